From an optimization exercise on the open Yosys and OpenROAD flow, aimed at small area; shortcuts taken in it are not production practice.
At most, simulation tests tie the RTL to the original design; equivalence was not proved.
Runs are listed by start time; runs that overlapped did not see each other's results, and the first one shown may already differ from the original design.
Not every run is shown, and edits may drop behaviour that the tests do not exercise.
The RTL of runs 4 and 6 was laid out without a check of its function.
The clock cells of runs 8 to 12 come from the design's own scripts or RTL, not from TritonCTS.
The clock port is modelled as an ideal driver, which makes a skipped or thinned clock tree look cheaper than it is; a real chip needs a root buffer or a tree.

--- flow/run.sh ---
#!/bin/bash
# synth_recipe.tcl (not shown) runs the flow's synth.tcl, then flattens the netlist and writes it again
# the make line also repeats each setting of config.mk as NAME=value (left out here)
make -C /OpenROAD-flow-scripts/flow DESIGN_CONFIG=/design/flow/config.mk WORK_HOME=/design/flow/orfs CLKGATE_MAP_FILE= SYNTH_SCRIPT=/design/flow/synth_recipe.tcl finish
--- flow/config.mk ---
export PLATFORM = sky130hd
export DESIGN_NAME = data
export DESIGN_NICKNAME = data
export VERILOG_FILES = /design/flow/design.v
export SDC_FILE = /design/flow/constraint.sdc
export NUM_CORES = 8
export LEC_CHECK = 0
export CAP_MARGIN = 20
export CORE_MARGIN = 2
export CORE_UTILIZATION = 18
export PLACE_DENSITY = 0.4
export SLEW_MARGIN = 20
--- flow/constraint.sdc ---
create_clock -name core_clock -period 20.0 [get_ports {clk}]
set_input_delay 4.0000 -clock core_clock [delete_from_list [all_inputs] [get_ports {clk}]]
set_output_delay 4.0000 -clock core_clock [all_outputs]
set_load 0.01 [all_outputs]
--- flow/design.v ---
`timescale 1ns / 1ps
module data(
input clr,input clk,
input [3:0]in_data,
input up,input down,input left,input right,
output reg death,output wire [3:0]out_data
    );
assign out_data = lab[in_data];
reg [3:0]state;
parameter stop=4'b0000,
			 change1=4'b0001,change2=4'b0010,change3=4'b0100,change4=4'b1000,
			 nec1=4'b1110,nec2=4'b1101,nec3=4'b1011,nec4=4'b0111,
			 trap=4'b1111,birthset=4'b0101,birth=4'b1010;
always @(posedge clk or posedge clr) begin
	if (clr) state <= stop;
	else begin
		case (state)
		stop: if (up || down || left || right) state <= change1;
				else state <= stop;
		change1: state <= change2;
		change2: state <= change3;
		change3: state <= change4;
		change4: state <= nec1;
		nec1: state <= nec2;
		nec2: state <= nec3;
		nec3: state <= nec4;
		nec4: state <= birthset;
		birthset: state <= birth;
		birth: state <= trap;
		trap: if (up || down || left || right) state <= trap;
				else state <= stop;
		endcase
	end
end
reg [3:0]lab[0:15];
reg [3:0]num1; reg [3:0]num2; reg [3:0]num3; reg [3:0]num4;
always @(posedge clk or posedge clr) begin
	if (clr) begin
		lab[0] = 4'd1; lab[1] = 4'd1; lab[2] = 4'd1; lab[3] = 4'd1;
		lab[4] = 4'd1; lab[5] = 4'd1; lab[6] = 4'd1; lab[7] = 4'd1;
		lab[8] = 4'd1; lab[9] = 4'd1; lab[10] = 4'd1; lab[11] = 4'd1;
		lab[12] = 4'd1; lab[13] = 4'd1; lab[14] = 4'd1; lab[15] = 4'd1;
		death = 1'b0;
	end
	else if ((state == change1) || (state == change2) || (state == change3) || (state == change4))
	begin
	if (((num2 == num1 + 4'd4) && (num3 == num2 + 4'd4) && (num4 == num3 + 4'd4))
	|| ((num2 == num1 - 4'd4) && (num3 == num2 - 4'd4) && (num4 == num3 - 4'd4))
	|| ((num2 == num1 + 4'd1) && (num3 == num2 + 4'd1) && (num4 == num3 + 4'd1))
	|| ((num2 == num1 - 4'd1) && (num3 == num2 - 4'd1) && (num4 == num3 - 4'd1)))
		begin
			if ((lab[num1] == lab[num2]) || (lab[num3] == lab[num4])) begin
				if ((lab[num1] == lab[num2]) && (lab[num1] != 4'd1)) begin lab[num1] = lab[num1] + 4'd1; lab[num2] = 4'd1; end
				if ((lab[num3] == lab[num4]) && (lab[num3] != 4'd1)) begin lab[num3] = lab[num3] + 4'd1; lab[num4] = 4'd1; end
			end
			else if ((lab[num2] == lab[num3]) && (lab[num2] != 4'd1)) begin lab[num2] = lab[num2] + 4'd1; lab[num3] = 4'd1; end
			else if ((lab[num1] == lab[num3]) && (lab[num1] != 4'd1) && (lab[num2] == 4'd1)) begin lab[num1] = lab[num1] + 4'd1; lab[num3] = 4'd1; end
			else if ((lab[num2] == lab[num4]) && (lab[num2] != 4'd1) && (lab[num3] == 4'd1)) begin lab[num2] = lab[num2] + 4'd1; lab[num4] = 4'd1; end
			else if ((lab[num1] == lab[num4]) && (lab[num1] != 4'd1) && (lab[num2] == 4'd1) && (lab[num3] == 4'd1)) begin lab[num1] = lab[num1] + 4'd1; lab[num4] = 4'd1; end
		end
	end
	else if ((state == nec1) || (state == nec2) || (state == nec3) || (state == nec4))
	begin
	if (((num2 == num1 + 4'd4) && (num3 == num2 + 4'd4) && (num4 == num3 + 4'd4))
	|| ((num2 == num1 - 4'd4) && (num3 == num2 - 4'd4) && (num4 == num3 - 4'd4))
	|| ((num2 == num1 + 4'd1) && (num3 == num2 + 4'd1) && (num4 == num3 + 4'd1))
	|| ((num2 == num1 - 4'd1) && (num3 == num2 - 4'd1) && (num4 == num3 - 4'd1)))
		begin
			if (lab[num1] != 1) lab[num1] = lab[num1];
			else if (lab[num2] != 4'd1) begin lab[num1] = lab[num2]; lab[num2] = 4'd1; end
			else if (lab[num3] != 4'd1) begin lab[num1] = lab[num3]; lab[num3] = 4'd1; end
			else begin lab[num1] = lab[num4]; lab[num4] = 4'd1; end
			if (lab[num2] != 4'd1) lab[num2] = lab[num2];
			else if (lab[num3] != 4'd1) begin lab[num2] = lab[num3]; lab[num3] = 4'd1; end
			else begin lab[num2] = lab[num4]; lab[num4] = 4'd1; end
			if (lab[num3] != 4'd1) lab[num3] = lab[num3];
			else begin lab[num3] = lab[num4]; lab[num4] = 4'd1; end
		end
	end
	else if (state == birth)
	begin
	if (((num2 == num1 + 4'd4) && (num3 == num2 + 4'd4) && (num4 == num3 + 4'd4))
	|| ((num2 == num1 + 4'd1) && (num3 == num2 + 4'd1) && (num4 == num3 + 4'd1)))
		begin
			if (lab[num1] == 1) lab[num1] = lab[num1] + 4'd1;
			else if (lab[num2] == 1) lab[num2] = lab[num2] + 4'd1;
			else if (lab[num3] == 1) lab[num3] = lab[num3] + 4'd1;
			else if (lab[num4] == 1) lab[num4] = lab[num4] + 4'd1;
			else death = 1;
		end
	end
end
reg [3:0]num1_q; reg [3:0]num2_q; reg [3:0]num3_q; reg [3:0]num4_q;
always @(posedge clk or posedge clr) begin
	if (clr) begin
		num1_q <= 0; num2_q <= 0; num3_q <= 0; num4_q <= 0;
	end
	else begin
		num1_q <= num1; num2_q <= num2; num3_q <= num3; num4_q <= num4;
	end
end
always @(*) begin
		num1 <= num1_q; num2 <= num2_q; num3 <= num3_q; num4 <= num4_q;
		case (state)
		stop: begin num1 <= 0; num2 <= 0; num3 <= 0; num4 <= 0; end
		change1: begin
			if (up) begin num1 <= 0; num2 <= 4; num3 <= 8; num4 <= 12; end
			else if (down) begin num1 <= 12; num2 <= 8; num3 <= 4; num4 <= 0; end
			else if (left) begin num1 <= 0; num2 <= 1; num3 <= 2; num4 <= 3; end
			else if (right) begin num1 <= 3; num2 <= 2; num3 <= 1; num4 <= 0; end
		end
		change2: begin
			if (up) begin num1 <= 1; num2 <= 5; num3 <= 9; num4 <= 13; end
			else if (down) begin num1 <= 13; num2 <= 9; num3 <= 5; num4 <= 1; end
			else if (left) begin num1 <= 4; num2 <= 5; num3 <= 6; num4 <= 7; end
			else if (right) begin num1 <= 7; num2 <= 6; num3 <= 5; num4 <= 4; end
		end
		change3: begin
			if (up) begin num1 <= 2; num2 <= 6; num3 <= 10; num4 <= 14; end
			else if (down) begin num1 <= 14; num2 <= 10; num3 <= 6; num4 <= 2; end
			else if (left) begin num1 <= 8; num2 <= 9; num3 <= 10; num4 <= 11; end
			else if (right) begin num1 <= 11; num2 <= 10; num3 <= 9; num4 <= 8; end
		end
		change4: begin
			if (up) begin num1 <= 3; num2 <= 7; num3 <= 11; num4 <= 15; end
			else if (down) begin num1 <= 15; num2 <= 11; num3 <= 7; num4 <= 3; end
			else if (left) begin num1 <= 12; num2 <= 13; num3 <= 14; num4 <= 15; end
			else if (right) begin num1 <= 15; num2 <= 14; num3 <= 13; num4 <= 12; end
		end
		nec1: begin
			if (up) begin num1 <= 0; num2 <= 4; num3 <= 8; num4 <= 12; end
			else if (down) begin num1 <= 12; num2 <= 8; num3 <= 4; num4 <= 0; end
			else if (left) begin num1 <= 0; num2 <= 1; num3 <= 2; num4 <= 3; end
			else if (right) begin num1 <= 3; num2 <= 2; num3 <= 1; num4 <= 0; end
		end
		nec2: begin
			if (up) begin num1 <= 1; num2 <= 5; num3 <= 9; num4 <= 13; end
			else if (down) begin num1 <= 13; num2 <= 9; num3 <= 5; num4 <= 1; end
			else if (left) begin num1 <= 4; num2 <= 5; num3 <= 6; num4 <= 7; end
			else if (right) begin num1 <= 7; num2 <= 6; num3 <= 5; num4 <= 4; end
		end
		nec3: begin
			if (up) begin num1 <= 2; num2 <= 6; num3 <= 10; num4 <= 14; end
			else if (down) begin num1 <= 14; num2 <= 10; num3 <= 6; num4 <= 2; end
			else if (left) begin num1 <= 8; num2 <= 9; num3 <= 10; num4 <= 11; end
			else if (right) begin num1 <= 11; num2 <= 10; num3 <= 9; num4 <= 8; end
		end
		nec4: begin
			if (up) begin num1 <= 3; num2 <= 7; num3 <= 11; num4 <= 15; end
			else if (down) begin num1 <= 15; num2 <= 11; num3 <= 7; num4 <= 3; end
			else if (left) begin num1 <= 12; num2 <= 13; num3 <= 14; num4 <= 15; end
			else if (right) begin num1 <= 15; num2 <= 14; num3 <= 13; num4 <= 12; end
		end
		birthset: begin
			if (up) begin num1 <= 12; num2 <= 13; num3 <= 14; num4 <= 15; end
			else if (down) begin num1 <= 0; num2 <= 1; num3 <= 2; num4 <= 3; end
			else if (left) begin num1 <= 3; num2 <= 7; num3 <= 11; num4 <= 15; end
			else if (right) begin num1 <= 0; num2 <= 4; num3 <= 8; num4 <= 12; end
		end
		default: begin
			num1 <= num1_q; num2 <= num2_q; num3 <= num3_q; num4 <= num4_q;
		end
		endcase
end
endmodule
==> results.yml, run 1 <==
outcome:
  status: "no timing/DRC/antenna violations"
logic_synthesis:
  yosys-top-cells-count: "487 x nand2_1, 439 x clkbuf_1, 431 x nor2_1"
  synth_ff_type: "dfrtp_1"
  synth_top_area_cell: "o21ai_0"
  synthTopCellsByArea: "o21ai_0 6.8%, a21oi_1 6.1%, nand2_1 5.9%"
  ys_ff_latch: 85
  syn_avg_cell_area_um2: 6.29
  syn-num-nets: 4938
  muxShareOfSynthArea_pct: 1.99
  yosysMostFrequentCell: "nand2_1"
  synth_top_family_by_area: "compound AO/OA/AOI/OAI gates"
  synthArstFlopShare_pct: 100
  synthXorXnorAreaFrac_pct: 1.73
  yosysSeqAreaShare_pct: 6.97
  yosysWarnings: 2
  synthAdderAreaFrac_pct: 1.38
  synth_cells: 4894
  synth_edf_count: 0
  synth_compound_area_share_pct: 52.1
  syn-cell-area_um2: 30800
  synth_top_area_share_pct: 6.76
  synth_cell_types: 130
  synth_simple_gate_area_share_pct: 26.7
clocking:
  clkTransAtPathRegs_ns: 0.08
  postCtsResizedCells: 0
  post-cts-setup-buffers: 0
  cts.sinks: 85
  clockRootBuffer: "clkbuf_16"
  htree_levels: 3
  insertion_delay_ns: 0.42
  cts_buffer_depth: 2
  cts_tree: "yes"
  postCtsHoldBufs: 0
  cts_buffers: 9
floorplan:
  start_util_pct: 18.2
  core_um2: 170000
  die_area_um2: 174000
  ios: 15
  fp.dieW_um: 418
  fp.dieH_um: 418
  rows: 151
critical_path:
  critical_path_arrival_ns: 18.84
  path_buf_inv: 7
  cpMaxStageDelayCell: "clkdlybuf4s50_1"
  critPathMaxFanout: 35
  cpMostUsedCell: "nand3_1"
  worst_setup_path_start_kind: "input pin"
  path_delay_family: "simple AND/OR/NAND/NOR gates"
  cp.required_ns: 20.34
  max_stage_delay_ns: 0.99
  crit_type: "in -> reg"
  end_kind: "register"
place:
  gp_congestion: 1.16
  io_buffers: 14
  post-dp-hpwl_um: 260000
routing:
  drt_iter0_markers: 11000
  dr.pass1.iters: 9
  vias_per_cell: 7.52
  via_count: 52900
  drt_wl_total_um: 360000
  drc: 0
  detail_route.wl_per_cell_um: 51.2
  ant_nets: 0
sta:
  fin_worst_skew_ns: 0.0179
  relSlewSlack_pct: 6.36
  finalSetupTns_ns: 0
  drv_slew: 0
  tightestPinTransition_ns: 1.40
  rsz0062_at_grt: "false"
  hold_viol: 0
  fin_crit_ns: 18.50
  fmax_mhz: 54.1
  setup_viol: 0
  period_share_pct: 92.5
global_route:
  grt_max_degree: 88
  grt_pass1_wl_um: 462000
  track_usage_pct: 39.2
  antenna_found_initial: 69
  grt_overflow_total: 0
  grt_pass1_vias: 45700
layout:
  fin_nets: 4777
  drive_gt1_share_pct: 14.1
  syn_to_final_growth_pct: 14.8
  utilization_pct: 20.8
  nFillCells: 19400
worst_hold_path:
  hold_class: "reg -> reg"
flow_run:
  maxCapViolations: 0
## kinds of logic after synthesis
group,Yosys count
AOI/OAI and AO/OA,2271
adders and majority gates,34
muxes,59
and+or+nand+nor,1714
xor gates and xnor gates,59
DFF,85
buffers and inverters,672
## layout make-up
type / count / area [um^2] / share of cell area (%)
antenna: 75 / 188 / 0.531
clock buffer: 9 / 225 / 0.637
clock inverter: 7 / 75.1 / 0.212
inverter: 78 / 295 / 0.835
multi-input combinational: 4137 / 26400 / 74.6
sequential: 85 / 2150 / 6.07
tap: 2218 / 2780 / 7.85
timing repair buffer: 422 / 3260 / 9.23
## worst paths after layout
check / cells past startpoint / to / start / slack [ns]
min in group asynchronous: 2 / num2_q[0] / clr / 3.99
setup / recovery: 42 / lab[14][3] / up / 1.50
hold reg to reg: 1 / lab[12][3] / lab[12][3] / 0.50
setup reg to reg: 38 / lab[14][3] / state[3] / 4.64
hold / removal: 1 / lab[12][3] / lab[12][3] / 0.50
max in group asynchronous: 3 / lab[6][2] / clr / 14.70
## per-stage QoR
stage	hold slack (ns)	std cells	worst slack, ns	area, um^2
after floorplan	0.461	4894	6.82	30800
after global placement	0.464	6934	2.00	34800
after detailed placement	0.476	6935	2.03	34800
after CTS	0.493	6951	2.42	35100
after global routing	0.510	6960	1.30	35200
final	0.501	7031	1.50	35300
## sequential cells by signal, summed over array words and instances, names as in the netlist
name and count:
death 1, num4_q 4, num2_q 4, num3_q 4, num1_q 4, lab 64
state 4
## layout by cell type (no fill, tap or decap), types with 23 or more instances in the layout
cell type    n
a2111oi_0   28
a211o_1     24
a211oi_1   102
a21o_1      36
a21oi_1    369
a221oi_1    95
a22o_1     135
a22oi_1    101
a311oi_1    29
a31oi_1    120
and2_1      59
and3_1      42
buf_4      398
dfrtp_1     69
diode_2     75
ha_1        34
inv_1       70
mux2i_1     42
nand2_1    484
nand2b_1    23
nand3_1    190
nand4_1     83
nor2_1     419
nor2b_1     25
nor3_1     138
nor3_2      25
nor4_1      46
o2111ai_1   42
o211ai_1   140
o21ai_0    414
o21ai_1     29
o221ai_1    38
o22ai_1    119
o311ai_0    31
o31ai_1     54
or3_1       42
xnor2_1     49
## per-layer routing
| metal | GRT usage, % | up-vias | share of wire, % |
|---|---|---|---|
| li1 | - | 19000 | - |
| met1 | 44.6 | 25700 | 35 |
| met2 | 50.7 | 6114 | 36 |
| met3 | 22.4 | 2093 | 17 |
| met4 | 35.1 | 50 | 11 |
| met5 | 2.67 | - | 0.14 |
Power of run 1 is not shown: default switching activity piles up to over one toggle a cycle in this logic, so the estimate is an artifact.
==> run 2: changes to the inputs <==
==> flow/design.v (replaced) <==
module data(
input clr,input clk,
input [3:0]in_data,
input up,input down,input left,input right,
output reg death,output wire [3:0]out_data
    );
reg [3:0] state;
localparam STOP = 4'b1011, BIRTHSET = 4'b1000, BIRTH = 4'b1001, TRAP = 4'b1010;
wire any = up | down | left | right;
always @(posedge clk or posedge clr) begin
	if (clr) state <= STOP;
	else if (state == STOP) begin
		if (any) state <= 4'b0000;
	end
	else if (state == TRAP) begin
		if (!any) state <= STOP;
	end
	else state <= state + 4'd1;
end
reg       v_q, col_q, rev_q;
reg [1:0] idx_q;
reg       v, col, rev;
reg [1:0] idx;
wire d_col = up | down;
wire d_rev = up ? 1'b0 : down ? 1'b1 : left ? 1'b0 : 1'b1;
always @(*) begin
	v = v_q; col = col_q; rev = rev_q; idx = idx_q;
	if (state == STOP) v = 1'b0;
	else if (!state[3]) begin
		if (any) begin v = 1'b1; col = d_col; rev = d_rev; idx = state[1:0]; end
	end
	else if (state == BIRTHSET) begin
		if (any) begin
			v = 1'b1; rev = 1'b0;
			col = ~up & ~down;
			idx = {2{up | (~down & left)}};
		end
	end
end
always @(posedge clk) begin
	v_q <= v; col_q <= col; rev_q <= rev; idx_q <= idx;
end
reg [3:0] lab [0:15];
assign out_data = lab[in_data];
reg [3:0] x0, x1, x2, x3;
always @(*) begin
	if (col) begin
		x0 = lab[{2'd0, idx}]; x1 = lab[{2'd1, idx}]; x2 = lab[{2'd2, idx}]; x3 = lab[{2'd3, idx}];
	end else begin
		x0 = lab[{idx, 2'd0}]; x1 = lab[{idx, 2'd1}]; x2 = lab[{idx, 2'd2}]; x3 = lab[{idx, 2'd3}];
	end
end
wire [3:0] a = rev ? x3 : x0;
wire [3:0] b = rev ? x2 : x1;
wire [3:0] c = rev ? x1 : x2;
wire [3:0] d = rev ? x0 : x3;
reg [3:0] ma, mb, mc, md;	 
always @(*) begin
	ma = a; mb = b; mc = c; md = d;
	if ((a == b) || (c == d)) begin
		if ((a == b) && (a != 4'd1)) begin ma = a + 4'd1; mb = 4'd1; end
		if ((c == d) && (c != 4'd1)) begin mc = c + 4'd1; md = 4'd1; end
	end
	else if ((b == c) && (b != 4'd1)) begin mb = b + 4'd1; mc = 4'd1; end
	else if ((a == c) && (a != 4'd1) && (b == 4'd1)) begin ma = a + 4'd1; mc = 4'd1; end
	else if ((b == d) && (b != 4'd1) && (c == 4'd1)) begin mb = b + 4'd1; md = 4'd1; end
	else if ((a == d) && (a != 4'd1) && (b == 4'd1) && (c == 4'd1)) begin ma = a + 4'd1; md = 4'd1; end
end
reg [3:0] sa, sb, sc, sd;	 
always @(*) begin
	sa = a; sb = b; sc = c; sd = d;
	if (sa != 4'd1) ;
	else if (sb != 4'd1) begin sa = sb; sb = 4'd1; end
	else if (sc != 4'd1) begin sa = sc; sc = 4'd1; end
	else begin sa = sd; sd = 4'd1; end
	if (sb != 4'd1) ;
	else if (sc != 4'd1) begin sb = sc; sc = 4'd1; end
	else begin sb = sd; sd = 4'd1; end
	if (sc != 4'd1) ;
	else begin sc = sd; sd = 4'd1; end
end
reg [3:0] ba, bb, bc, bd;	 
reg full;
always @(*) begin
	ba = a; bb = b; bc = c; bd = d; full = 1'b0;
	if (a == 4'd1) ba = 4'd2;
	else if (b == 4'd1) bb = 4'd2;
	else if (c == 4'd1) bc = 4'd2;
	else if (d == 4'd1) bd = 4'd2;
	else full = 1'b1;
end
wire do_merge = v & (state[3:2] == 2'b00);
wire do_slide = v & (state[3:2] == 2'b01);
wire do_birth = v & ~rev & (state == BIRTH);
wire act = do_merge | do_slide | do_birth;
reg [3:0] ya, yb, yc, yd;
always @(*) begin
	if (do_merge) begin ya = ma; yb = mb; yc = mc; yd = md; end
	else if (do_slide) begin ya = sa; yb = sb; yc = sc; yd = sd; end
	else begin ya = ba; yb = bb; yc = bc; yd = bd; end
end
wire [3:0] y0 = rev ? yd : ya;
wire [3:0] y1 = rev ? yc : yb;
wire [3:0] y2 = rev ? yb : yc;
wire [3:0] y3 = rev ? ya : yd;
wire [3:0] yp [0:3];
assign yp[0] = y0; assign yp[1] = y1; assign yp[2] = y2; assign yp[3] = y3;
integer i;
always @(posedge clk or posedge clr) begin
	if (clr) begin
		for (i = 0; i < 16; i = i + 1) lab[i] <= 4'd1;
		death <= 1'b0;
	end
	else begin
		for (i = 0; i < 16; i = i + 1) begin
			if (act & ~col & (idx == i[3:2])) lab[i] <= yp[i[1:0]];
			else if (act & col & (idx == i[1:0])) lab[i] <= yp[i[3:2]];
		end
		if (do_birth & full) death <= 1'b1;
	end
end
endmodule
--- a/flow/config.mk
+++ b/flow/config.mk
@@ -6,4 +6,5 @@
 export NUM_CORES = 8
 export LEC_CHECK = 0
+export ABC_AREA = 1
 export CAP_MARGIN = 20
 export CORE_MARGIN = 2
==> run 2 against run 1 <==
Still clean on timing, DRC and antenna. Final cell count fell by 75%. Fmax rose by 84%. Register-to-register slack improved by 9.6 ns.
==> results.yml, run 2 <==
logic_synthesis:
  synth_compound_area_share_pct: 6.11
  synth_cell_types: 48
  synth_top_area_cell: "nand2_1"
  synth_top_area_share_pct: 21.4
  syn_avg_cell_area_um2: 6.24
  synth_top_family_by_area: "simple AND/OR/NAND/NOR gates"
  syn-num-nets: 1248
  yosysWarnings: 2
  synthArstFlopShare_pct: 93.2
  synthAdderAreaFrac_pct: 1.63
  yosys-top-cells-count: "437 x nand2_1, 273 x nand3_1, 69 x nor2_1"
  muxShareOfSynthArea_pct: 0.131
  syn-cell-area_um2: 7660
  synth_edf_count: 0
  ys_ff_latch: 74
  synth_simple_gate_area_share_pct: 59.0
  synth_ff_type: "dfrtp_1"
  synth_cells: 1228
  synthXorXnorAreaFrac_pct: 1.13
  synthTopCellsByArea: "nand2_1 21%, nand3_1 18%, dfrtp_1 16%"
  yosysMostFrequentCell: "nand2_1"
  yosysSeqAreaShare_pct: 24.2
layout:
  final_common_cell: "nand2_1"
  diodes: 0
  drive_gt1_share_pct: 14.0
  mostFrequentLayoutCells: "437 x nand2_1, 273 x nand3_1, 66 x nor2_1"
  layout_top_registers: "lab: 64 flops, state: 4 flops, idx_q: 2 flops"
  fin_area_um2: 8590
  largest_register_ffs: 64
  fin_nets: 1240
  instances_no_fill: 1764
  syn_to_final_growth_pct: 12.1
sta:
  fmax_mhz: 99.2
  drv_slew: 0
  fin_ws_ns: 9.92
  tightestPinTransition_ns: 1.13
  fin_crit_ns: 10.08
  setup_viol: 0
  hold_viol: 0
  rsz0062_at_grt: "false"
  relSlewSlack_pct: 24.7
  finalSetupTns_ns: 0
  period_share_pct: 50.4
  fin_worst_skew_ns: 0.0147
worst_hold_path:
  hold_class: "reg -> reg"
  min_to: "death"
  worstHoldPathCells: 1
  hp-start: "death"
routing:
  dr.pass1.iters: 5
  vias_per_cell: 5.00
  drt_wl_total_um: 36600
  via_count: 8817
  ant_nets: 0
  drt_iter0_markers: 927
  drc: 0
  detail_route.wl_per_cell_um: 20.7
floorplan:
  rows: 75
  core_um2: 41900
  start_util_pct: 18.3
  ios: 15
  fp.dieW_um: 210
  fp.dieH_um: 210
  die_area_um2: 44200
clocking:
  postCtsHoldBufs: 0
  post-cts-setup-buffers: 0
  postCtsResizedCells: 0
  cts_tree: "yes"
  clockRootBuffer: "clkbuf_16"
  cts_buffers: 9
  cts_buffer_depth: 2
  clkTransAtPathRegs_ns: 0.07
  insertion_delay_ns: 0.36
  htree_levels: 3
  cts.sinks: 74
critical_path:
  reg2reg_from: "state[0]"
  worst_setup_path_start_kind: "input pin"
  regToRegEndpoint: "lab[4][2]"
  crit_type: "in -> out"
  cp.required_ns: 16.00
  end_kind: "primary output"
  critPathMaxFanout: 5
  rr_worst_depth: 29
  regToRegSetupSlack_ns: 14.27
  critical_path_arrival_ns: 6.08
global_route:
  grt_max_degree: 70
  grt_pass1_wl_um: 55000
  grt_overflow_total: 0
  grt_pass1_vias: 8339
  track_usage_pct: 16.5
  antenna_found_initial: 0
place:
  placedCellCount: 1747
  gp_congestion: 0.899
  post-dp-hpwl_um: 27300
  placed_cell_area_um2: 8260
  place_ws_ns: 9.91
  io_buffers: 14
outcome:
  status: "no timing/DRC/antenna violations"
flow_run:
  maxCapViolations: 0
run 2: metal layers:
| layer | global-route usage [%] | routed length, um | vias up |
|---|---|---|---|
| met1 | 22.5 | 16500 | 4293 |
| met3 | 2.76 | 2300 | 68 |
| met2 | 26.2 | 16600 | 327 |
| met4 | 6.19 | 1210 | 0 |
| met5 | 0 | 0 | - |
| li1 | - | - | 4129 |
run 2: logic make-up after synthesis:
kind of cell,count (synthesis)
buf+inv,121
compound gates,73
flops,74
xor+xnor,9
simple gates,940
mux,1
fa+ha+maj,10
run 2: how the worst max path moves through the flow:
stage | from | to | cells past startpoint | slack (ns)
floorplan | in_data[3] | out_data[1] | 7 | 11.14
global placement | in_data[0] | out_data[1] | 10 | 9.91
detailed placement | in_data[2] | out_data[1] | 9 | 9.91
CTS | in_data[2] | out_data[1] | 9 | 9.91
global route | in_data[2] | out_data[1] | 9 | 9.80
finish | in_data[2] | out_data[1] | 9 | 9.92
run 2: cell type report:
class                      instances  area (um^2)
sequential                        74         1850
multi-input combinational       1033         5220
timing repair buffer              25          243
inverter                          77          298
tap                              539          674
clock buffer                      10          239
clock inverter                     6         63.8
fill                            4757        33400
run 2: critical path, cell delays in order:
cell and delay, ns:
clkdlybuf4s50_1 0.46, nor2_1 0.11, inv_1 0.08, nor2_1 0.32
inv_1 0.14, nand4_1 0.12, a2111oi_0 0.06, a32oi_1 0.22
clkdlybuf4s50_1 0.56
run 2: through the flow:
stage / util, % / hold WS, ns
3_3_place_gp: 19.7 / 0.477
4_1_cts: 20.4 / 0.487
6_report: 20.5 / 0.476
2_1_floorplan: - / 0.454
5_1_grt: 20.5 / 0.492
3_5_place_dp: 19.7 / 0.469
Power of run 2 is left out for the same reason.
==> run 3: changes to the inputs <==
==> flow/design.v (replaced) <==
module data(
input clr,input clk,
input [3:0]in_data,
input up,input down,input left,input right,
output reg death,output wire [3:0]out_data
    );
reg [3:0] state;
localparam STOP = 4'b1011, BIRTHSET = 4'b1000, BIRTH = 4'b1001, TRAP = 4'b1010;
wire any = up | down | left | right;
always @(posedge clk or posedge clr) begin
	if (clr) state <= STOP;
	else if (state == STOP) begin
		if (any) state <= 4'b0000;
	end
	else if (state == TRAP) begin
		if (!any) state <= STOP;
	end
	else state <= state + 4'd1;
end
reg       v_q, col_q, rev_q;
reg [1:0] idx_q;
reg       v, col, rev;
reg [1:0] idx;
wire d_col = up | down;
wire d_rev = up ? 1'b0 : down ? 1'b1 : left ? 1'b0 : 1'b1;
always @(*) begin
	v = v_q; col = col_q; rev = rev_q; idx = idx_q;
	if (state == STOP) v = 1'b0;
	else if (!state[3]) begin
		if (any) begin v = 1'b1; col = d_col; rev = d_rev; idx = state[1:0]; end
	end
	else if (state == BIRTHSET) begin
		if (any) begin
			v = 1'b1; rev = 1'b0;
			col = ~up & ~down;
			idx = {2{up | (~down & left)}};
		end
	end
end
always @(posedge clk) begin
	v_q <= v; col_q <= col; rev_q <= rev; idx_q <= idx;
end
reg [3:0] lab [0:15];
assign out_data = lab[in_data];
wire mm = v & (state[3:2] == 2'b00);		 
wire ms = v & (state[3:2] == 2'b01);		 
wire mb = v & ~rev & (state == BIRTH);		 
wire act = mm | ms | mb;
wire [3:0] rs, cs;	 
genvar g;
generate for (g = 0; g < 4; g = g + 1) begin : S
	assign rs[g] = ~col & (idx == g);
	assign cs[g] = col & (idx == g);
end endgenerate
wire [1:0] key = idx ^ {2{rev}};
wire [15:0] sel;
generate for (g = 0; g < 16; g = g + 1) begin : SL
	assign sel[g] = rs[g/4] | cs[g%4];
end endgenerate
wire [3:0] rb [0:3];
generate for (g = 0; g < 4; g = g + 1) begin : RB
	assign rb[g] = ({4{sel[0*4+(0^g)]}} & lab[0*4+(0^g)]) | ({4{sel[1*4+(1^g)]}} & lab[1*4+(1^g)])
	             | ({4{sel[2*4+(2^g)]}} & lab[2*4+(2^g)]) | ({4{sel[3*4+(3^g)]}} & lab[3*4+(3^g)]);
end endgenerate
wire [3:0] a = rb[key];
wire [3:0] b = rb[key ^ 2'd1];
wire [3:0] c = rb[key ^ 2'd2];
wire [3:0] d = rb[key ^ 2'd3];
wire [3:0] ya, yb, yc, yd;
wire full;
op u_op (.a(a), .b(b), .c(c), .d(d), .mm(mm), .ms(ms), .mb(mb),
	.ya(ya), .yb(yb), .yc(yc), .yd(yd), .full(full));
wire [3:0] yq [0:3];
assign yq[0] = ya; assign yq[1] = yb; assign yq[2] = yc; assign yq[3] = yd;
wire [3:0] wb [0:3];
generate for (g = 0; g < 4; g = g + 1) begin : WB
	assign wb[g] = yq[g ^ key];
end endgenerate
generate for (g = 0; g < 16; g = g + 1) begin : W
	wire en = act & sel[g];
	always @(posedge clk or posedge clr)
		if (clr) lab[g] <= 4'd1; else if (en) lab[g] <= wb[(g/4) ^ (g%4)];
end endgenerate
always @(posedge clk or posedge clr)
	if (clr) death <= 1'b0;
	else if (mb & full) death <= 1'b1;
endmodule
module op(input [3:0] a, b, c, d, input mm, ms, mb,
	output [3:0] ya, yb, yc, yd, output full);
wire a1 = a == 4'd1, b1 = b == 4'd1, c1 = c == 4'd1, d1 = d == 4'd1;
wire eab = a == b, ecd = c == d;
wire [3:0] x = c1 ? d : c;
wire [3:0] y = b1 ? a : b;
wire m_ab = mm & eab & ~a1;
wire m_cd = mm & ecd & ~c1;
wire m_yx = mm & ~eab & ~ecd & (y == x);
assign full = ~a1 & ~b1 & ~c1 & ~d1;
wire inc_a = m_ab | (m_yx & b1) | (mb & a1);
wire inc_b = (m_yx & ~b1) | (mb & ~a1 & b1);
wire inc_c = m_cd | (mb & ~a1 & ~b1 & c1);
wire inc_d = mb & ~a1 & ~b1 & ~c1 & d1;
wire one_b = m_ab;
wire one_c = m_yx & ~c1;
wire one_d = m_cd | (m_yx & c1);
reg [3:0] s0, s1, s2, s3;
always @(*) begin
	s0 = a; s1 = b; s2 = c; s3 = d;
	if (s0 != 4'd1) ;
	else if (s1 != 4'd1) begin s0 = s1; s1 = 4'd1; end
	else if (s2 != 4'd1) begin s0 = s2; s2 = 4'd1; end
	else begin s0 = s3; s3 = 4'd1; end
	if (s1 != 4'd1) ;
	else if (s2 != 4'd1) begin s1 = s2; s2 = 4'd1; end
	else begin s1 = s3; s3 = 4'd1; end
	if (s2 != 4'd1) ;
	else begin s2 = s3; s3 = 4'd1; end
end
assign ya = inc_a ? a + 4'd1 : ms ? s0 : a;
assign yb = inc_b ? b + 4'd1 : one_b ? 4'd1 : ms ? s1 : b;
assign yc = inc_c ? c + 4'd1 : one_c ? 4'd1 : ms ? s2 : c;
assign yd = inc_d ? 4'd2 : one_d ? 4'd1 : ms ? s3 : d;
endmodule
==> flow/flow/run.sh (new file) <==
#!/bin/bash
# Layout: the standard flow (standard.sh) with an area-oriented ABC script
# for synthesis, no adder cells (ABC maps the adders), small clock buffers
# without dummy loads and buf_1 port buffers. Each make step logs to
# orfs/logs as usual; make's own output goes to flow_make.log.
set -euo pipefail
W=$(pwd)
rm -rf "$W/scripts_local"
cp -r "$FLOW_HOME/scripts" "$W/scripts_local"
cp "$W/flow/abc_area.script" "$W/scripts_local/abc_area.script"
export SCRIPTS_DIR="$W/scripts_local"
bash "$W/standard.sh" \
  "ADDER_MAP_FILE=" \
  "CTS_ARGS=-sink_clustering_enable -repair_clock_nets -dont_use_dummy_load -buf_list {sky130_fd_sc_hd__clkbuf_4 sky130_fd_sc_hd__clkbuf_8}" \
  "BUFFER_PORTS_ARGS=-buffer_cell sky130_fd_sc_hd__buf_1" \
  finish > "$W/flow_make.log" 2>&1
==> flow/flow/abc_area.script (new file) <==
strash
&get -n
&st
&deepsyn -T 120
&put
dch -f
amap
==> flow/standard.sh (new file) <==
#!/bin/bash
# synth_recipe.tcl (not shown) runs the flow's synth.tcl, then flattens the netlist and writes it again
# the make line also repeats each setting of config.mk as NAME=value (left out here)
make -C /OpenROAD-flow-scripts/flow DESIGN_CONFIG=/design/flow/config.mk WORK_HOME=/design/flow/orfs CLKGATE_MAP_FILE= SYNTH_SCRIPT=/design/flow/synth_recipe.tcl "${@:-finish}"
--- a/flow/config.mk
+++ b/flow/config.mk
@@ -9,5 +9,5 @@
 export CAP_MARGIN = 20
 export CORE_MARGIN = 2
-export CORE_UTILIZATION = 18
-export PLACE_DENSITY = 0.4
+export CORE_UTILIZATION = 40
+export PLACE_DENSITY = 0.6
 export SLEW_MARGIN = 20
removed: flow/run.sh
==> run 3 against run 2 <==
Via count down 44%. Design area shrank 41%. Still clean on timing, DRC and antenna. Fmax shrank 20%. Synthesized area decreased by 39%. Utilization up 24 points. Hold slack better by 0.0035 ns. Critical path depth is 20 higher. First-iteration DRC count down 47%. Non-clock buffer count decreased by 7. Flip-flop and latch count stayed put. Synthesized cell count shrank 53%. Wire length down 57%.
==> results.yml, run 3 <==
clocking:
  cts.sinks: 74
  insertion_delay_ns: 0.35
  cts_buffers: 9
  postCtsHoldBufs: 0
  clkTransAtPathRegs_ns: 0.07
  cts_tree: "yes"
  htree_levels: 3
  postCtsResizedCells: 0
  cts_buffer_depth: 2
  post-cts-setup-buffers: 0
  clockRootBuffer: "clkbuf_8"
sta:
  setup_viol: 0
  fin_crit_ns: 12.63
  hold_viol: 0
  relSlewSlack_pct: 32.8
  finalSetupTns_ns: 0
  rsz0062_at_grt: "false"
  fin_worst_skew_ns: 0.0312
  period_share_pct: 63.1
  drv_slew: 0
  fmax_mhz: 79.2
  tightestPinTransition_ns: 0.983
logic_synthesis:
  synth_edf_count: 0
  yosysWarnings: 3
  syn-cell-area_um2: 4650
  synthTopCellsByArea: "dfrtp_1 27%, o22ai_1 11%, dfstp_2 11%"
  syn-num-nets: 591
  synth_top_area_cell: "dfrtp_1"
  synth_cell_types: 35
  synth_top_area_share_pct: 26.9
  yosys-top-cells-count: "100 x nor2_1, 84 x o22ai_1, 82 x clkinv_1"
  syn_avg_cell_area_um2: 8.00
  yosysMostFrequentCell: "nor2_1"
  synthArstFlopShare_pct: 93.2
  synth_cells: 581
  yosysSeqAreaShare_pct: 39.8
  ys_ff_latch: 74
  synth_ff_type: "dfrtp_1"
layout:
  largest_register_ffs: 64
  drive_gt1_share_pct: 5.76
  diodes: 0
  fin_nets: 620
  instances_no_fill: 751
  mostFrequentLayoutCells: "100 x nor2_1, 82 x o22ai_1, 81 x clkinv_1"
  final_common_cell: "nor2_1"
  layout_top_registers: "lab: 64 flops, state: 4 flops, idx_q: 2 flops"
  syn_to_final_growth_pct: 8.56
  fin_area_um2: 5040
place:
  gp_congestion: 0.999
  post-dp-hpwl_um: 12100
  io_buffers: 14
  placedCellCount: 742
  placed_cell_area_um2: 4920
routing:
  drc: 0
  dr.pass1.iters: 7
  detail_route.wl_per_cell_um: 20.8
  via_count: 4958
  drt_wl_total_um: 15600
  drt_iter0_markers: 493
  vias_per_cell: 6.60
  ant_nets: 0
flow_run:
  maxCapViolations: 0
critical_path:
  max_stage_delay_ns: 0.86
  crit_type: "in -> reg"
  cpMaxStageDelayCell: "a2111oi_0"
  path_delay_family: "compound AO/OA/AOI/OAI gates"
  worst_setup_path_start_kind: "input pin"
  path_buf_inv: 5
  critPathMaxFanout: 10
  cp.required_ns: 20.19
  critical_path_arrival_ns: 12.82
  end_kind: "register"
global_route:
  grt_pass1_vias: 4561
  antenna_found_initial: 0
  grt_max_degree: 70
  grt_overflow_total: 0
  track_usage_pct: 25.0
  grt_pass1_wl_um: 24600
floorplan:
  rows: 39
  die_area_um2: 12500
  ios: 15
  fp.dieW_um: 112
  start_util_pct: 40.9
  fp.dieH_um: 112
  core_um2: 11400
outcome:
  status: "no timing/DRC/antenna violations"
worst_hold_path:
  hold_class: "reg -> reg"
[run 3: stage by stage]
stage          setup WS [ns]  hold slack (ns)  util (%)
6_report                7.37            0.479      44.4
5_1_grt                 6.67            0.496      44.4
4_1_cts                 7.77            0.482      44.4
3_5_place_dp            7.42            0.472      43.3
3_3_place_gp            7.66            0.467      43.3
2_1_floorplan           8.04            0.443         -
[run 3: routing by layer]
metal / share of wire, % / up-vias / GRT usage (%)
met5: 0 / - / 0
met4: 4.0 / 0 / 10.5
met3: 6.6 / 41 / 3.10
met2: 45 / 244 / 38.9
met1: 44 / 2367 / 35.3
li1: - / 2306 / -
[run 3: cell families (layout without fill, tap and decap cells)]
kind of cell	after synthesis	in the layout	share of synthesized area, %
AOI/OAI and AO/OA	269	269	39.7
buffers and inverters	82	109	6.63
DFF	74	74	39.8
and+or+nand+nor	156	156	13.8
[run 3: path summary, 6_finish.rpt]
| check | cells after the start | start | end | slack, ns |
|---|---|---|---|---|
| setup / recovery | 29 | down | lab[14][3] | 7.37 |
| hold / removal | 1 | death | death | 0.48 |
| setup reg to reg | 27 | state[3] | lab[14][3] | 10.77 |
| hold reg to reg | 1 | death | death | 0.48 |
| max in group asynchronous | 3 | clr | lab[0][3] | 15.52 |
| min in group asynchronous | 3 | clr | lab[12][2] | 3.90 |
[run 3: final cells by class]
cell class,instances,area [um^2]
fillers,1146,6330
multi-input cells,425,2500
flip-flops and latches,74,1850
inverters,82,308
well taps,143,179
clock buffers,9,124
repair buffers,18,82.6
Power of run 3 is left out for the same reason.
==> run 4: changes to the inputs <==
--- a/flow/design.v
+++ b/flow/design.v
@@ -42,5 +42,6 @@
 end
 reg [3:0] lab [0:15];
-assign out_data = lab[in_data];
+wire [3:0] cell_out = lab[in_data];
+assign out_data = clr ? 4'd1 : cell_out;
 wire mm = v & (state[3:2] == 2'b00);		 
 wire ms = v & (state[3:2] == 2'b01);		 
@@ -53,9 +54,9 @@
 	assign cs[g] = col & (idx == g);
 end endgenerate
-wire [1:0] key = idx ^ {2{rev}};
-wire [15:0] sel;
+wire [15:0] sel;	 
 generate for (g = 0; g < 16; g = g + 1) begin : SL
 	assign sel[g] = rs[g/4] | cs[g%4];
 end endgenerate
+wire [1:0] key = idx ^ {2{rev}};
 wire [3:0] rb [0:3];
 generate for (g = 0; g < 4; g = g + 1) begin : RB
@@ -78,7 +79,8 @@
 end endgenerate
 generate for (g = 0; g < 16; g = g + 1) begin : W
-	wire en = act & sel[g];
-	always @(posedge clk or posedge clr)
-		if (clr) lab[g] <= 4'd1; else if (en) lab[g] <= wb[(g/4) ^ (g%4)];
+	wire en = (act & sel[g]) | clr;
+	wire [3:0] nv = clr ? 4'd1 : wb[(g/4) ^ (g%4)];
+	always @(posedge clk)
+		if (en) lab[g] <= nv;
 end endgenerate
 always @(posedge clk or posedge clr)
--- a/flow/flow/run.sh
+++ b/flow/flow/run.sh
@@ -12,5 +12,5 @@
 bash "$W/standard.sh" \
   "ADDER_MAP_FILE=" \
-  "CTS_ARGS=-sink_clustering_enable -repair_clock_nets -dont_use_dummy_load -buf_list {sky130_fd_sc_hd__clkbuf_4 sky130_fd_sc_hd__clkbuf_8}" \
+  "CTS_ARGS=-sink_clustering_enable -repair_clock_nets -dont_use_dummy_load -buf_list {sky130_fd_sc_hd__clkbuf_4}" \
   "BUFFER_PORTS_ARGS=-buffer_cell sky130_fd_sc_hd__buf_1" \
   finish > "$W/flow_make.log" 2>&1
==> run 4 against run 3 <==
Still clean. Fmax decreased by 2.5%. Wire length decreased by 0.45%. Critical path depth increased by 7. First-iteration DRC count increased by 34%. Via count decreased by 7.5%. Sequential share of layout area increased by 7.4 points. Setup slack got worse by 0.32 ns. Final cell count decreased by 6.8%. Register-to-register slack got worse by 0.50 ns. Global-route usage increased by 0.28 points. Non-clock buffer count decreased by 2. Critical endpoint is now lab[15][3].
==> results.yml, run 4 <==
outcome:
  status: "no timing/DRC/antenna violations"
place:
  post-dp-hpwl_um: 12600
  io_buffers: 14
  gp_congestion: 0.963
logic_synthesis:
  syn-num-nets: 542
  syn_avg_cell_area_um2: 8.59
  ys_ff_latch: 74
  synth_top_area_share_pct: 42.1
  synth_cell_types: 43
  synthTopCellsByArea: "edfxtp_1 42%, o22ai_1 7.4%, nor2_1 7.2%"
  synth_ff_type: "edfxtp_1"
  yosys-top-cells-count: "88 x nor2_1, 70 x clkinv_1, 64 x edfxtp_1"
  yosysMostFrequentCell: "nor2_1"
  yosysSeqAreaShare_pct: 47.1
  synth_top_area_cell: "edfxtp_1"
  syn-cell-area_um2: 4570
  synthArstFlopShare_pct: 6.76
  synth_cells: 532
  synth_edf_count: 64
  yosysWarnings: 3
critical_path:
  regToRegSetupSlack_ns: 10.27
  regToRegEndpoint: "lab[15][3]"
  worst_setup_path_start_kind: "input pin"
  end_kind: "register"
  rr_worst_depth: 35
  cp.required_ns: 20.10
  max_stage_delay_ns: 0.78
  cpMostUsedCell: "nor2_1"
  reg2reg_from: "state[3]"
  critical_path_arrival_ns: 13.05
  critPathMaxFanout: 16
  crit_type: "in -> reg"
  cpMaxStageDelayCell: "nor2_1"
clocking:
  clkTransAtPathRegs_ns: 0.12
  cts_tree: "yes"
  clockRootBuffer: "clkbuf_4"
  htree_levels: 3
  insertion_delay_ns: 0.42
  cts.sinks: 74
  postCtsResizedCells: 0
  cts_buffers: 9
  cts_buffer_depth: 2
  postCtsHoldBufs: 0
  post-cts-setup-buffers: 0
floorplan:
  core_um2: 11300
  fp.dieH_um: 111
  rows: 39
  ios: 15
  start_util_pct: 40.5
  die_area_um2: 12300
  fp.dieW_um: 111
sta:
  setup_viol: 0
  finalSetupTns_ns: 0
  fin_crit_ns: 12.95
  period_share_pct: 64.7
  hold_viol: 0
  tightestPinTransition_ns: 1.10
  relSlewSlack_pct: 26.1
  fmax_mhz: 77.2
  fin_worst_skew_ns: 0.0389
  drv_slew: 0
  rsz0062_at_grt: "false"
routing:
  vias_per_cell: 6.55
  drt_wl_total_um: 15600
  via_count: 4587
  drc: 0
  ant_nets: 0
  detail_route.wl_per_cell_um: 22.2
  dr.pass1.iters: 7
  drt_iter0_markers: 661
worst_hold_path:
  min_to: "death"
  hp-start: "death"
  hold_class: "reg -> reg"
  worstHoldPathCells: 1
layout:
  fin_nets: 569
  final_common_cell: "nor2_1"
  mostFrequentLayoutCells: "88 x nor2_1, 70 x clkinv_1, 64 x edfxtp_1"
  multiInputGateArea_um2: 2150
  nFillCells: 1099
  layout_top_registers: "lab: 64 flops, state: 4 flops, idx_q: 2 flops"
  seqCellArea_um2: 2150
  largest_register_ffs: 64
  diodes: 0
  drive_gt1_share_pct: 2.51
  syn_to_final_growth_pct: 6.87
global_route:
  grt_max_degree: 31
  grt_overflow_total: 0
  grt_pass1_wl_um: 23800
  antenna_found_initial: 0
  track_usage_pct: 25.3
  grt_pass1_vias: 4163
flow_run:
  maxCapViolations: 0
run 4: layer usage:
layer / GRT usage, % / part of all wire, % / wire (um)
met5: 0 / 0 / 0
met4: 10.3 / 3.8 / 599
met3: 3.61 / 11 / 1670
met1: 35.4 / 40 / 6300
met2: 39.6 / 45 / 7000
run 4: area by class of cell:
type | instances | share of cell area, %
timing repair buffer | 16 | 1.38
tap | 143 | 3.66
inverter | 70 | 5.38
clock buffer | 9 | 1.38
multi-input combinational | 388 | 44.1
sequential | 74 | 44.1
run 4: worst max-delay path by stage:
| stage | start | end | slack (ns) |
|---|---|---|---|
| after global routing | down | lab[15][3] | 6.27 |
| after CTS | down | lab[15][3] | 7.38 |
| final | down | lab[15][3] | 7.05 |
| after detailed placement | down | lab[15][3] | 6.96 |
| after global placement | down | lab[0][3] | 7.21 |
| after floorplan | down | lab[11][3] | 8.81 |
run 4: cell families after synthesis:
kind of cell / after synthesis / synth area share [%]
buffers and inverters: 70 / 5.75
DFF: 74 / 47.1
AOI/OAI and AO/OA: 210 / 30.6
and+or+nand+nor: 178 / 16.6
run 4: stage by stage:
step | std cells | setup slack [ns] | util (%) | instance area (um^2) | hold WS (ns)
6_report | 700 | 7.05 | 43.3 | 4880 | 0.486
5_1_grt | 700 | 6.27 | 43.3 | 4880 | 0.523
4_1_cts | 700 | 7.38 | 43.3 | 4880 | 0.495
3_5_place_dp | 691 | 6.96 | 42.7 | 4810 | 0.462
3_3_place_gp | 691 | 7.21 | 42.7 | 4810 | 0.449
2_1_floorplan | 532 | 8.81 | - | 4570 | 0.435
run 4: critical path, delay by kind of cell:
| kind | cells | cell delay (ns) |
|---|---|---|
| AO/OA/AOI/OAI | 12 | 3.04 |
| buffers and inverters | 9 | 2.43 |
| AND/OR/NAND/NOR | 15 | 3.54 |
Power of run 4 is left out for the same reason.
==> run 5: changes to the inputs <==
--- a/flow/design.v
+++ b/flow/design.v
@@ -42,6 +42,10 @@
 end
 reg [3:0] lab [0:15];
+reg fresh;
+always @(posedge clk or posedge clr)
+	if (clr) fresh <= 1'b1;
+	else fresh <= 1'b0;
 wire [3:0] cell_out = lab[in_data];
-assign out_data = clr ? 4'd1 : cell_out;
+assign out_data = fresh ? 4'd1 : cell_out;
 wire mm = v & (state[3:2] == 2'b00);		 
 wire ms = v & (state[3:2] == 2'b01);		 
@@ -79,8 +83,7 @@
 end endgenerate
 generate for (g = 0; g < 16; g = g + 1) begin : W
-	wire en = (act & sel[g]) | clr;
-	wire [3:0] nv = clr ? 4'd1 : wb[(g/4) ^ (g%4)];
 	always @(posedge clk)
-		if (en) lab[g] <= nv;
+		if (fresh) lab[g] <= 4'd1;
+		else if (act & sel[g]) lab[g] <= wb[(g/4) ^ (g%4)];
 end endgenerate
 always @(posedge clk or posedge clr)
--- a/flow/flow/run.sh
+++ b/flow/flow/run.sh
@@ -12,5 +12,5 @@
 bash "$W/standard.sh" \
   "ADDER_MAP_FILE=" \
-  "CTS_ARGS=-sink_clustering_enable -repair_clock_nets -dont_use_dummy_load -buf_list {sky130_fd_sc_hd__clkbuf_4}" \
+  "CTS_ARGS=-sink_clustering_enable -repair_clock_nets -dont_use_dummy_load -buf_list {sky130_fd_sc_hd__clkbuf_4 sky130_fd_sc_hd__clkbuf_8}" \
   "BUFFER_PORTS_ARGS=-buffer_cell sky130_fd_sc_hd__buf_1" \
   finish > "$W/flow_make.log" 2>&1
==> run 5 against run 4 <==
Still clean on timing, DRC and antenna. Setup slack gained 0.47 ns. Die area grew 1.8%. Flip-flop and latch count grew 1. Design area grew 3.4%. First-iteration DRC count shrank 25%. Synthesized area grew 1.9%. Wire length grew 8.7%. Fmax grew 3.8%. Critical path depth shrank 3. Register-to-register slack gained 0.69 ns.
==> results.yml, run 5 <==
outcome:
  status: "no timing/DRC/antenna violations"
clocking:
  clkTransAtPathRegs_ns: 0.08
  postCtsResizedCells: 0
  cts_buffer_depth: 2
  cts.sinks: 75
  cts_buffers: 9
  insertion_delay_ns: 0.38
  postCtsHoldBufs: 0
  htree_levels: 3
  post-cts-setup-buffers: 0
  cts_tree: "yes"
  clockRootBuffer: "clkbuf_8"
routing:
  drt_iter0_markers: 495
  vias_per_cell: 6.49
  ant_nets: 0
  via_count: 5345
  met2WireLength_um: 7690
  dr_wl_met3_um: 1250
  drc: 0
  detail_route.wl_per_cell_um: 20.6
  drt-met1-wl_um: 7140
  drt_wl_total_um: 16900
  highest_layer: "met4"
  dr.pass1.iters: 6
layout:
  nFillCells: 1194
  largest_register_ffs: 64
  mostFrequentLayoutCells: "118 x clkinv_1, 113 x o22ai_1, 105 x nor2_1"
  fin_nets: 692
  final_common_cell: "clkinv_1"
  fin_area_um2: 5050
  utilization_pct: 44.4
  multiInputGateArea_um2: 2680
  syn_to_final_growth_pct: 8.41
  layout_top_registers: "lab: 64 flops, state: 4 flops, idx_q: 2 flops"
  diodes: 0
  seqCellArea_um2: 1540
  drive_gt1_share_pct: 2.65
sta:
  drv_slew: 0
  fmax_mhz: 80.2
  relSlewSlack_pct: 39.3
  fin_crit_ns: 12.47
  fin_worst_skew_ns: 0.0279
  hold_viol: 0
  setup_viol: 0
  rsz0062_at_grt: "false"
  finalSetupTns_ns: 0
  tightestPinTransition_ns: 0.900
  period_share_pct: 62.4
critical_path:
  endpoint: "lab[15][1]"
  reg2reg_from: "state[3]"
  cp.required_ns: 20.22
  cpMaxStageDelayCell: "o21ai_0"
  worst_setup_path_start_kind: "input pin"
  crit_type: "in -> reg"
  critPathMaxFanout: 34
  regToRegEndpoint: "lab[15][1]"
  critical_path_arrival_ns: 12.69
  path_buf_inv: 11
  path_delay_family: "compound AO/OA/AOI/OAI gates"
  regToRegSetupSlack_ns: 10.96
  worstSetupStartpoint: "down"
  cpMostUsedCell: "clkinv_1"
  end_kind: "register"
  max_stage_delay_ns: 0.73
  rr_worst_depth: 31
  crit_cells: 33
logic_synthesis:
  synthTopCellsByArea: "dfxtp_1 30%, o22ai_1 15%, clkinv_1 9.5%"
  synth_top_area_share_pct: 29.7
  ys_ff_latch: 75
  synth_cells: 653
  yosysWarnings: 3
  yosys-top-cells-count: "118 x clkinv_1, 114 x o22ai_1, 105 x nor2_1"
  synth_cell_types: 37
  synth_ff_type: "dfxtp_1"
  syn_avg_cell_area_um2: 7.13
  synth_edf_count: 0
  synth_top_area_cell: "dfxtp_1"
  yosysMostFrequentCell: "clkinv_1"
  syn-cell-area_um2: 4650
  syn-num-nets: 663
  yosysSeqAreaShare_pct: 33.0
  synthArstFlopShare_pct: 8.00
place:
  post-dp-hpwl_um: 13600
  gp_congestion: 1.05
  io_buffers: 14
  placed_cell_area_um2: 4920
global_route:
  track_usage_pct: 27.1
  grt_max_degree: 37
  grt_overflow_total: 0
  antenna_found_initial: 0
  grt_pass1_wl_um: 26400
  grt_pass1_vias: 4798
floorplan:
  ios: 15
  rows: 39
  fp.dieH_um: 112
  fp.dieW_um: 112
  start_util_pct: 40.9
  die_area_um2: 12500
  core_um2: 11400
flow_run:
  maxCapViolations: 0
worst_hold_path:
  hold_class: "reg -> reg"
[run 5: routing by layer]
layer | track usage, % | vias up
li1 | - | 2501
met1 | 35.1 | 2460
met2 | 42.9 | 310
met3 | 4.84 | 74
met4 | 14.7 | 0
met5 | 0 | -
[run 5: kinds of logic after synthesis]
kind of cell,after synthesis,synth area share [%]
compound gates,263,38.3
simple gates,195,18.9
buf+inv,118,9.52
flops,75,33.0
xor+xnor,1,0.188
other cells,1,0.0806
[run 5: final cells by class]
| class | count | area share [%] |
|---|---|---|
| sequential | 75 | 30.4 |
| timing repair buffer | 18 | 1.64 |
| inverter | 118 | 8.78 |
| multi-input combinational | 460 | 53.1 |
| clock buffer | 9 | 2.45 |
| tap | 143 | 3.55 |
[run 5: how the worst min path moves through the flow]
| stage | endpoint | cells past startpoint | from |
|---|---|---|---|
| 6_report | death | 1 | death |
| 5_1_grt | lab[13][1] | 2 | lab[13][1] |
| 4_1_cts | death | 1 | death |
| 3_5_place_dp | death | 1 | death |
| 3_3_place_gp | death | 1 | death |
| 2_1_floorplan | lab[15][1] | 2 | lab[15][1] |
[run 5: worst reg2reg max path: cells and delay by family, from the launching register on]
kind	cells	cell delay [ns]
simple gates	8	1.41
buf+inv	9	2.52
flops	1	0.59
compound gates	14	4.36
[run 5: metrics by stage]
step | hold slack (ns) | instances | setup slack (ns)
floorplan | 0.447 | 653 | 7.51
global placement | 0.465 | 814 | 7.44
detailed placement | 0.459 | 814 | 7.41
CTS | 0.475 | 823 | 7.78
global route | 0.502 | 823 | 6.56
finish | 0.468 | 823 | 7.53
Power of run 5 is left out for the same reason.
==> run 6: changes to the inputs <==
--- a/flow/design.v
+++ b/flow/design.v
@@ -83,7 +83,8 @@
 end endgenerate
 generate for (g = 0; g < 16; g = g + 1) begin : W
+	wire en = (act & sel[g]) | fresh;
+	wire [3:0] nv = fresh ? 4'd1 : wb[(g/4) ^ (g%4)];
 	always @(posedge clk)
-		if (fresh) lab[g] <= 4'd1;
-		else if (act & sel[g]) lab[g] <= wb[(g/4) ^ (g%4)];
+		if (en) lab[g] <= nv;
 end endgenerate
 always @(posedge clk or posedge clr)
==> run 6 against run 5 <==
Hold slack gained 0.024 ns. Wire length shrank 7.4%. Final cell count shrank 14%. Non-clock buffer count grew 1. Design area shrank 1.1%. Global-route usage shrank 1.5 points. Die area shrank 1.3%. Flip-flop and latch count is the same. Synthesized area shrank 1.3%. Count of clock-buffer cells in the layout is the same. Utilization shrank 0.32 points. Sequential share of layout area grew 13 points. Highest routed layer unchanged.
==> results.yml, run 6 <==
sta:
  fin_crit_ns: 11.86
  hold_viol: 0
  rsz0062_at_grt: "false"
  fmax_mhz: 84.3
  finalSetupTns_ns: 0
  period_share_pct: 59.3
  setup_viol: 0
  tightestPinTransition_ns: 1.04
  relSlewSlack_pct: 30.6
  drv_slew: 0
  fin_worst_skew_ns: 0.0172
logic_synthesis:
  syn-cell-area_um2: 4590
  syn-num-nets: 546
  yosysMostFrequentCell: "nor2_1"
  ys_ff_latch: 75
  synth_top_area_share_pct: 41.8
  synth_edf_count: 64
  yosysWarnings: 3
  synth_top_area_cell: "edfxtp_1"
  synthTopCellsByArea: "edfxtp_1 42%, nor2_1 8.2%, o22ai_1 7.1%"
  synth_cells: 536
  synthArstFlopShare_pct: 8.00
  synth_ff_type: "edfxtp_1"
  yosys-top-cells-count: "100 x nor2_1, 66 x clkinv_1, 64 x edfxtp_1"
  synth_cell_types: 42
  syn_avg_cell_area_um2: 8.57
  yosysSeqAreaShare_pct: 47.4
routing:
  drc: 0
  drt_iter0_markers: 741
  ant_nets: 0
  detail_route.wl_per_cell_um: 22.2
  via_count: 4613
  vias_per_cell: 6.52
  dr.pass1.iters: 6
  drt_wl_total_um: 15700
critical_path:
  critPathMaxFanout: 19
  crit_type: "in -> reg"
  max_stage_delay_ns: 0.68
  end_kind: "register"
  cpMostUsedCell: "clkinv_1"
  cpMaxStageDelayCell: "o22ai_1"
  cp.required_ns: 20.05
  worst_setup_path_start_kind: "input pin"
  critical_path_arrival_ns: 11.91
layout:
  final_common_cell: "nor2_1"
  mostFrequentLayoutCells: "99 x nor2_1, 66 x clkinv_1, 64 x edfxtp_1"
  largest_register_ffs: 64
  drive_gt1_share_pct: 3.37
  layout_top_registers: "lab: 64 flops, state: 4 flops, idx_q: 2 flops"
  fin_nets: 576
  diodes: 0
  syn_to_final_growth_pct: 8.61
clocking:
  cts_buffers: 9
  cts_buffer_depth: 2
  insertion_delay_ns: 0.35
  clockRootBuffer: "clkbuf_8"
  clkTransAtPathRegs_ns: 0.06
  cts.sinks: 75
  postCtsHoldBufs: 0
  post-cts-setup-buffers: 0
  htree_levels: 3
  postCtsResizedCells: 0
  cts_tree: "yes"
outcome:
  status: "no timing/DRC/antenna violations"
floorplan:
  rows: 39
  fp.dieW_um: 111
  ios: 15
  start_util_pct: 40.6
  fp.dieH_um: 111
  core_um2: 11300
  die_area_um2: 12400
global_route:
  grt_overflow_total: 0
  antenna_found_initial: 0
  grt_pass1_vias: 4195
  track_usage_pct: 25.7
  grt_max_degree: 21
  grt_pass1_wl_um: 24300
place:
  io_buffers: 14
  post-dp-hpwl_um: 12500
  gp_congestion: 1.05
flow_run:
  maxCapViolations: 0
worst_hold_path:
  hold_class: "reg -> reg"
## run 6: changes by cell type after synthesis, sizes merged, moves of 24 or more
| cell | previous run | this run |
|---|---|---|
| o22a | 30 | 6 |
| dfxtp | 69 | 5 |
| edfxtp | 0 | 64 |
| clkinv | 118 | 66 |
| o22ai | 114 | 52 |
## run 6: layout make-up
type                    instances  area [um^2]
flip-flops and latches         75         2180
well taps                     143          179
multi-input cells             395         2170
fillers                      1113         6330
repair buffers                 19         90.1
clock buffers                   9          124
inverters                      66          248
## run 6: routing by layer
| layer | vias to the layer above | part of all wire, % | GRT usage [%] |
|---|---|---|---|
| met1 | 2180 | 42 | 37.0 |
| li1 | 2098 | - | - |
| met2 | 306 | 45 | 39.1 |
| met5 | - | 0 | 0 |
| met3 | 29 | 11 | 5.47 |
| met4 | 0 | 2.1 | 7.65 |
## run 6: stage by stage
step / setup slack, ns / cell area [um^2] / std cells / hold WS (ns) / utilization, %
5_1_grt: 7.30 / 4990 / 707 / 0.519 / 44.1
6_report: 8.14 / 4990 / 707 / 0.492 / 44.1
4_1_cts: 7.96 / 4990 / 707 / 0.492 / 44.0
2_1_floorplan: 9.26 / 4590 / 536 / 0.470 / -
3_5_place_dp: 7.62 / 4860 / 698 / 0.474 / 42.9
3_3_place_gp: 7.68 / 4860 / 698 / 0.467 / 42.9
## run 6: final timing paths
check                         start  cells past startpoint  slack (ns)        end
max reg2reg                state[1]                     29       11.52  lab[7][1]
min reg2reg                   death                      1        0.49      death
min in group asynchronous       clr                      2        3.50      death
max                            down                     29        8.14  lab[7][1]
min                           death                      1        0.49      death
max in group asynchronous       clr                      2       16.27   state[3]
## run 6: critical path, delay by kind of cell
| family | cells | cell delay (ns) |
|---|---|---|
| simple gates | 13 | 3.14 |
| buf+inv | 8 | 1.91 |
| compound gates | 8 | 2.84 |
## run 6: kinds of logic after synthesis
| kind of cell | share of synthesized area (%) |
|---|---|
| other | 0.0816 |
| AO/OA/AOI/OAI | 28.6 |
| buffers and inverters | 5.39 |
| AND/OR/NAND/NOR | 18.3 |
| flip-flops | 47.4 |
| XOR/XNOR | 0.191 |
Power of run 6 is left out for the same reason.
==> run 7: changes to the inputs <==
--- a/flow/design.v
+++ b/flow/design.v
@@ -83,8 +83,7 @@
 end endgenerate
 generate for (g = 0; g < 16; g = g + 1) begin : W
-	wire en = (act & sel[g]) | fresh;
-	wire [3:0] nv = fresh ? 4'd1 : wb[(g/4) ^ (g%4)];
 	always @(posedge clk)
-		if (en) lab[g] <= nv;
+		if (fresh) lab[g] <= 4'd1;
+		else if (act & sel[g]) lab[g] <= wb[(g/4) ^ (g%4)];
 end endgenerate
 always @(posedge clk or posedge clr)
==> flow/flow/run.sh (replaced) <==
#!/bin/bash
# Layout: the standard flow (standard.sh) with two changes to synthesis
# and two to the layout steps:
# - synthesis maps the logic with ABC several times (multi_abc.tcl, area
#   oriented, seeds fixed) and keeps the smallest result; registers are
#   mapped as in the standard synthesis and keep their names;
# - no adder cells (ABC maps the adders with the rest of the logic);
# - small clock buffers and no dummy loads in clock tree synthesis;
# - buf_1 port buffers.
# Each make step logs to orfs/logs as usual; make's own output goes to
# flow_make.log.
set -euo pipefail
W=$(pwd)
rm -rf "$W/scripts_local"
cp -r "$FLOW_HOME/scripts" "$W/scripts_local"
cp "$W/flow/multi_abc.tcl" "$W/scripts_local/multi_abc.tcl"
grep -q '^  log_cmd abc {\*}\$abc_args$' "$W/scripts_local/synth.tcl"
sed -i 's/^  log_cmd abc {\*}\$abc_args$/  source $::env(SCRIPTS_DIR)\/multi_abc.tcl/' "$W/scripts_local/synth.tcl"
export SCRIPTS_DIR="$W/scripts_local"
bash "$W/standard.sh" \
  "ADDER_MAP_FILE=" \
  "CTS_ARGS=-sink_clustering_enable -repair_clock_nets -dont_use_dummy_load -buf_list {sky130_fd_sc_hd__clkbuf_4 sky130_fd_sc_hd__clkbuf_8}" \
  "BUFFER_PORTS_ARGS=-buffer_cell sky130_fd_sc_hd__buf_1" \
  finish > "$W/flow_make.log" 2>&1
==> flow/flow/multi_abc.tcl (new file) <==
# Sourced by synth.tcl in place of its single abc call. Maps the logic with
# ABC several times from the same starting netlist, each run with its own
# random seeds for &deepsyn, and keeps the run with the smallest cell area.
# The registers are already mapped and ABC does not touch them.
design -save multi_abc_start
set multi_abc_best -1
foreach multi_abc_seed {1 3 5 7 9 11 13 15} {
  design -load multi_abc_start
  set script $::env(OBJECTS_DIR)/abc_area_s$multi_abc_seed.script
  set fh [open $script w]
  puts $fh "strash"
  puts $fh "&get -n"
  puts $fh "&st"
  puts $fh "&deepsyn -T 30 -S $multi_abc_seed"
  puts $fh "&deepsyn -T 30 -S [expr {$multi_abc_seed + 1}]"
  puts $fh "&put"
  puts $fh "dch -f -x"
  puts $fh "amap -F 4 -A 10"
  close $fh
  log_cmd abc {*}[lreplace $abc_args 1 1 $script]
  set st [tee -q -s result.string stat {*}$lib_args]
  if {![regexp {Chip area for module '[^']*': ([0-9.eE+]+)} $st -> area]} { error "multi_abc: no area in stat" }
  puts "multi_abc: seed $multi_abc_seed area $area"
  if {$multi_abc_best < 0 || $area < $multi_abc_best} {
    set multi_abc_best $area
    design -save multi_abc_best
  }
}
design -load multi_abc_best
puts "multi_abc: kept area $multi_abc_best"
removed: flow/flow/abc_area.script
==> run 7 against run 6 <==
Synthesized cell count increased by 10%. Hold slack got worse by 0.015 ns. Design area decreased by 4.8%. Critical path depth increased by 3. Wire length decreased by 2.3%. Die area decreased by 4.7%. Via count increased by 6.0%. Non-clock buffer count decreased by 2. Final cell count increased by 7.1%. Largest cell class is now multi-input gates. Highest routed layer unchanged.
==> results.yml, run 7 <==
sta:
  tightestPinTransition_ns: 0.898
  period_share_pct: 60.7
  fin_crit_ns: 12.14
  fmax_mhz: 82.4
  fin_worst_skew_ns: 0.0202
  finalSetupTns_ns: 0
  relSlewSlack_pct: 39.5
  rsz0062_at_grt: "false"
  setup_viol: 0
  hold_viol: 0
  drv_slew: 0
routing:
  detail_route.wl_per_cell_um: 20.2
  ant_nets: 0
  drc: 0
  dr.pass1.iters: 10
  vias_per_cell: 6.46
  via_count: 4892
  drt_wl_total_um: 15300
  drt_iter0_markers: 651
critical_path:
  end_kind: "register"
  worst_setup_path_start_kind: "input pin"
  max_stage_delay_ns: 0.66
  cpMostUsedCell: "clkinv_1"
  cp.required_ns: 20.20
  critical_path_arrival_ns: 12.34
  crit_type: "in -> reg"
  critPathMaxFanout: 25
  cpMaxStageDelayCell: "a2111oi_0"
layout:
  nFillCells: 1137
  layout_top_registers: "lab: 64 flops, state: 4 flops, idx_q: 2 flops"
  mostFrequentLayoutCells: "119 x clkinv_1, 116 x o22ai_1, 69 x dfxtp_1"
  largest_register_ffs: 64
  final_common_cell: "clkinv_1"
  fin_nets: 629
  diodes: 0
  syn_to_final_growth_pct: 8.65
  drive_gt1_share_pct: 2.76
logic_synthesis:
  ys_ff_latch: 75
  yosysSeqAreaShare_pct: 35.2
  syn_avg_cell_area_um2: 7.39
  syn-num-nets: 601
  synth_cell_types: 35
  synth_top_area_share_pct: 31.6
  yosysWarnings: 3
  yosys-top-cells-count: "119 x clkinv_1, 116 x o22ai_1, 69 x dfxtp_1"
  syn-cell-area_um2: 4370
  synth_cells: 591
  synthArstFlopShare_pct: 8.00
  synth_ff_type: "dfxtp_1"
  yosysMostFrequentCell: "clkinv_1"
  synth_edf_count: 0
  synthTopCellsByArea: "dfxtp_1 32%, o22ai_1 17%, clkinv_1 10%"
  synth_top_area_cell: "dfxtp_1"
global_route:
  grt_max_degree: 35
  grt_pass1_wl_um: 23800
  track_usage_pct: 26.8
  grt_pass1_vias: 4429
  grt_overflow_total: 0
  antenna_found_initial: 0
outcome:
  status: "no timing/DRC/antenna violations"
flow_run:
  maxCapViolations: 0
clocking:
  post-cts-setup-buffers: 0
  postCtsHoldBufs: 0
  postCtsResizedCells: 0
  clkTransAtPathRegs_ns: 0.07
  cts_tree: "yes"
  cts_buffers: 9
  insertion_delay_ns: 0.35
  cts_buffer_depth: 2
  cts.sinks: 75
  clockRootBuffer: "clkbuf_8"
  htree_levels: 3
worst_hold_path:
  hold_class: "reg -> reg"
place:
  gp_congestion: 1.03
  post-dp-hpwl_um: 12200
  io_buffers: 14
floorplan:
  start_util_pct: 40.7
  rows: 38
  die_area_um2: 11800
  core_um2: 10700
  fp.dieH_um: 109
  fp.dieW_um: 109
  ios: 15
==> run 7: changes by cell type after synthesis, moves of 24 or more <==
cell,previous run,this run
clkinv_1,66,119
dfxtp_1,5,69
edfxtp_1,64,0
nor2_1,100,66
o21ai_0,51,26
o22a_1,6,30
o22ai_1,52,116
==> run 7: cell families (layout without fill, tap and decap cells) <==
kind of cell / count (synthesis) / count (layout) / synth area share (%)
buffers and inverters: 119 / 145 / 10.2
and+or+nand+nor: 137 / 137 / 13.1
DFF: 75 / 75 / 35.2
xor gates and xnor gates: 1 / 1 / 0.200
AOI/OAI and AO/OA: 258 / 258 / 41.2
other: 1 / 1 / 0.0858
==> run 7: through the flow <==
step | cell area, um^2 | setup WS, ns | hold WS [ns] | cells | utilization, %
final | 4750 | 7.86 | 0.477 | 757 | 44.2
after global routing | 4750 | 6.93 | 0.492 | 757 | 44.2
after CTS | 4750 | 8.15 | 0.483 | 757 | 44.2
after detailed placement | 4620 | 7.82 | 0.464 | 748 | 43.0
after global placement | 4620 | 8.12 | 0.460 | 748 | 43.0
after floorplan | 4370 | 6.83 | 0.447 | 591 | -
==> run 7: path summary, 6_finish.rpt <==
path	startpoint	to	slack, ns	cells past startpoint
hold / removal	death	death	0.48	1
setup reg to reg	state[3]	lab[8][1]	11.09	28
min in group asynchronous	clr	state[2]	3.50	2
hold reg to reg	death	death	0.48	1
max in group asynchronous	clr	state[0]	16.25	2
setup / recovery	down	lab[8][1]	7.86	32
==> run 7: layout make-up <==
cell class	instances	area, um^2	area share (%)
inverters	119	447	9.41
well taps	140	175	3.69
multi-input cells	397	2390	50.3
flip-flops and latches	75	1540	32.4
repair buffers	17	75.1	1.58
clock buffers	9	124	2.61
==> run 7: worst max-delay path, delay by kind of cell <==
| kind | cells | cell delay (ns) |
|---|---|---|
| buffers and inverters | 9 | 1.79 |
| and+or+nand+nor | 8 | 2.24 |
| AOI/OAI and AO/OA | 15 | 4.29 |
==> run 7: metal layers <==
layer	GRT usage, %	vias to the layer above	wire [um]
li1	-	2308	-
met1	36.7	2233	6530
met2	40.8	303	6750
met3	6.81	48	1590
met4	9.16	0	453
met5	0	-	0
Power of run 7 is left out for the same reason.
==> run 8: changes to the inputs <==
==> flow/flow/run.sh (replaced) <==
#!/bin/bash
# Layout: the standard flow (standard.sh) with these changes:
# - synthesis maps the logic with ABC several times (multi_abc.tcl, area
#   oriented, seeds fixed) and keeps the smallest result; registers are
#   mapped as in the standard synthesis and keep their names;
# - no adder cells (ABC maps the adders with the rest of the logic);
# - clock tree: one level of clkbuf_16, one per group of flip-flops
#   (clock_tree.tcl) instead of clock_tree_synthesis;
# - buf_1 port buffers.
# Each make step logs to orfs/logs as usual; make's own output goes to
# flow_make.log.
set -euo pipefail
W=$(pwd)
rm -rf "$W/scripts_local"
cp -r "$FLOW_HOME/scripts" "$W/scripts_local"
cp "$W/flow/multi_abc.tcl" "$W/flow/clock_tree.tcl" "$W/scripts_local/"
grep -q '^  log_cmd abc {\*}\$abc_args$' "$W/scripts_local/synth.tcl"
sed -i 's/^  log_cmd abc {\*}\$abc_args$/  source $::env(SCRIPTS_DIR)\/multi_abc.tcl/' "$W/scripts_local/synth.tcl"
grep -q '^log_cmd clock_tree_synthesis {\*}\$cts_args$' "$W/scripts_local/cts.tcl"
sed -i 's/^log_cmd clock_tree_synthesis {\*}\$cts_args$/source $::env(SCRIPTS_DIR)\/clock_tree.tcl/' "$W/scripts_local/cts.tcl"
export SCRIPTS_DIR="$W/scripts_local"
export CLOCK_TREE_PORT=clk CLOCK_TREE_BUF=sky130_fd_sc_hd__clkbuf_16 CLOCK_TREE_GROUPS=3
bash "$W/standard.sh" \
  "ADDER_MAP_FILE=" \
  "BUFFER_PORTS_ARGS=-buffer_cell sky130_fd_sc_hd__buf_1" \
  finish > "$W/flow_make.log" 2>&1
==> flow/flow/clock_tree.tcl (new file) <==
# Sourced by cts.tcl in place of clock_tree_synthesis. A one-level clock
# tree: the flip-flops are split into CLOCK_TREE_GROUPS groups of equal size
# by location (balanced k-means), and each group gets one clock buffer at its centre, driven by
# the clock port. Every buffer is the same cell, so the clock reaches all
# groups through the same kind of stage.
set ct_block [ord::get_db_block]
set ct_groups $::env(CLOCK_TREE_GROUPS)
set ct_master [[ord::get_db] findMaster $::env(CLOCK_TREE_BUF)]
set ct_clk_net [[$ct_block findBTerm $::env(CLOCK_TREE_PORT)] getNet]
set ct_sinks {}
foreach it [$ct_clk_net getITerms] {
  if {[$it isInputSignal] || [[$it getMTerm] getSigType] eq "CLOCK"} { lappend ct_sinks $it }
}
set ct_pts {}
foreach it $ct_sinks {
  set bb [[$it getInst] getBBox]
  lappend ct_pts [list [expr {([$bb xMin] + [$bb xMax]) / 2.0}] [expr {([$bb yMin] + [$bb yMax]) / 2.0}]]
}
set n [llength $ct_pts]
# start from points spread along x+y
set order [lsort -real -indices [lmap p $ct_pts {expr {[lindex $p 0] + [lindex $p 1]}}]]
set cents {}
for {set k 0} {$k < $ct_groups} {incr k} {
  lappend cents [lindex $ct_pts [lindex $order [expr {int(($k + 0.5) * $n / $ct_groups)}]]]
}
# balanced k-means: each group takes at most ceil(n / groups) flip-flops
set cap [expr {($n + $ct_groups - 1) / $ct_groups}]
for {set iter 0} {$iter < 50} {incr iter} {
  set pairs {}
  set i 0
  foreach p $ct_pts {
    for {set k 0} {$k < $ct_groups} {incr k} {
      set c [lindex $cents $k]
      lappend pairs [list [expr {abs([lindex $p 0] - [lindex $c 0]) + abs([lindex $p 1] - [lindex $c 1])}] $i $k]
    }
    incr i
  }
  set assign [lrepeat $n -1]
  set fill [lrepeat $ct_groups 0]
  foreach pr [lsort -real -index 0 $pairs] {
    lassign $pr d i k
    if {[lindex $assign $i] >= 0 || [lindex $fill $k] >= $cap} continue
    lset assign $i $k
    lset fill $k [expr {[lindex $fill $k] + 1}]
  }
  set new {}
  for {set k 0} {$k < $ct_groups} {incr k} {
    set sx 0.0; set sy 0.0; set m 0
    foreach p $ct_pts a $assign { if {$a == $k} { set sx [expr {$sx + [lindex $p 0]}]; set sy [expr {$sy + [lindex $p 1]}]; incr m } }
    if {$m > 0} { lappend new [list [expr {$sx / $m}] [expr {$sy / $m}]] } else { lappend new [lindex $cents $k] }
  }
  if {$new eq $cents} break
  set cents $new
}
for {set k 0} {$k < $ct_groups} {incr k} {
  set c [lindex $cents $k]
  set buf [odb::dbInst_create $ct_block $ct_master "clkbuf_leaf_$k"]
  $buf setLocation [expr {int([lindex $c 0]) - [$ct_master getWidth] / 2}] [expr {int([lindex $c 1])}]
  $buf setPlacementStatus PLACED
  set net [odb::dbNet_create $ct_block "clknet_leaf_$k"]
  $net setSigType CLOCK
  [$buf findITerm A] connect $ct_clk_net
  [$buf findITerm X] connect $net
  set m 0
  foreach it $ct_sinks a $assign {
    if {$a == $k} { $it disconnect; $it connect $net; incr m }
  }
  puts "clock_tree: buffer $k at [lindex $c 0] [lindex $c 1] drives $m flip-flops"
}
global_connect
==> run 8 against run 7 <==
Fmax down 5.3%. Global-route usage shrank 0.16 points. Synthesized cell count up 0.68%. Still clean. Die area hardly changed.
==> results.yml, run 8 <==
critical_path:
  max_stage_delay_ns: 0.82
  path_buf_inv: 7
  worst_setup_path_start_kind: "input pin"
  reg2reg_from: "state[0]"
  crit_type: "in -> reg"
  end_kind: "register"
  worstSetupStartpoint: "down"
  crit_cells: 32
  critical_path_arrival_ns: 12.84
  regToRegEndpoint: "lab[8][2]"
  path_delay_family: "compound AO/OA/AOI/OAI gates"
  cp.required_ns: 20.02
  cpMaxStageDelayCell: "nor4_1"
  rr_worst_depth: 30
  regToRegSetupSlack_ns: 10.86
  critPathMaxFanout: 8
  endpoint: "lab[8][2]"
floorplan:
  start_util_pct: 40.6
  fp.dieH_um: 108
  rows: 38
  fp.dieW_um: 108
  die_area_um2: 11800
  ios: 15
  core_um2: 10700
routing:
  drt_wl_total_um: 15700
  drt_iter0_markers: 631
  detail_route.wl_per_cell_um: 20.8
  dr.pass1.iters: 6
  drc: 0
  ant_nets: 0
  via_count: 4849
  vias_per_cell: 6.42
flow_run:
  maxCapViolations: 0
logic_synthesis:
  synthArstFlopShare_pct: 8.00
  syn_avg_cell_area_um2: 7.34
  synthTopCellsByArea: "dfxtp_1 32%, o22ai_1 15%, clkinv_1 9.9%"
  synth_top_area_share_pct: 31.6
  yosysMostFrequentCell: "clkinv_1"
  synth_ff_type: "dfxtp_1"
  ys_ff_latch: 75
  yosysSeqAreaShare_pct: 35.2
  synth_cell_types: 37
  syn-cell-area_um2: 4370
  synth_edf_count: 0
  yosysWarnings: 3
  syn-num-nets: 605
  synth_top_area_cell: "dfxtp_1"
  yosys-top-cells-count: "115 x clkinv_1, 105 x o22ai_1, 71 x nor2_1"
  synth_cells: 595
layout:
  diodes: 0
  fin_nets: 627
  mostFrequentLayoutCells: "115 x clkinv_1, 105 x o22ai_1, 71 x nor2_1"
  drive_gt1_share_pct: 1.79
  syn_to_final_growth_pct: 7.54
  seqCellArea_um2: 1540
  largest_register_ffs: 64
  final_common_cell: "clkinv_1"
  layout_top_registers: "lab: 64 flops, state: 4 flops, idx_q: 2 flops"
  multiInputGateArea_um2: 2400
  nFillCells: 1152
global_route:
  grt_max_degree: 36
  antenna_found_initial: 0
  grt_pass1_vias: 4303
  grt_overflow_total: 0
  track_usage_pct: 26.6
  grt_pass1_wl_um: 24300
place:
  io_buffers: 14
  gp_congestion: 0.983
  post-dp-hpwl_um: 12600
outcome:
  status: "no timing/DRC/antenna violations"
sta:
  finalSetupTns_ns: 0
  fin_crit_ns: 12.82
  rsz0062_at_grt: "false"
  fmax_mhz: 78.0
  drv_slew: 0
  setup_viol: 0
  tightestPinTransition_ns: 0.993
  period_share_pct: 64.1
  hold_viol: 0
  fin_worst_skew_ns: 0.0136
  relSlewSlack_pct: 33.2
clocking:
  postCtsResizedCells: 0
  postCtsHoldBufs: 0
  post-cts-setup-buffers: 0
  insertion_delay_ns: 0.16
  clkTransAtPathRegs_ns: 0.09
worst_hold_path:
  hold_class: "reg -> reg"
  hp-start: "lab[14][2]"
-- run 8: cell types whose count changed after synthesis, sizes merged, moves of 5 or more --
cell	change
o22ai	-11
a222oi	+9
nand2	+9
a21oi	+7
nor2	+5
o22a	-5
-- run 8: layout make-up --
| class | instances | area share, % |
|---|---|---|
| plain buffers | 3 | 1.60 |
| repair buffers | 17 | 1.60 |
| multi-input cells | 405 | 51.1 |
| inverters | 115 | 9.20 |
| flip-flops and latches | 75 | 32.7 |
| well taps | 140 | 3.73 |
-- run 8: logic make-up (layout without fill, tap and decap cells) --
| family | after synthesis | count (layout) | share of synthesized area, % |
|---|---|---|---|
| compound gates | 256 | 256 | 40.9 |
| flops | 75 | 75 | 35.2 |
| xor+xnor | 1 | 1 | 0.201 |
| buf+inv | 115 | 135 | 9.89 |
| other cells | 1 | 1 | 0.0859 |
| simple gates | 147 | 147 | 13.7 |
-- run 8: through the flow --
stage / hold WS [ns] / area (um^2) / util [%] / cells / worst slack [ns]
6_report: 0.502 / 4690 / 43.7 / 755 / 7.18
5_1_grt: 0.521 / 4690 / 43.7 / 755 / 6.36
3_5_place_dp: 0.484 / 4620 / 43.0 / 752 / 7.36
4_1_cts: 0.488 / 4690 / 43.7 / 755 / 7.32
2_1_floorplan: 0.446 / 4370 / - / 595 / 8.11
3_3_place_gp: 0.477 / 4620 / 43.0 / 752 / 7.43
-- run 8: worst reg2reg max path: cells and delay by family (launching register included) --
kind / cells / cell delay, ns
compound gates: 15 / 4.51
xor+xnor: 1 / 0.14
buf+inv: 6 / 1.56
flops: 1 / 0.58
simple gates: 8 / 2.16
-- run 8: worst min-delay path by stage --
stage                       endpoint  slack (ns)  depth (start not counted)
after floorplan            lab[5][3]        0.45                          2
after global placement    lab[11][2]        0.48                          2
after detailed placement   lab[4][3]        0.48                          2
after CTS                  lab[4][3]        0.49                          2
after global routing      lab[11][2]        0.52                          2
final                     lab[14][2]        0.50                          2
-- run 8: per-layer routing --
layer | GRT usage, % | vias to the layer above | part of all wire, % | wire length [um]
met1 | 38.8 | 2264 | 45 | 7040
met4 | 6.68 | 0 | 3.1 | 488
met2 | 42.1 | 249 | 44 | 6910
li1 | - | 2311 | - | -
met5 | 0 | - | 0 | 0
met3 | 2.35 | 25 | 8.2 | 1290
Power of run 8 is left out for the same reason.
==> run 9: changes to the inputs <==
--- a/flow/flow/run.sh
+++ b/flow/flow/run.sh
@@ -1,7 +1,7 @@
 #!/bin/bash
 # Layout: the standard flow (standard.sh) with these changes:
-# - synthesis maps the logic with ABC several times (multi_abc.tcl, area
-#   oriented, seeds fixed) and keeps the smallest result; registers are
-#   mapped as in the standard synthesis and keep their names;
+# - synthesis maps the logic with ABC 24 times in parallel (multi_abc.tcl,
+#   abc_par.sh; area oriented, seeds fixed) and keeps the smallest result;
+#   registers are mapped as in the standard synthesis and keep their names;
 # - no adder cells (ABC maps the adders with the rest of the logic);
 # - clock tree: one level of clkbuf_16, one per group of flip-flops
@@ -14,5 +14,5 @@
 rm -rf "$W/scripts_local"
 cp -r "$FLOW_HOME/scripts" "$W/scripts_local"
-cp "$W/flow/multi_abc.tcl" "$W/flow/clock_tree.tcl" "$W/scripts_local/"
+cp "$W/flow/multi_abc.tcl" "$W/flow/abc_par.sh" "$W/flow/clock_tree.tcl" "$W/scripts_local/"
 grep -q '^  log_cmd abc {\*}\$abc_args$' "$W/scripts_local/synth.tcl"
 sed -i 's/^  log_cmd abc {\*}\$abc_args$/  source $::env(SCRIPTS_DIR)\/multi_abc.tcl/' "$W/scripts_local/synth.tcl"
==> flow/flow/abc_par.sh (new file) <==
#!/bin/bash
# abc_par.sh ABC IN_BLIF OUT_DIR JOBS PREAMBLE SCRIPT...
# Runs each SCRIPT (a string of ABC commands) on IN_BLIF after PREAMBLE (the
# library commands), JOBS at a time; run i writes OUT_DIR/out_i.blif and its
# full log OUT_DIR/log_i.txt. Prints "i area" for each run that finished.
abc=$1; in=$2; out=$3; jobs=$4; pre=$5; shift 5
i=0
for s in "$@"; do
  i=$((i + 1))
  ( "$abc" -c "read_blif $in; $pre; $s; write_blif $out/out_$i.blif; print_stats" > "$out/log_$i.txt" 2>&1 ) &
  while [ "$(jobs -rp | wc -l)" -ge "$jobs" ]; do sleep 0.5; done
done
wait
for j in $(seq 1 $i); do
  a=$(grep -o 'area *= *[0-9.]*' "$out/log_$j.txt" | tail -1 | grep -o '[0-9.]*$')
  if [ -n "$a" ] && [ -s "$out/out_$j.blif" ]; then echo "$j $a"; fi
done
==> flow/flow/multi_abc.tcl (replaced) <==
# Sourced by synth.tcl in place of its single abc call. Maps the logic with
# ABC several times from the same starting netlist, each run with its own
# random seeds for &deepsyn (area oriented), and keeps the run with the
# smallest cell area. The runs go in parallel (abc_par.sh, NUM_CORES at a
# time) on the netlist yosys hands to ABC; the chosen mapping is then read
# back through yosys's abc pass. The registers are already mapped and ABC
# does not touch them.
set ma_dir $::env(OBJECTS_DIR)/multi_abc
file delete -force $ma_dir
file mkdir $ma_dir
proc ma_script {path lines} {
  set fh [open $path w]
  foreach l $lines { puts $fh $l }
  close $fh
}
# the netlist yosys gives ABC, and the library commands it uses
design -save multi_abc_start
ma_script $ma_dir/dump.script [list "write_blif $ma_dir/in.blif" "strash" "map"]
log_cmd abc {*}[lreplace $abc_args 1 1 $ma_dir/dump.script]
design -load multi_abc_start
set ma_lib {}
set ma_x {}
foreach {k v} [lrange $abc_args 2 end] {
  if {$k eq "-liberty"} { lappend ma_lib $v }
  if {$k eq "-dont_use"} { append ma_x " -X $v" }
}
set ma_pre ""
foreach l $ma_lib { append ma_pre "read_lib$ma_x -w $l; " }
set ma_runs {}
foreach s {1 3 5 7 9 11 13 15 17 19 21 23 25 27 29 31 33 35 37 39 41 43 45 47} {
  lappend ma_runs "strash; &get -n; &st; &deepsyn -T 30 -S $s; &deepsyn -T 30 -S [expr {$s + 1}]; &put; dch -f -x; amap -F 4 -A 10"
}
set ma_abc [file join [file dirname $::env(YOSYS_EXE)] yosys-abc]
set ma_best -1
set ma_area -1
if {[catch {exec bash $::env(SCRIPTS_DIR)/abc_par.sh $ma_abc $ma_dir/in.blif $ma_dir $::env(NUM_CORES) $ma_pre {*}$ma_runs 2>@1} ma_res]} {
  puts "multi_abc: parallel runs failed: $ma_res"
  set ma_res ""
}
foreach l [split $ma_res "\n"] {
  if {[scan $l "%d %f" i a] == 2} {
    puts "multi_abc: run $i area $a"
    if {$ma_area < 0 || $a < $ma_area} { set ma_area $a; set ma_best $i }
  }
}
if {$ma_best < 0} {
  # fall back to the first script, run by yosys's abc pass itself
  puts "multi_abc: no parallel result; running the first script directly"
  ma_script $ma_dir/first.script [split [lindex $ma_runs 0] ";"]
  log_cmd abc {*}[lreplace $abc_args 1 1 $ma_dir/first.script]
} else {
  puts "multi_abc: keeping run $ma_best (logic area $ma_area)"
  ma_script $ma_dir/load.script [list "read_blif $ma_dir/out_$ma_best.blif"]
  log_cmd abc {*}[lreplace $abc_args 1 1 $ma_dir/load.script]
}
==> run 9 against run 8 <==
Highest routed layer unchanged. Register-to-register slack barely moved. Wire length did not move. Still clean. Die area did not move.
==> results.yml, run 9 <==
logic_synthesis:
  synthArstFlopShare_pct: 8.00
  yosysSeqAreaShare_pct: 35.2
  syn-num-nets: 605
  yosysWarnings: 3
  syn_avg_cell_area_um2: 7.34
  syn-cell-area_um2: 4370
  ys_ff_latch: 75
  yosys-top-cells-count: "115 x clkinv_1, 105 x o22ai_1, 71 x nor2_1"
  synth_top_area_share_pct: 31.6
  synth_edf_count: 0
  synth_cells: 595
  yosysMostFrequentCell: "clkinv_1"
  synth_top_area_cell: "dfxtp_1"
  synth_cell_types: 37
  synth_ff_type: "dfxtp_1"
  synthTopCellsByArea: "dfxtp_1 32%, o22ai_1 15%, clkinv_1 9.9%"
clocking:
  post-cts-setup-buffers: 0
  clkTransAtPathRegs_ns: 0.09
  postCtsHoldBufs: 0
  postCtsResizedCells: 0
  insertion_delay_ns: 0.16
sta:
  rsz0062_at_grt: "false"
  hold_viol: 0
  fin_crit_ns: 12.82
  period_share_pct: 64.1
  relSlewSlack_pct: 33.2
  drv_slew: 0
  tightestPinTransition_ns: 0.993
  fin_worst_skew_ns: 0.0136
  finalSetupTns_ns: 0
  fmax_mhz: 78.0
  setup_viol: 0
layout:
  mostFrequentLayoutCells: "115 x clkinv_1, 105 x o22ai_1, 71 x nor2_1"
  multiInputGateArea_um2: 2400
  layout_top_registers: "lab: 64 flops, state: 4 flops, idx_q: 2 flops"
  fin_nets: 627
  largest_register_ffs: 64
  drive_gt1_share_pct: 1.79
  diodes: 0
  seqCellArea_um2: 1540
  nFillCells: 1152
  final_common_cell: "clkinv_1"
  syn_to_final_growth_pct: 7.54
global_route:
  grt_pass1_wl_um: 24300
  grt_max_degree: 36
  grt_pass1_vias: 4303
  grt_overflow_total: 0
  track_usage_pct: 26.6
  antenna_found_initial: 0
routing:
  drt_wl_total_um: 15700
  via_count: 4849
  drt_iter0_markers: 631
  ant_nets: 0
  detail_route.wl_per_cell_um: 20.8
  drc: 0
  vias_per_cell: 6.42
  dr.pass1.iters: 6
floorplan:
  start_util_pct: 40.6
  rows: 38
  fp.dieW_um: 108
  ios: 15
  fp.dieH_um: 108
  die_area_um2: 11800
  core_um2: 10700
critical_path:
  regToRegSetupSlack_ns: 10.86
  critPathMaxFanout: 8
  rr_worst_depth: 30
  regToRegEndpoint: "lab[8][2]"
  crit_type: "in -> reg"
  cpMaxStageDelayCell: "nor4_1"
  end_kind: "register"
  max_stage_delay_ns: 0.82
  worst_setup_path_start_kind: "input pin"
  endpoint: "lab[8][2]"
  cp.required_ns: 20.02
  worstSetupStartpoint: "down"
  critical_path_arrival_ns: 12.84
  reg2reg_from: "state[0]"
place:
  gp_congestion: 0.983
  post-dp-hpwl_um: 12600
  io_buffers: 14
worst_hold_path:
  worstHoldPathCells: 2
  hold_class: "reg -> reg"
flow_run:
  maxCapViolations: 0
outcome:
  status: "no timing/DRC/antenna violations"
run 9: cell counts in the layout (fill, tap and decap cells not counted):
Identical to the previous run, type by type.
run 9: stage by stage:
stage	worst slack, ns	util [%]	hold WS [ns]	instances	instance area [um^2]
2_1_floorplan	8.11	-	0.446	595	4370
3_3_place_gp	7.43	43.0	0.477	752	4620
3_5_place_dp	7.36	43.0	0.484	752	4620
4_1_cts	7.32	43.7	0.488	755	4690
5_1_grt	6.36	43.7	0.521	755	4690
6_report	7.18	43.7	0.502	755	4690
run 9: worst max-delay path, delay by kind of cell:
family          cells  cell delay [ns]
compound gates     15             4.51
xor+xnor            1             0.14
buf+inv             7             1.64
simple gates        9             2.51
run 9: per-layer routing:
metal | global-route usage [%] | routed length, um
met1 | 38.8 | 7040
met2 | 42.1 | 6910
met3 | 2.35 | 1290
met4 | 6.68 | 488
met5 | 0 | 0
run 9: kinds of logic (layout without fill, tap and decap cells):
| family | count (synthesis) | after routing | synth area share (%) |
|---|---|---|---|
| compound gates | 256 | 256 | 40.9 |
| simple gates | 147 | 147 | 13.7 |
| buf+inv | 115 | 135 | 9.89 |
| flops | 75 | 75 | 35.2 |
| other cells | 1 | 1 | 0.0859 |
| xor+xnor | 1 | 1 | 0.201 |
run 9: final cells by class:
| type | count | area share (%) |
|---|---|---|
| Timing Repair Buffer | 17 | 1.60 |
| Sequential cell | 75 | 32.7 |
| Inverter | 115 | 9.20 |
| Tap cell | 140 | 3.73 |
| Multi-Input combinational cell | 405 | 51.1 |
| Buffer | 3 | 1.60 |
run 9: how the worst min path moves through the flow:
stage | start | end | slack [ns]
after detailed placement | lab[4][3] | lab[4][3] | 0.48
after CTS | lab[4][3] | lab[4][3] | 0.49
final | lab[14][2] | lab[14][2] | 0.50
after floorplan | lab[5][3] | lab[5][3] | 0.45
after global routing | lab[11][2] | lab[11][2] | 0.52
after global placement | lab[11][2] | lab[11][2] | 0.48
Power of run 9 is left out for the same reason.
==> run 10: changes to the inputs <==
--- a/flow/config.mk
+++ b/flow/config.mk
@@ -9,5 +9,5 @@
 export CAP_MARGIN = 20
 export CORE_MARGIN = 2
-export CORE_UTILIZATION = 40
-export PLACE_DENSITY = 0.6
+export CORE_UTILIZATION = 65
+export PLACE_DENSITY = 0.75
 export SLEW_MARGIN = 20
==> run 10 against run 9 <==
Largest cell class unchanged. Fmax up 6.2%. Clock skew rose by 0.0087 ns. Synthesized area up 1.1%.
==> results.yml, run 10 <==
outcome:
  status: "no timing/DRC/antenna violations"
sta:
  setup_viol: 0
  drv_slew: 0
  fin_ws_ns: 7.93
  fmax_mhz: 82.8
  period_share_pct: 60.4
  finalSetupTns_ns: 0
  relSlewSlack_pct: 41.1
  rsz0062_at_grt: "false"
  tightestPinTransition_ns: 0.861
  fin_crit_ns: 12.07
  fin_worst_skew_ns: 0.0223
  hold_viol: 0
critical_path:
  crit_type: "in -> reg"
  worst_setup_path_start_kind: "input pin"
  critPathMaxFanout: 26
  critical_path_arrival_ns: 12.10
  end_kind: "register"
  max_stage_delay_ns: 0.69
  cpMaxStageDelayCell: "a2111oi_0"
  cpMostUsedCell: "nor2_1"
  cp.required_ns: 20.03
clocking:
  post-cts-setup-buffers: 0
  clkTransAtPathRegs_ns: 0.11
  postCtsResizedCells: 0
  insertion_delay_ns: 0.17
  postCtsHoldBufs: 0
layout:
  mostFrequentLayoutCells: "127 x clkinv_1, 124 x o22ai_1, 69 x dfxtp_1"
  syn_to_final_growth_pct: 5.92
  layout_top_registers: "lab: 64 flops, state: 4 flops, idx_q: 2 flops"
  final_common_cell: "clkinv_1"
  diodes: 0
  largest_register_ffs: 64
  drive_gt1_share_pct: 1.89
  fin_nets: 647
floorplan:
  fp.dieH_um: 86.4
  core_um2: 6680
  start_util_pct: 66.1
  ios: 15
  die_area_um2: 7470
  rows: 30
  fp.dieW_um: 86.4
global_route:
  grt_pass1_vias: 4513
  antenna_found_initial: 0
  grt_pass1_wl_um: 22900
  track_usage_pct: 38.8
  grt_max_degree: 36
  grt_overflow_total: 0
routing:
  vias_per_cell: 7.07
  ant_nets: 0
  detail_route.wl_per_cell_um: 20.6
  drt_wl_total_um: 14700
  drc: 0
  dr.pass1.iters: 9
  drt_iter0_markers: 795
  via_count: 5056
logic_synthesis:
  yosys-top-cells-count: "127 x clkinv_1, 124 x o22ai_1, 69 x dfxtp_1"
  synth_cells: 614
  synth_top_area_share_pct: 31.3
  synth_cell_types: 35
  yosysMostFrequentCell: "clkinv_1"
  synthTopCellsByArea: "dfxtp_1 31%, o22ai_1 18%, clkinv_1 11%"
  ys_ff_latch: 75
  synth_ff_type: "dfxtp_1"
  yosysSeqAreaShare_pct: 34.8
  yosysWarnings: 3
  syn_avg_cell_area_um2: 7.19
  syn-cell-area_um2: 4420
  synth_edf_count: 0
  synthArstFlopShare_pct: 8.00
  syn-num-nets: 624
  synth_top_area_cell: "dfxtp_1"
worst_hold_path:
  hold_class: "reg -> reg"
place:
  post-dp-hpwl_um: 11700
  gp_congestion: 1.05
  io_buffers: 14
  place_ws_ns: 8.07
flow_run:
  maxCapViolations: 0
==> run 10: cell types whose count changed in the layout (fill, tap and decap cells not counted), moves of 7 or more <==
cell,delta
a221oi_1,-8
a222oi_1,-10
clkinv_1,+12
o21ai_0,+7
o221ai_1,+10
o22ai_1,+19
==> run 10: per-layer routing <==
layer  track usage (%)  share of wire (%)  wire length (um)
met5                 0                  0                 0
met3              5.43                 11              1660
met4              15.9                5.2               759
met1              50.8                 39              5670
met2              64.3                 45              6630
==> run 10: kinds of logic after synthesis <==
group | count (synthesis) | synth area share, %
AOI/OAI and AO/OA | 268 | 41.0
and+or+nand+nor | 143 | 13.3
buffers and inverters | 127 | 10.8
DFF | 75 | 34.8
other | 1 | 0.0849
==> run 10: stage by stage <==
step,instance area [um^2],utilization [%],std cells,hold WS [ns]
CTS,4680,70.0,715,0.464
global route,4680,70.0,715,0.511
detailed placement,4600,68.9,712,0.461
floorplan,4420,-,614,0.445
global placement,4600,68.9,712,0.461
finish,4680,70.0,715,0.484
==> run 10: worst max-delay path, delay by kind of cell <==
family	cells	cell delay (ns)
simple gates	13	2.35
buf+inv	8	1.70
compound gates	15	4.03
==> run 10: path summary, 6_finish.rpt <==
kind                            startpoint         to  slack (ns)  depth (start not counted)
worst max-delay path                  down  lab[1][3]        7.93                         36
worst min-delay path                 death      death        0.48                          1
worst max register to register    state[0]  lab[1][3]       11.67                         34
worst min register to register       death      death        0.48                          1
max in group asynchronous              clr      fresh       16.08                          2
min in group asynchronous              clr   state[2]        3.66                          2
==> run 10: area by class of cell <==
cell class              instances  area, um^2
fillers                       581        2000
flip-flops and latches         75        1540
inverters                     127         477
well taps                      80         100
multi-input cells             412        2410
repair buffers                 18        82.6
plain buffers                   3        75.1
Power of run 10 is left out for the same reason.
==> run 11: changes to the inputs <==
--- a/flow/design.v
+++ b/flow/design.v
@@ -41,11 +41,12 @@
 	v_q <= v; col_q <= col; rev_q <= rev; idx_q <= idx;
 end
-reg [3:0] lab [0:15];
 reg fresh;
 always @(posedge clk or posedge clr)
 	if (clr) fresh <= 1'b1;
 	else fresh <= 1'b0;
-wire [3:0] cell_out = lab[in_data];
-assign out_data = fresh ? 4'd1 : cell_out;
+reg [63:0] lab;
+wire [63:0] lab_d;
+always @(posedge clk) lab <= lab_d;
+board_out u_out (.lab(lab), .in_data(in_data), .fresh(fresh), .out_data(out_data));
 wire mm = v & (state[3:2] == 2'b00);		 
 wire ms = v & (state[3:2] == 2'b01);		 
@@ -63,31 +64,44 @@
 end endgenerate
 wire [1:0] key = idx ^ {2{rev}};
-wire [3:0] rb [0:3];
-generate for (g = 0; g < 4; g = g + 1) begin : RB
-	assign rb[g] = ({4{sel[0*4+(0^g)]}} & lab[0*4+(0^g)]) | ({4{sel[1*4+(1^g)]}} & lab[1*4+(1^g)])
-	             | ({4{sel[2*4+(2^g)]}} & lab[2*4+(2^g)]) | ({4{sel[3*4+(3^g)]}} & lab[3*4+(3^g)]);
-end endgenerate
-wire [3:0] a = rb[key];
-wire [3:0] b = rb[key ^ 2'd1];
-wire [3:0] c = rb[key ^ 2'd2];
-wire [3:0] d = rb[key ^ 2'd3];
-wire [3:0] ya, yb, yc, yd;
+wire [3:0] a, b, c, d, ya, yb, yc, yd;
 wire full;
+line_read u_read (.lab(lab), .sel(sel), .key(key), .a(a), .b(b), .c(c), .d(d));
 op u_op (.a(a), .b(b), .c(c), .d(d), .mm(mm), .ms(ms), .mb(mb),
 	.ya(ya), .yb(yb), .yc(yc), .yd(yd), .full(full));
+line_write u_write (.lab(lab), .sel(sel), .key(key), .act(act), .fresh(fresh),
+	.ya(ya), .yb(yb), .yc(yc), .yd(yd), .lab_d(lab_d));
+always @(posedge clk or posedge clr)
+	if (clr) death <= 1'b0;
+	else if (mb & full) death <= 1'b1;
+endmodule
+module board_out(input [63:0] lab, input [3:0] in_data, input fresh, output [3:0] out_data);
+wire [3:0] cv = lab[{in_data, 2'b00} +: 4];
+assign out_data = fresh ? 4'd1 : cv;
+endmodule
+module line_read(input [63:0] lab, input [15:0] sel, input [1:0] key, output [3:0] a, b, c, d);
+wire [3:0] rb [0:3];
+genvar g;
+generate for (g = 0; g < 4; g = g + 1) begin : RB
+	assign rb[g] = ({4{sel[0*4+(0^g)]}} & lab[4*(0*4+(0^g)) +: 4]) | ({4{sel[1*4+(1^g)]}} & lab[4*(1*4+(1^g)) +: 4])
+	             | ({4{sel[2*4+(2^g)]}} & lab[4*(2*4+(2^g)) +: 4]) | ({4{sel[3*4+(3^g)]}} & lab[4*(3*4+(3^g)) +: 4]);
+end endgenerate
+assign a = rb[key];
+assign b = rb[key ^ 2'd1];
+assign c = rb[key ^ 2'd2];
+assign d = rb[key ^ 2'd3];
+endmodule
+module line_write(input [63:0] lab, input [15:0] sel, input [1:0] key, input act, fresh,
+	input [3:0] ya, yb, yc, yd, output [63:0] lab_d);
 wire [3:0] yq [0:3];
 assign yq[0] = ya; assign yq[1] = yb; assign yq[2] = yc; assign yq[3] = yd;
 wire [3:0] wb [0:3];
+genvar g;
 generate for (g = 0; g < 4; g = g + 1) begin : WB
-	assign wb[g] = yq[g ^ key];
+	assign wb[g] = fresh ? 4'd1 : yq[g ^ key];
 end endgenerate
 generate for (g = 0; g < 16; g = g + 1) begin : W
-	always @(posedge clk)
-		if (fresh) lab[g] <= 4'd1;
-		else if (act & sel[g]) lab[g] <= wb[(g/4) ^ (g%4)];
+	wire en = (act & sel[g]) | fresh;
+	assign lab_d[4*g +: 4] = ({4{en}} & wb[(g/4) ^ (g%4)]) | ({4{~en}} & lab[4*g +: 4]);
 end endgenerate
-always @(posedge clk or posedge clr)
-	if (clr) death <= 1'b0;
-	else if (mb & full) death <= 1'b1;
 endmodule
 module op(input [3:0] a, b, c, d, input mm, ms, mb,
--- a/flow/flow/run.sh
+++ b/flow/flow/run.sh
@@ -1,7 +1,9 @@
 #!/bin/bash
 # Layout: the standard flow (standard.sh) with these changes:
-# - synthesis maps the logic with ABC 24 times in parallel (multi_abc.tcl,
-#   abc_par.sh; area oriented, seeds fixed) and keeps the smallest result;
-#   registers are mapped as in the standard synthesis and keep their names;
+# - synthesis keeps the hierarchy (SYNTH_HIERARCHICAL 1) and maps each
+#   module with ABC 24 times in parallel (multi_abc.tcl, abc_par.sh; area
+#   oriented, seeds fixed), keeping the smallest result for each; the
+#   registers are all in the top module, mapped as in the standard synthesis
+#   and keep their names; synth_recipe.tcl flattens the design afterwards;
 # - no adder cells (ABC maps the adders with the rest of the logic);
 # - clock tree: one level of clkbuf_16, one per group of flip-flops
==> flow/flow/multi_abc.tcl (replaced) <==
# Sourced by synth.tcl in place of its single abc call. The design is
# synthesized with its hierarchy (SYNTH_HIERARCHICAL 1); each module's logic
# is mapped with ABC several times from the same starting netlist, each run
# with its own random seeds for &deepsyn (area oriented), and the run with
# the smallest cell area is kept for that module. The runs go in parallel (abc_par.sh, NUM_CORES at a
# time) on the netlist yosys hands to ABC; the chosen mapping is then read
# back through yosys's abc pass. The registers are already mapped and ABC
# does not touch them.
set ma_dir $::env(OBJECTS_DIR)/multi_abc
file delete -force $ma_dir
file mkdir $ma_dir
proc ma_script {path lines} {
  set fh [open $path w]
  foreach l $lines { puts $fh $l }
  close $fh
}
set ma_lib {}
set ma_x {}
foreach {k v} [lrange $abc_args 2 end] {
  if {$k eq "-liberty"} { lappend ma_lib $v }
  if {$k eq "-dont_use"} { append ma_x " -X $v" }
}
set ma_pre ""
foreach l $ma_lib { append ma_pre "read_lib$ma_x -w $l; " }
set ma_runs {}
foreach s {1 3 5 7 9 11 13 15 17 19 21 23 25 27 29 31 33 35 37 39 41 43 45 47} {
  lappend ma_runs "strash; &get -n; &st; &deepsyn -T 30 -S $s; &deepsyn -T 30 -S [expr {$s + 1}]; &put; dch -f -x; amap -F 4 -A 10"
}
set ma_abc [file join [file dirname $::env(YOSYS_EXE)] yosys-abc]
set ma_mods {}
foreach l [split [tee -q -s result.string ls] "\n"] {
  if {[regexp {^\s+(\S+)\s*$} $l -> m]} { lappend ma_mods $m }
}
foreach m $ma_mods {
  set md $ma_dir/$m
  file mkdir $md
  # the netlist yosys gives ABC for this module
  design -save multi_abc_start
  ma_script $md/dump.script [list "write_blif $md/in.blif" "strash" "map"]
  log_cmd abc {*}[lreplace $abc_args 1 1 $md/dump.script] $m
  design -load multi_abc_start
  set ma_best -1
  set ma_area -1
  if {[catch {exec bash $::env(SCRIPTS_DIR)/abc_par.sh $ma_abc $md/in.blif $md $::env(NUM_CORES) $ma_pre {*}$ma_runs 2>@1} ma_res]} {
    puts "multi_abc: $m: parallel runs failed: $ma_res"
    set ma_res ""
  }
  foreach l [split $ma_res "\n"] {
    if {[scan $l "%d %f" i a] == 2} {
      puts "multi_abc: $m: run $i area $a"
      if {$ma_area < 0 || $a < $ma_area} { set ma_area $a; set ma_best $i }
    }
  }
  if {$ma_best < 0} {
    puts "multi_abc: $m: no parallel result; running the first script directly"
    ma_script $md/first.script [split [lindex $ma_runs 0] ";"]
    log_cmd abc {*}[lreplace $abc_args 1 1 $md/first.script] $m
  } else {
    puts "multi_abc: $m: keeping run $ma_best (logic area $ma_area)"
    ma_script $md/load.script [list "read_blif $md/out_$ma_best.blif"]
    log_cmd abc {*}[lreplace $abc_args 1 1 $md/load.script] $m
  }
}
--- a/flow/config.mk
+++ b/flow/config.mk
@@ -9,5 +9,6 @@
 export CAP_MARGIN = 20
 export CORE_MARGIN = 2
-export CORE_UTILIZATION = 65
-export PLACE_DENSITY = 0.75
+export CORE_UTILIZATION = 40
+export PLACE_DENSITY = 0.6
 export SLEW_MARGIN = 20
+export SYNTH_HIERARCHICAL = 1
==> run 11 against run 10 <==
Synthesized cell count is 3.6% lower. Wire length up 1.9%. Register-to-register slack got worse by 0.04 ns. Critical path type unchanged. Utilization fell by 26 points. Critical endpoint is now lab[7]. Sequential share of layout area hardly changed. Critical path depth down 8. Design area about the same. Fmax down 1.0%. First-iteration DRC count shrank 22%. Setup slack got worse by 0.13 ns. Final cell count rose by 4.9%.
==> results.yml, run 11 <==
global_route:
  grt_max_degree: 29
  met2_usage_pct: 41.6
  met3_usage_pct: 4.40
  antenna_found_initial: 0
  use_met1_pct: 34.9
  grt_pass1_vias: 4361
  track_usage_pct: 25.6
  busiest_layer: "met2"
  grt_overflow_total: 0
  grt_pass1_wl_um: 23600
routing:
  drt_wl_total_um: 15000
  drc: 0
  dr.pass1.iters: 8
  drt_iter0_markers: 623
  vias_per_cell: 6.52
  via_count: 4891
  ant_nets: 0
  detail_route.wl_per_cell_um: 20.0
layout:
  syn_to_final_growth_pct: 7.56
  largest_register_ffs: 64
  multiInputGateArea_um2: 2620
  seqCellArea_um2: 1540
  instances_no_fill: 750
  final_common_cell: "nand2_1"
  layout_top_registers: "lab: 64 flops, state: 4 flops, idx_q: 2 flops"
  mostFrequentLayoutCells: "95 x nand2_1, 91 x o21ai_0, 69 x dfxtp_1"
  fin_nets: 622
  diodes: 0
  nFillCells: 1130
  drive_gt1_share_pct: 1.80
worst_hold_path:
  hold_class: "reg -> reg"
flow_run:
  maxCapViolations: 0
logic_synthesis:
  synth_ff_type: "dfxtp_1"
  yosysMostFrequentCell: "nand2_1"
  synth_top_area_cell: "dfxtp_1"
  synth_top_area_share_pct: 31.8
  synth_cells: 592
  synth_cell_types: 41
  yosys-top-cells-count: "95 x nand2_1, 91 x o21ai_0, 69 x dfxtp_1"
  synthTopCellsByArea: "dfxtp_1 32%, o21ai_0 10%, o22ai_1 9.2%"
  syn-num-nets: 602
  syn-cell-area_um2: 4350
  synth_edf_count: 0
  yosysSeqAreaShare_pct: 35.3
  ys_ff_latch: 75
  yosysWarnings: 10
  syn_avg_cell_area_um2: 7.35
  synthArstFlopShare_pct: 8.00
place:
  io_buffers: 14
  placedCellCount: 747
  post-dp-hpwl_um: 12100
  gp_congestion: 1.00
sta:
  fmax_mhz: 82.0
  hold_viol: 0
  fin_crit_ns: 12.20
  finalSetupTns_ns: 0
  period_share_pct: 61.0
  rsz0062_at_grt: "false"
  tightestPinTransition_ns: 1.00
  setup_viol: 0
  drv_slew: 0
  fin_worst_skew_ns: 0.0228
  relSlewSlack_pct: 33.1
critical_path:
  cp.required_ns: 20.07
  critPathMaxFanout: 28
  end_kind: "register"
  worst_setup_path_start_kind: "input pin"
  critical_path_arrival_ns: 12.27
  crit_type: "in -> reg"
floorplan:
  core_um2: 10700
  die_area_um2: 11700
  fp.dieW_um: 108
  fp.dieH_um: 108
  start_util_pct: 40.5
  rows: 38
  ios: 15
outcome:
  status: "no timing/DRC/antenna violations"
clocking:
  postCtsHoldBufs: 0
  clkTransAtPathRegs_ns: 0.11
  postCtsResizedCells: 0
  insertion_delay_ns: 0.17
  post-cts-setup-buffers: 0
run 11: logic make-up (layout without fill, tap and decap cells):
kind of cell,Yosys count,count (layout),share of synthesized area (%)
compound gates,282,282,43.2
flops,75,75,35.3
buf+inv,56,74,4.83
other cells,1,1,0.0862
simple gates,178,178,16.6
run 11: path summary, 6_finish.rpt:
check	start	end	slack, ns	cells after the start
max	down	lab[7]	7.80	28
min	death	death	0.48	1
max reg2reg	state[3]	lab[7]	11.63	24
min reg2reg	death	death	0.48	1
max in group asynchronous	clr	state[3]	16.09	2
min in group asynchronous	clr	death	3.66	2
run 11: per-module statistics from Yosys (local to each module, per instance):
module	area [um^2]	times used
data	1850	1
line_write	902	1
op	641	1
line_read	566	1
board_out	395	1
run 11: cell type report:
cell class	count	area share, %
Buffer	3	1.60
Inverter	56	4.49
Multi-Input combinational cell	461	56.0
Sequential cell	75	32.8
Tap cell	140	3.74
Timing Repair Buffer	15	1.28
run 11: routing by layer:
layer  routed length, um  up-vias
li1                    -     2326
met1                6190     2250
met2                6670      270
met3                1660       45
met4                 487        0
met5                   0        -
run 11: critical path, stage by stage:
cell and delay, ns:
buf_1 0.09, nor2_1 0.16, clkinv_1 0.10, nor3_1 0.30, nor4_1 0.15, nor2_1 0.16, clkinv_1 0.14, o221ai_1 0.52
clkinv_1 0.38, o22ai_2 0.88, clkinv_1 0.54, nand2_1 0.37, o22a_1 0.19, o221ai_1 0.28, nor4_2 0.67, clkinv_1 0.27
o21ai_0 0.32, clkinv_1 0.13, a2111oi_0 0.44, o2111ai_1 0.36, o221ai_1 0.36, nand2_1 0.14, nor2_1 0.19, nand2_1 0.10
a21oi_1 0.29, o221ai_1 0.19, o22a_1 0.30, o21ai_0 0.21
run 11: per-stage QoR:
| step | setup WS [ns] | area [um^2] | hold WS (ns) | utilization (%) |
|---|---|---|---|---|
| after detailed placement | 7.54 | 4590 | 0.447 | 42.7 |
| after global routing | 6.84 | 4680 | 0.504 | 43.5 |
| after floorplan | 8.78 | 4350 | 0.440 | - |
| after CTS | 7.49 | 4670 | 0.451 | 43.4 |
| final | 7.80 | 4680 | 0.476 | 43.5 |
| after global placement | 7.84 | 4590 | 0.449 | 42.7 |
Power of run 11 is left out for the same reason.
==> run 12: changes to the inputs <==
--- a/flow/flow/run.sh
+++ b/flow/flow/run.sh
@@ -2,5 +2,5 @@
 # Layout: the standard flow (standard.sh) with these changes:
 # - synthesis keeps the hierarchy (SYNTH_HIERARCHICAL 1) and maps each
-#   module with ABC 24 times in parallel (multi_abc.tcl, abc_par.sh; area
+#   module with ABC 48 times in parallel (multi_abc.tcl, abc_par.sh; area
 #   oriented, seeds fixed), keeping the smallest result for each; the
 #   registers are all in the top module, mapped as in the standard synthesis
--- a/flow/flow/multi_abc.tcl
+++ b/flow/flow/multi_abc.tcl
@@ -24,5 +24,5 @@
 foreach l $ma_lib { append ma_pre "read_lib$ma_x -w $l; " }
 set ma_runs {}
-foreach s {1 3 5 7 9 11 13 15 17 19 21 23 25 27 29 31 33 35 37 39 41 43 45 47} {
+foreach s {1 3 5 7 9 11 13 15 17 19 21 23 25 27 29 31 33 35 37 39 41 43 45 47 49 51 53 55 57 59 61 63 65 67 69 71 73 75 77 79 81 83 85 87 89 91 93 95} {
   lappend ma_runs "strash; &get -n; &st; &deepsyn -T 30 -S $s; &deepsyn -T 30 -S [expr {$s + 1}]; &put; dch -f -x; amap -F 4 -A 10"
 }
==> run 12 against run 11 <==
Hold slack lost 0.012 ns. Via count is 1.7% lower. Flip-flop and latch count stayed put. Register-to-register slack got worse by 0.62 ns. Setup slack got worse by 0.51 ns. Utilization up 1.1 points. Sequential share of layout area up 0.24 points. Highest routed layer unchanged.
==> results.yml, run 12 <==
clocking:
  postCtsResizedCells: 0
  post-cts-setup-buffers: 0
  insertion_delay_ns: 0.17
  postCtsHoldBufs: 0
  clkTransAtPathRegs_ns: 0.11
outcome:
  status: "no timing/DRC/antenna violations"
logic_synthesis:
  ys_ff_latch: 75
  yosysSeqAreaShare_pct: 35.5
  synth_cells: 589
  synth_top_area_cell: "dfxtp_1"
  synth_ff_type: "dfxtp_1"
  syn-num-nets: 599
  synthTopCellsByArea: "dfxtp_1 32%, o22ai_1 11%, o21ai_0 11%"
  synth_cell_types: 41
  yosys-top-cells-count: "93 x nand2_1, 91 x o21ai_0, 78 x o22ai_1"
  yosysMostFrequentCell: "nand2_1"
  synthArstFlopShare_pct: 8.00
  syn-cell-area_um2: 4330
  synth_edf_count: 0
  syn_avg_cell_area_um2: 7.35
  synth_top_area_share_pct: 31.9
  yosysWarnings: 10
sta:
  tightestPinTransition_ns: 1.15
  hold_viol: 0
  fin_crit_ns: 12.70
  fmax_mhz: 78.7
  period_share_pct: 63.5
  drv_slew: 0
  fin_worst_skew_ns: 0.0211
  relSlewSlack_pct: 22.9
  finalSetupTns_ns: 0
  setup_viol: 0
  rsz0062_at_grt: "false"
floorplan:
  core_um2: 10400
  ios: 15
  fp.dieH_um: 108
  rows: 37
  die_area_um2: 11700
  fp.dieW_um: 108
  start_util_pct: 41.5
global_route:
  grt_overflow_total: 0
  grt_max_degree: 29
  antenna_found_initial: 0
  grt_pass1_vias: 4420
  grt_pass1_wl_um: 24000
  track_usage_pct: 26.2
routing:
  detail_route.wl_per_cell_um: 20.2
  ant_nets: 0
  drt_iter0_markers: 554
  vias_per_cell: 6.46
  drc: 0
  drt_wl_total_um: 15000
  via_count: 4806
  dr.pass1.iters: 7
layout:
  nFillCells: 1070
  largest_register_ffs: 64
  fin_area_um2: 4650
  drive_gt1_share_pct: 1.64
  seqCellArea_um2: 1540
  mostFrequentLayoutCells: "93 x nand2_1, 91 x o21ai_0, 77 x o22ai_1"
  syn_to_final_growth_pct: 7.37
  fin_nets: 620
  multiInputGateArea_um2: 2600
  layout_top_registers: "lab: 64 flops, state: 4 flops, idx_q: 2 flops"
  diodes: 0
  final_common_cell: "nand2_1"
place:
  placed_cell_area_um2: 4570
  post-dp-hpwl_um: 11900
  gp_congestion: 0.936
  io_buffers: 14
flow_run:
  maxCapViolations: 0
critical_path:
  regToRegEndpoint: "lab[23]"
  cp.required_ns: 20.08
  crit_type: "in -> reg"
  max_stage_delay_ns: 1.03
  cpMaxStageDelayCell: "nor4_1"
  critical_path_arrival_ns: 12.78
  critPathMaxFanout: 28
  reg2reg_from: "state[3]"
  regToRegSetupSlack_ns: 11.01
  rr_worst_depth: 26
  end_kind: "register"
  worst_setup_path_start_kind: "input pin"
  cpMostUsedCell: "clkinv_1"
worst_hold_path:
  worstHoldPathCells: 1
  hold_class: "reg -> reg"
  hp-start: "death"
  min_to: "death"
[run 12: kinds of logic (layout without fill, tap and decap cells)]
group	Yosys count	in the layout	synth area share (%)
compound gates	287	287	43.6
simple gates	174	174	16.3
flops	75	75	35.5
buf+inv	52	71	4.51
other cells	1	1	0.0867
[run 12: per-layer routing]
layer  up-vias  wire [um]  global-route usage [%]
met4         0        555                    7.33
met5         -          0                       0
met2       242       6750                    43.3
met3        45       1240                    2.71
met1      2197       6500                    36.3
li1       2322          -                       -
[run 12: metrics by stage]
step                util [%]  hold WS (ns)  instances  setup WS, ns
floorplan                  -         0.436        589          8.74
global placement        43.9         0.437        741          7.65
detailed placement      43.9         0.442        741          7.41
CTS                     44.6         0.442        744          7.37
global route            44.6         0.517        744          6.29
finish                  44.6         0.464        744          7.30
[run 12: layout make-up]
cell class,count,area share [%]
Multi-Input combinational cell,462,56.0
Buffer,3,1.62
Inverter,52,4.20
Tap cell,136,3.66
Timing Repair Buffer,16,1.45
Sequential cell,75,33.1
[run 12: how the worst max path moves through the flow]
stage,from,cells past startpoint,end
global route,down,29,lab[42]
global placement,down,29,lab[6]
CTS,down,29,lab[6]
finish,down,28,lab[23]
detailed placement,down,29,lab[14]
floorplan,down,28,lab[18]
[run 12: worst max-delay path: cells and delay by family]
kind	cells	cell delay (ns)
AOI/OAI and AO/OA	14	4.68
buffers and inverters	7	1.80
and+or+nand+nor	7	2.29
[run 12: per-module statistics from Yosys, one instance, submodules excluded]
module,flops+latches,cells inside
data,75,141
line_write,0,181
op,0,124
line_read,0,80
board_out,0,63
Power of run 12 is left out for the same reason.

[re-timing with driven ports]
Ports are ideal in the flow. The routed layouts listed here were re-timed in OpenROAD. Step 1 assumes that a clkbuf_16 drives the clock port and a buf_2 every other input. Step 2 times the ports against the registers' clock, not the clock port: input delays grow and output delays shrink by t, the midpoint of the rising clock arrivals with the driver on. a / b / c = no drivers / after step 1 / after step 2; a / b = the first two.
run	t, ns	setup WS [ns]	worst setup path after step 2	slew at the worst register clock pin (ns)	worst slew at a driven data input, ns
run 1	0.483	1.505 / 1.555 / 1.072	input to register	0.09 / 0.09	0.04
run 2	0.399	9.922 / 9.902 / 9.902	input to output	0.07 / 0.07	0.03
run 3	0.365	7.370 / 7.381 / 7.016	input to register	0.08 / 0.08	0.03
run 4	0.432	7.051 / 7.066 / 6.634	input to register	0.12 / 0.12	0.03
run 5	0.395	7.525 / 7.535 / 7.139	input to register	0.09 / 0.09	0.03
run 6	0.377	8.141 / 8.149 / 7.772	input to register	0.08 / 0.08	0.03
run 7	0.372	7.862 / 7.876 / 7.504	input to register	0.08 / 0.08	0.03
run 8	0.224	7.185 / 7.233 / 7.009	input to register	0.10 / 0.10	0.03
run 9	0.224	7.185 / 7.233 / 7.009	input to register	0.10 / 0.10	0.03
run 10	0.229	7.929 / 7.975 / 7.746	input to register	0.11 / 0.11	0.03
run 11	0.233	7.803 / 7.852 / 7.618	input to register	0.11 / 0.11	0.03
run 12	0.226	7.297 / 7.341 / 7.115	input to register	0.11 / 0.11	0.03
After both steps setup and hold are still met in every run listed. For run 1, which loses most, drivers alone change the setup slack by +0.050 ns; drivers and shift together by -0.433 ns.
